From an optimization exercise on the open Yosys and OpenROAD flow, aimed at small area, a short achievable clock period and few clock cycles; shortcuts taken in it are not production practice. At most, simulation tests tie the RTL to the original design; equivalence was not proved. Order is by start time. A run may have started before the one above it ended, and the first run may already hold edits. Some runs may be left out. An edit can pass the tests and still lose a function that they never use. Only the layout flow was run in run 1; the RTL was not checked for function there. The clock cells of runs 9 to 15 come from the design's own scripts or RTL, not from TritonCTS. The clock port is modelled as an ideal driver, which makes a skipped or thinned clock tree look cheaper than it is; a real chip needs a root buffer or a tree. Power is estimated from default activity; no workload was simulated.

`flow/constraint.sdc`:
```
create_clock -name core_clock -period 35.0 [get_ports {clk}]
set_input_delay 7.0000 -clock core_clock [delete_from_list [all_inputs] [get_ports {clk}]]
set_output_delay 7.0000 -clock core_clock [all_outputs]
set_load 0.01 [all_outputs]
```
`flow/run.sh`:
```
#!/bin/bash
# synth_recipe.tcl (not shown) runs the flow's synth.tcl, then flattens the netlist and writes it again
# the make line also repeats each setting of config.mk as NAME=value (left out here)
make -C /OpenROAD-flow-scripts/flow DESIGN_CONFIG=/design/flow/config.mk WORK_HOME=/design/flow/orfs CLKGATE_MAP_FILE= SYNTH_SCRIPT=/design/flow/synth_recipe.tcl finish
```
`flow/config.mk`:
```
export PLATFORM = sky130hd
export DESIGN_NAME = alu19
export DESIGN_NICKNAME = alu19
export VERILOG_FILES = /design/flow/design.v
export SDC_FILE = /design/flow/constraint.sdc
export NUM_CORES = 4
export LEC_CHECK = 0
export CAP_MARGIN = 20
export CORE_MARGIN = 2
export CORE_UTILIZATION = 40
export SLEW_MARGIN = 20
```
`flow/design.v`:
```
module alu19 (
    input             clk,
    input             rst,
    input             in_valid,
    output            in_ready,
    input      [3:0]  op,
    input      [18:0] a,
    input      [18:0] b,
    output reg        out_valid,
    output reg [18:0] result,
    output reg        zero,
    output reg        carry,
    output reg        overflow
);
    localparam integer KM = 3;              
    reg          busy;      
    reg          vq;        
    reg          first;     
    reg  [3:0]   opq;
    reg  [18:0]  A;         
    reg  [18:0]  B;         
    reg  [4:0]   cnt;       
    assign in_ready = ~busy;
    wire accept = in_valid & ~busy;
    wire is_mul = (opq == 4'd2);
    wire is_div = (opq == 4'd3);
    wire is_md  = is_mul | is_div;
    wire [18:0] res_in = first ? 19'd0 : result;
    reg [4:0] lz;
    integer i;
    always @(*) begin
        lz = 5'd18;
        for (i = 0; i < 19; i = i + 1)
            if (B[i]) lz = 5'd18 - i[4:0];
    end
    wire [18:0] dn    = B << lz;
    wire [18:0] d_in  = first ? dn : B;
    wire        b_zero = (B == 19'd0);
    wire [4:0]  cnt_in = first ? lz : cnt;
    reg [18:0] cs_s, cs_c, row;
    integer j;
    always @(*) begin
        cs_s = res_in;
        cs_c = 19'd0;
        for (j = 0; j < KM; j = j + 1) begin
            row  = (A << j) & {19{B[j]}};
            {cs_c, cs_s} = {((cs_s & cs_c) | (cs_s & row) | (cs_c & row)) << 1,
                            cs_s ^ cs_c ^ row};
        end
    end
    reg  [18:0] x, y;
    reg         cin;
    always @(*) begin
        x = A; cin = 1'b0;
        case (opq)
            4'd0:    y = B;
            4'd1:    begin y = ~B; cin = 1'b1; end
            4'd2:    begin x = cs_s; y = cs_c; end
            4'd3:    begin y = ~d_in; cin = 1'b1; end
            4'd4:    begin y = 19'd0; cin = 1'b1; end
            default: y = 19'h7FFFF;
        endcase
    end
    wire [19:0] sum = {1'b0, x} + {1'b0, y} + {19'd0, cin};
    wire        ge  = sum[19];               
    reg [18:0] r_next;
    always @(*) begin
        case (opq)
            4'd0, 4'd1, 4'd2, 4'd4, 4'd5: r_next = sum[18:0];
            4'd3:    r_next = (first & b_zero) ? 19'h7FFFF : {res_in[17:0], ge};
            4'd6:    r_next = A & B;
            4'd7:    r_next = A | B;
            4'd8:    r_next = A ^ B;
            4'd9:    r_next = ~A;
            default: r_next = 19'd0;
        endcase
    end
    wire c_add = (opq == 4'd0) & sum[19];
    wire v_add = (opq == 4'd0) & (A[18] == B[18]) & (sum[18] != A[18]);
    wire mul_done      = (B[18:KM] == 0);
    wire mul_last_next = (B[18:2*KM] == 0);
    wire div_done      = (first & b_zero) | (cnt_in == 5'd0);
    wire div_last_next = (cnt_in == 5'd1);
    wire fin = vq & (~is_md | (is_mul & mul_done) | (is_div & div_done));
    always @(posedge clk) begin
        result   <= r_next;
        zero     <= (r_next == 19'd0);
        carry    <= c_add;
        overflow <= v_add;
        if (accept) begin
            opq   <= op;
            A     <= a;
            B     <= b;
            first <= 1'b1;
        end else if (vq) begin
            first <= 1'b0;
            cnt   <= cnt_in - 5'd1;
            if (is_mul) begin
                A <= A << KM;
                B <= B >> KM;
            end else begin
                if (ge) A <= sum[18:0];
                B <= d_in >> 1;
            end
        end
        if (rst) begin
            busy      <= 1'b0;
            vq        <= 1'b0;
            out_valid <= 1'b0;
        end else begin
            out_valid <= fin;
            if (accept) begin
                vq   <= 1'b1;
                busy <= (op[3:1] == 3'b001);
            end else if (fin) begin
                vq   <= 1'b0;
                busy <= 1'b0;
            end else if (vq) begin
                busy <= is_mul ? ~mul_last_next : ~div_last_next;
            end
        end
    end
endmodule
```
==> results.yml, run 1 <==
outcome:
  status: "finished clean"
route:
  antenna_left: 0
  routed_wl_microns: 34000
  wl_per_cell_microns: 22.0
  wl_met1_microns: 15000
  viasPerCell: 6.11
  maxUsedRoutingLayer: "met4"
  wl_met2_microns: 14900
  first_pass_iters: 6
  met3_length_microns: 2670
  vias: 9463
  drc: 0
  drtIter0Drc: 1076
worst_setup_path:
  worstReg2RegEnd: "A[17]"
  start_kind: "input port"
  critPathCaptureType: "register"
  ff2ff_path_depth: 21
  r2r_slack_ns: 28.12
  worstPathRequired_ns: 35.02
  critical_path.max_fanout: 55
  crit_type: "input port to register"
  worst_ep_arrival_time_ns: 8.96
  rr_startpoint: "B[1]"
clocking:
  post_cts_resized: 0
  clock-root-buffer: "clkbuf_16"
  clk_pin_slew_worst_paths_ns: 0.07
  cts_tree: "built"
  cts_buffer_depth: 2
  cts_htree_levels: 3
  postCtsSetupRepairBufs: 0
  insertion_delay_ns: 0.37
  clock_sinks: 73
  cts_buffers: 9
  cts.hold.buffers_added: 0
global_route:
  grt_pass1_wl_microns: 52900
  antenna_found_initial: 0
  grt_pass1_vias: 8963
  grt_max_degree: 96
  grt_usage_pct: 28.0
  overflow: 0
logic_synthesis:
  synth_edf_count: 47
  yosys.area.top_type: "edfxtp_1"
  yosysSeqAreaShare_pct: 20.5
  async_flop_share_pct: 0
  synth.area.top_cells: "edfxtp_1 15%, ha_1 10%, fa_1 7.4%"
  yosys_most_used_dff: "edfxtp_1"
  synth_area_per_cell_sq_um: 7.68
  ys_warn_count: 1
  synth_area_sq_mm: 0.00944
  ys_ff_latch: 73
  syn_nets: 1386
  synth_top_area_share_pct: 15.0
  synthCells: 1229
  synth_cell_types: 86
final_layout:
  drive_gt1_share_pct: 5.61
  layout.nets: 1383
  design_area_sq_mm: 0.0105
  syn_to_final_growth_pct: 11.3
  ff_latch_area_sq_mm: 0.00193
  fillers: 2374
  antennaDiodeCount: 0
  multiInputGateArea_sq_mm: 0.00663
  final_cells: 1550
sta:
  period_minus_slack_ns: 8.94
  holdWs_ns: 0.484
  max_freq_mhz: 112
  setup_viol_count_final: 0
  post-route-period-util_pct: 25.5
  hold_viol: 0
  maxSlewHeadroom_pct: 20.2
  fin_skew_ns: 0.00958
  slew_violations: 0
  rsz0062_at_grt: "no"
  worst_pin_slew_ns: 1.19
  setup_slack_ns: 26.06
  setup_tns_ns: 0
floorplan:
  dieHeight_microns: 158
  io_pins: 69
  start_util_pct: 40.4
  core_sq_mm: 0.0233
  die-area_sq_mm: 0.0248
  num_rows: 56
  die_x_microns: 158
place:
  dp_slack_ns: 25.65
  gp_routability_congestion: 1.03
  post-dp-hpwl_microns: 25000
  numPortBuffers: 68
  dp.cells: 1534
  dpl_cell_area_sq_mm: 0.0102
hold_path:
  hp-start: "vq"
  hold_depth: 1
  hold_end: "first"
  hold_class: "register to register"
flow_run:
  maxCapViolCount: 0
pwr:
  power.leakage_nw: 4.33
  p_per_area_mw_per_mm2: 60.0
  irDropWorstVdd_mv: 0.0237
-- through the flow --
| stage | util, % | total power [mW] |
|---|---|---|
| 4_1_cts | 45.0 | 0.623 |
| 5_1_grt | 45.0 | 0.678 |
| 6_report | 45.0 | 0.631 |
| 3_5_place_dp | 43.8 | 0.523 |
| 2_1_floorplan | - | 0.404 |
| 3_3_place_gp | 43.8 | 0.519 |
-- Yosys cell counts, drive strengths merged (8+ instances only) --
library cell / instances
mux2: 8
o21a: 10
nor2: 122
inv: 121
buf: 29
o22ai: 17
a21o: 16
fa: 35
a211oi: 11
nor4: 11
a31oi: 14
dfxtp: 26
o221ai: 8
nor2b: 28
a21oi: 90
and2: 10
nor3: 22
a221o: 12
o21ai: 112
nand3: 18
o31ai: 12
nand2: 111
o211ai: 27
clkbuf: 67
mux2i: 37
edfxtp: 47
xnor2: 13
ha: 77
a22oi: 21
-- power breakdown --
group / total [mW] / switching (mW) / internal, mW / leakage [nW]
logic: 0.381 / 0.228 / 0.153 / 3.50
clock network: 0.0990 / 0.0484 / 0.0506 / 0.147
registers: 0.151 / 0.0315 / 0.119 / 0.678
total: 0.631 / 0.308 / 0.322 / 4.33
-- per-layer routing --
layer  GRT usage (%)  up-vias
li1                -     4371
met1            39.3     4527
met2            42.1      478
met3            5.12       87
met4            12.2        0
met5               0        -
-- critical path, cell delays in order --
cell             delay, ns
clkdlybuf4s50_1       0.40
nand2_1               0.06
buf_4                 0.41
inv_2                 0.52
nor2_1                0.54
-- kinds of logic (layout without fill, tap and decap cells) --
kind of cell | count (synthesis) | after routing | synth area share [%]
AOI/OAI and AO/OA | 395 | 395 | 27.5
xor gates and xnor gates | 20 | 20 | 1.86
adders and majority gates | 112 | 112 | 17.6
buffers and inverters | 219 | 221 | 9.35
DFF | 73 | 73 | 20.5
muxes | 45 | 45 | 4.92
and+or+nand+nor | 365 | 365 | 18.2
-- sequential cells by signal, summed over array words and instances, names as in the netlist --
signal,cells
A,19
B,19
busy,1
carry,1
cnt,5
first,1
opq,4
out_valid,1
overflow,1
result,19
vq,1
zero,1
-- worst max-delay path by stage --
stage | from | endpoint | slack, ns | cells after the start
detailed placement | in_valid | cnt[0] | 25.65 | 5
CTS | in_valid | busy | 26.02 | 7
finish | in_valid | cnt[0] | 26.06 | 5
global placement | in_valid | cnt[2] | 25.71 | 5
floorplan | in_valid | A[0] | 26.61 | 4
global route | in_valid | busy | 25.84 | 7
-- placed cells by master (no fill, tap or decap), types with 10 or more instances in the layout --
master           synthesis  final
a22oi_1                 21     21
a21o_1                  16     16
o211ai_1                26     26
o31ai_1                 11     11
buf_4                    2     14
nor2_1                 122    121
o21a_1                  10     10
nor2b_1                 28     28
edfxtp_1                47     47
a211oi_1                10     10
clkdlybuf4s50_1          0     68
a221o_1                 12     12
nor3_1                  22     22
a31oi_1                 14     14
ha_1                    77     77
nand3_1                 18     18
o21ai_0                104    104
dfxtp_1                 26     25
a21oi_1                 88     88
inv_1                  120    120
fa_1                    35     35
o22ai_1                 16     16
nand2_1                110    110
mux2i_1                 36     36
xnor2_1                 13     13
-- area by class of cell --
class | instances | area share, %
flip-flops and latches | 73 | 18.4
inverters | 123 | 4.40
clock buffers | 9 | 2.14
multi-input cells | 937 | 63.1
well taps | 319 | 3.80
repair buffers | 82 | 7.48
clock inverters | 7 | 0.655
==> inputs of run 2 (changes only) <==
==> flow/design.v (replaced) <==
module add19 (
    input  [18:0] x,
    input  [18:0] y,
    input         cin,
    output [18:0] s,
    output        cout,
    output [18:0] p,
    output [18:0] g
);
    assign p = x ^ y;
    assign g = x & y;
    wire [19:0] G [0:5];
    wire [19:0] P [0:5];
    assign G[0] = {g, cin};
    assign P[0] = {p, 1'b0};
    genvar l, i;
    generate
        for (l = 0; l < 5; l = l + 1) begin : lvl
            for (i = 0; i < 20; i = i + 1) begin : pos
                if ((i >> l) % 2 == 1) begin : comb
                    assign G[l+1][i] = G[l][i] | (P[l][i] & G[l][((i >> l) << l) - 1]);
                    assign P[l+1][i] = P[l][i] & P[l][((i >> l) << l) - 1];
                end else begin : pass
                    assign G[l+1][i] = G[l][i];
                    assign P[l+1][i] = P[l][i];
                end
            end
        end
    endgenerate
    assign s    = p ^ G[5][18:0];
    assign cout = G[5][19];
endmodule
module norm19 (
    input  [18:0] v,
    output [18:0] n,
    output [4:0]  lz
);
    wire [18:0] v16 = lz[4] ? {v[2:0], 16'd0}   : v;
    wire [18:0] v8  = lz[3] ? {v16[10:0], 8'd0} : v16;
    wire [18:0] v4  = lz[2] ? {v8[14:0], 4'd0}  : v8;
    wire [18:0] v2  = lz[1] ? {v4[16:0], 2'd0}  : v4;
    assign lz[4] = (v[18:3]   == 16'd0);
    assign lz[3] = (v16[18:11] == 8'd0);
    assign lz[2] = (v8[18:15]  == 4'd0);
    assign lz[1] = (v4[18:17]  == 2'd0);
    assign lz[0] = ~v2[18];
    assign n = lz[0] ? {v2[17:0], 1'b0} : v2;
endmodule
module alu19 (
    input             clk,
    input             rst,
    input             in_valid,
    output            in_ready,
    input      [3:0]  op,
    input      [18:0] a,
    input      [18:0] b,
    output reg        out_valid,
    output reg [18:0] result,
    output reg        zero,
    output reg        carry,
    output reg        overflow
);
    localparam integer KM = 3;              
    reg          busy;      
    reg          vq;        
    reg          first;     
    reg  [3:0]   opq;
    reg  [18:0]  A;         
    reg  [18:0]  B;         
    reg  [4:0]   cnt;       
    assign in_ready = ~busy;
    wire is_mul = (opq == 4'd2);
    wire is_div = (opq == 4'd3);
    wire is_md  = is_mul | is_div;
    wire [18:0] res_in = first ? 19'd0 : result;
    wire [18:0] dn;
    wire [4:0]  lz;
    norm19 nrm (.v(B), .n(dn), .lz(lz));
    wire [18:0] d_in   = first ? dn : B;
    wire        b_zero = (B == 19'd0);
    wire [4:0]  cnt_in = first ? lz : cnt;
    reg [18:0] cs_s, cs_c, row;
    integer j;
    always @(*) begin
        cs_s = res_in;
        cs_c = A & {19{B[0]}};
        for (j = 1; j < KM; j = j + 1) begin
            row  = (A << j) & {19{B[j]}};
            {cs_c, cs_s} = {((cs_s & cs_c) | (cs_s & row) | (cs_c & row)) << 1,
                            cs_s ^ cs_c ^ row};
        end
    end
    reg  [18:0] x, y;
    reg         cin;
    always @(*) begin
        x = A; cin = 1'b0;
        case (opq)
            4'd0, 4'd6, 4'd7, 4'd8: y = B;
            4'd1:    begin y = ~B; cin = 1'b1; end
            4'd2:    begin x = cs_s; y = cs_c; end
            4'd3:    begin y = ~d_in; cin = 1'b1; end
            4'd4:    begin y = 19'd0; cin = 1'b1; end
            default: y = 19'h7FFFF;
        endcase
    end
    wire [18:0] sum, pr, gn;
    wire        cout;
    add19 add (.x(x), .y(y), .cin(cin), .s(sum), .cout(cout), .p(pr), .g(gn));
    wire        ge = cout;                   
    reg [18:0] r_next;
    always @(*) begin
        case (opq)
            4'd0, 4'd1, 4'd2, 4'd4, 4'd5: r_next = sum;
            4'd3:    r_next = (first & b_zero) ? 19'h7FFFF : {res_in[17:0], ge};
            4'd6:    r_next = gn;                
            4'd7:    r_next = gn | pr;           
            4'd8, 4'd9: r_next = pr;             
            default: r_next = 19'd0;
        endcase
    end
    wire c_add = (opq == 4'd0) & cout;
    wire v_add = (opq == 4'd0) & (A[18] == B[18]) & (sum[18] != A[18]);
    wire mul_done      = (B[18:KM] == 0);
    wire mul_last_next = (B[18:2*KM] == 0);
    wire div_done      = (first & b_zero) | (cnt_in == 5'd0);
    wire div_last_next = (cnt_in == 5'd1);
    wire md_done       = is_mul ? mul_done : div_done;
    wire fin = vq & (~busy | md_done);
    always @(posedge clk) begin
        result   <= r_next;
        zero     <= (r_next == 19'd0);
        carry    <= c_add;
        overflow <= v_add;
        if (~busy) begin
            opq   <= op;
            A     <= a;
            B     <= b;
            first <= 1'b1;
        end else begin
            first <= 1'b0;
            cnt   <= cnt_in - 5'd1;
            if (is_mul) begin
                A <= A << KM;
                B <= B >> KM;
            end else begin
                if (ge) A <= sum;
                B <= d_in >> 1;
            end
        end
        if (rst) begin
            busy      <= 1'b0;
            vq        <= 1'b0;
            out_valid <= 1'b0;
        end else begin
            out_valid <= fin;
            if (~busy) begin
                vq   <= in_valid;
                busy <= in_valid & (op[3:1] == 3'b001);
            end else begin
                vq   <= ~md_done;
                busy <= ~md_done & ~(is_mul ? mul_last_next : div_last_next);
            end
        end
    end
endmodule
--- a/flow/config.mk
+++ b/flow/config.mk
@@ -5,6 +5,7 @@
 export SDC_FILE = /design/flow/constraint.sdc
 export NUM_CORES = 4
 export LEC_CHECK = 0
+export ABC_AREA = 1
 export CAP_MARGIN = 20
 export CORE_MARGIN = 2
 export CORE_UTILIZATION = 40
==> results.yml, run 2 <==
logic_synthesis:
  synth_edf_count: 28
  syn_nets: 1424
  synth_fa_ha_area_share_pct: 15.7
  synthCells: 1298
  yosys.area.top_type: "nand2_1"
  synth_top_family_by_area: "simple AND/OR/NAND/NOR gates"
  ys_ff_latch: 73
  async_flop_share_pct: 0
  ys_warn_count: 2
  synth.most_common_cell: "nand2_1"
  synth_cell_types: 45
  yosysSeqAreaShare_pct: 21.1
  yosys_most_used_dff: "dfxtp_1"
  synth_area_sq_mm: 0.00827
  synthTopCellsByCount: "391 x nand2_1, 208 x inv_1, 121 x o21ai_0"
  synth.area.top_cells: "nand2_1 18%, dfxtp_1 11%, edfxtp_1 10%"
  synth_xor_area_share_pct: 1.27
  synth_compound_area_share_pct: 15.0
  synthSimpleGateAreaFrac_pct: 33.9
  synth_top_area_share_pct: 17.8
  synthMuxAreaShare_pct: 0
  synth_area_per_cell_sq_um: 6.37
route:
  wl_met1_microns: 12400
  routed_wl_microns: 26900
  maxUsedRoutingLayer: "met4"
  drtIter0Drc: 764
  wl_per_cell_microns: 16.7
  met3_length_microns: 1540
  vias: 8376
  wl_met2_microns: 12400
  viasPerCell: 5.20
  first_pass_iters: 5
  antenna_left: 0
  drc: 0
pwr:
  power_frac_comb_pct: 51.7
  p_int_uw: 256
  switching_share_pct: 44.4
  p_per_area_mw_per_mm2: 48.8
  seqPwrFrac_pct: 26.0
  p_switching_uw: 204
  irDropWorstVdd_mv: 0.0250
  pwr-share-clk_pct: 22.3
  power.leakage_nw: 5.05
sta:
  worst_pin_slew_ns: 1.08
  period_minus_slack_ns: 8.26
  slew_violations: 0
  setup_tns_ns: 0
  max_freq_mhz: 121
  setup_viol_count_final: 0
  rsz0062_at_grt: "no"
  hold_viol: 0
  post-route-period-util_pct: 23.6
  fin_skew_ns: 0.00607
  holdWs_ns: 0.421
  maxSlewHeadroom_pct: 27.8
place:
  gp_routability_congestion: 0.937
  post-dp-hpwl_microns: 19600
  numPortBuffers: 68
worst_setup_path:
  crit_type: "register to output pin"
  critPathCaptureType: "output pin"
  ff2ff_path_depth: 36
  critical_path.max_fanout: 2
  worst_ep_arrival_time_ns: 1.26
  start_kind: "register"
  worstPathRequired_ns: 28.00
clocking:
  cts_tree: "built"
  cts_buffer_depth: 2
  clock_sinks: 73
  post_cts_resized: 0
  cts_htree_levels: 3
  clk_pin_slew_worst_paths_ns: 0.06
  cts.hold.buffers_added: 0
  postCtsSetupRepairBufs: 0
  cts_buffers: 9
  insertion_delay_ns: 0.36
  clock-root-buffer: "clkbuf_16"
final_layout:
  layout.nets: 1463
  final_cell_mix: "390 x nand2_1, 207 x inv_1, 121 x o21ai_0, 110 x nor2_1, 68 x clkdlybuf4s50_1"
  syn_to_final_growth_pct: 14.3
  antennaDiodeCount: 0
  layout_commonest_cell: "nand2_1"
  drive_gt1_share_pct: 6.71
  final_core_util_pct: 46.7
  top_regs: "A: 19 flops, B: 19 flops, result: 19 flops"
floorplan:
  dieHeight_microns: 148
  core_sq_mm: 0.0202
  num_rows: 52
  start_util_pct: 40.9
  die-area_sq_mm: 0.0218
  io_pins: 69
  die_x_microns: 148
global_route:
  grt_pass1_vias: 7981
  grt_usage_pct: 25.5
  grt_max_degree: 52
  antenna_found_initial: 0
  overflow: 0
  grt_pass1_wl_microns: 43200
hold_path:
  hold_class: "register to register"
  hold_depth: 2
outcome:
  status: "finished clean"
flow_run:
  maxCapViolCount: 0
-- run 2: per-layer routing --
layer  vias up  track usage, %
li1       4196               -
met1      3883            35.8
met2       260            40.7
met3        37            2.99
met4         0            8.85
met5         -               0
-- run 2: path summary, 6_finish.rpt --
check	startpoint	end	slack, ns
min reg2reg	vq	out_valid	0.42
max reg2reg	B[8]	zero	28.36
min	vq	out_valid	0.42
max	busy	in_ready	26.74
-- run 2: area by class of cell --
class / count / area (sq um)
fillers: 2160 / 10800
multi-input cells: 953 / 5450
flip-flops and latches: 73 / 1740
inverters: 220 / 831
repair buffers: 80 / 771
well taps: 270 / 338
clock buffers: 9 / 225
clock inverters: 7 / 92.6
-- run 2: through the flow --
stage | total power [mW] | setup slack [ns] | instances | instance area (sq um)
floorplan | 0.280 | 26.76 | 1298 | 8270
global placement | 0.354 | 26.91 | 1596 | 9130
detailed placement | 0.355 | 26.93 | 1596 | 9130
CTS | 0.460 | 26.73 | 1612 | 9450
global route | 0.498 | 26.70 | 1612 | 9450
finish | 0.461 | 26.74 | 1612 | 9450
-- run 2: cell families (layout without fill, tap and decap cells) --
| kind of cell | after synthesis | after routing |
|---|---|---|
| and+or+nand+nor | 637 | 637 |
| buffers and inverters | 272 | 316 |
| AOI/OAI and AO/OA | 223 | 223 |
| adders and majority gates | 81 | 81 |
| DFF | 73 | 73 |
| xor gates and xnor gates | 12 | 12 |
-- run 2: power by group through the flow --
stage,Sequential (mW),Combinational [mW],Clock [mW]
4_1_cts,0.120,0.236,0.105
6_report,0.120,0.238,0.103
3_3_place_gp,0.121,0.233,0
2_1_floorplan,0.120,0.160,0
3_5_place_dp,0.121,0.234,0
5_1_grt,0.122,0.268,0.108
-- run 2: critical path, cell delays in order (launching register included) --
cell	delay, ns
dfxtp_1	0.32
inv_2	0.05
clkdlybuf4s50_1	0.53
Testbench counts for the RTL of run 2, summed over its fixed seeds: cycles 42,245.
==> inputs of run 3 (changes only) <==
==> flow/flow/run.sh (new file) <==
#!/bin/bash
set -euo pipefail
W=$(pwd)
P=${FLOW_PLATFORM:-sky130hd}
R=$W/orfs/results/$P/alu19/base
L=$W/orfs/logs/$P/alu19/base
LIB=$FLOW_HOME/platforms/$P/lib/sky130_fd_sc_hd__tt_025C_1v80.lib
YOSYS=$FLOW_HOME/../tools/install/yosys/bin/yosys
[[ -x $YOSYS ]] || YOSYS=yosys

# 1. standard synthesis
bash standard.sh synth > $W/log_1_standard_synth.txt 2>&1
cp $R/1_2_yosys.v $W/netlist_standard.v

# 2. re-map the combinational logic
python3 flow/lib2map.py $LIB > $W/cellmap.v
DONTUSE=$(grep -o -- '-dont_use [^ ]*' $L/1_2_yosys.log | sort -u | tr '\n' ' ')
ABCSCRIPT='+strash;&get,-n;&fraig,-x;&put;scorr;dc2;strash;&get,-n;&dch,-f;&nf;&put;topo;upsize,-D,4500;dnsize,-D,4500'
cat > $W/reabc.ys <<YS
read_liberty -lib $LIB
read_verilog $W/netlist_standard.v
hierarchy -top $FLOW_TOP
techmap -map $W/cellmap.v
techmap
opt -fast
abc -liberty $LIB $DONTUSE -script $ABCSCRIPT
setundef -zero
splitnets
opt_clean -purge
hilomap -singleton -hicell sky130_fd_sc_hd__conb_1 HI -locell sky130_fd_sc_hd__conb_1 LO
insbuf -buf sky130_fd_sc_hd__buf_4 A X
opt_clean -purge
check -assert
stat -liberty $LIB
write_verilog -noattr -nohex -nodec $W/netlist_reabc.v
YS
$YOSYS -l $W/log_2_reabc.txt -q $W/reabc.ys > /dev/null 2>&1
grep -E '^\s*sky130_fd_sc_hd__[a-z]*df' $W/netlist_standard.v | awk '{print $1, $2}' | sort > $W/regs_standard.txt
grep -E '^\s*sky130_fd_sc_hd__[a-z]*df' $W/netlist_reabc.v | awk '{print $1, $2}' | sort > $W/regs_reabc.txt
cmp $W/regs_standard.txt $W/regs_reabc.txt
cp $W/netlist_reabc.v $R/1_2_yosys.v
rm -f $R/1_synth.odb $R/1_synth.sdc

# 3. the standard layout from the new netlist
export BUFFER_PORTS_ARGS="-buffer_cell sky130_fd_sc_hd__buf_1"
bash standard.sh > $W/log_3_standard_layout.txt 2>&1
==> flow/flow/lib2map.py (new file) <==
# write a yosys techmap file giving each combinational sky130hd cell its function
import re, sys
lib = open(sys.argv[1]).read()
out = []
pos = 0
cells = re.finditer(r'\n\s*cell\s*\(\s*"?(\w+)"?\s*\)\s*\{', lib)
starts = [(m.group(1), m.end()) for m in cells]
for idx, (name, st) in enumerate(starts):
    en = starts[idx+1][1] if idx+1 < len(starts) else len(lib)
    body = lib[st:en]
    if re.search(r'\b(ff|latch|statetable)\s*\(', body): continue
    pins = re.finditer(r'\n\s*pin\s*\(\s*"?(\w+)"?\s*\)\s*\{', body)
    ins, outs = [], []
    pl = [(m.group(1), m.end()) for m in pins]
    for j, (pn, ps) in enumerate(pl):
        pe = pl[j+1][1] if j+1 < len(pl) else len(body)
        pb = body[ps:pe]
        d = re.search(r'direction\s*:\s*"?(\w+)"?', pb)
        if not d: continue
        if d.group(1) == 'input': ins.append(pn)
        elif d.group(1) == 'output':
            f = re.search(r'function\s*:\s*"([^"]*)"', pb)
            if not f: outs = None; break
            outs.append((pn, f.group(1)))
    if not outs: continue
    def conv(f):
        f = f.replace('!', '~')
        # liberty: space between operands means AND; sky130 uses & so just strip
        return f
    ports = ins + [o for o, _ in outs]
    s = f"module {name} ({', '.join(ports)});\n"
    for i in ins: s += f"  input {i};\n"
    for o, f in outs: s += f"  output {o};\n  assign {o} = {conv(f)};\n"
    s += "endmodule\n"
    out.append(s)
print("".join(out))
==> flow/standard.sh (new file) <==
#!/bin/bash
# synth_recipe.tcl (not shown) runs the flow's synth.tcl, then flattens the netlist and writes it again
# the make line also repeats each setting of config.mk as NAME=value (left out here)
make -C /OpenROAD-flow-scripts/flow DESIGN_CONFIG=/design/flow/config.mk WORK_HOME=/design/flow/orfs CLKGATE_MAP_FILE= SYNTH_SCRIPT=/design/flow/synth_recipe.tcl "${@:-finish}"
removed: flow/run.sh
==> results.yml, run 3 <==
place:
  numPortBuffers: 68
  gp_routability_congestion: 0.978
  dpl_cell_area_sq_mm: 0.00762
  dp.cells: 1237
  post-dp-hpwl_microns: 19100
final_layout:
  drive_gt1_share_pct: 5.64
  layout.nets: 1068
  final_cell_mix: "127 x nand2_1, 87 x a21oi_1, 82 x nor2_1, 77 x o21ai_0, 68 x buf_1"
  final_cells: 1253
  design_area_sq_mm: 0.00794
  antennaDiodeCount: 0
  syn_to_final_growth_pct: 14.7
  top_regs: "A: 19 flops, B: 19 flops, result: 19 flops"
  layout_commonest_cell: "nand2_1"
sta:
  setup_tns_ns: 0
  maxSlewHeadroom_pct: 37.6
  slew_violations: 0
  fin_skew_ns: 0.00981
  max_freq_mhz: 127
  setup_viol_count_final: 0
  holdWs_ns: 0.459
  hold_viol: 0
  worst_pin_slew_ns: 0.933
  post-route-period-util_pct: 22.5
  period_minus_slack_ns: 7.88
  rsz0062_at_grt: "no"
route:
  viasPerCell: 6.46
  drtIter0Drc: 897
  vias: 8091
  drc: 0
  antenna_left: 0
  first_pass_iters: 5
  routed_wl_microns: 26900
  wl_per_cell_microns: 21.5
logic_synthesis:
  ys_warn_count: 2
  synthCells: 925
  synth_area_per_cell_sq_um: 7.49
  synth_area_sq_mm: 0.00692
  syn_nets: 970
clocking:
  postCtsSetupRepairBufs: 0
  clock_sinks: 73
  cts_buffers: 9
  clk_pin_slew_worst_paths_ns: 0.06
  cts_htree_levels: 3
  insertion_delay_ns: 0.35
  cts_buffer_depth: 2
  clock-root-buffer: "clkbuf_16"
  cts.hold.buffers_added: 0
  cts_tree: "built"
  post_cts_resized: 0
floorplan:
  start_util_pct: 40.5
  core_sq_mm: 0.0171
  dieHeight_microns: 136
  die-area_sq_mm: 0.0184
  num_rows: 48
  die_x_microns: 136
  io_pins: 69
flow_run:
  maxCapViolCount: 0
pwr:
  power.leakage_nw: 2.70
  irDropWorstVdd_mv: 0.0261
  p_per_area_mw_per_mm2: 42.6
  power.total_uw: 338
worst_setup_path:
  worst_ep_arrival_time_ns: 0.88
  worstPathRequired_ns: 28.00
  worstReg2RegEnd: "zero"
  r2r_slack_ns: 27.58
  ff2ff_path_depth: 21
  crit_type: "register to output pin"
  critPathCaptureType: "output pin"
  critical_path.max_fanout: 2
  rr_startpoint: "B[8]"
  start_kind: "register"
global_route:
  grt_pass1_wl_microns: 41100
  antenna_found_initial: 0
  grt_max_degree: 44
  grt_pass1_vias: 7276
  grt_usage_pct: 29.3
  overflow: 0
hold_path:
  hold_end: "out_valid"
  hp-start: "vq"
  hold_depth: 1
  hold_class: "register to register"
outcome:
  status: "finished clean"
## run 3: critical path, cell delays in order, from the launching register on
cell	delay, ns
dfxtp_1	0.33
clkinv_1	0.07
buf_1	0.13
## run 3: worst max path at each step
stage	startpoint	slack, ns	to
5_1_grt	busy	27.06	in_ready
2_1_floorplan	busy	26.64	in_ready
6_report	busy	27.12	in_ready
3_5_place_dp	op[2]	27.28	busy
4_1_cts	busy	27.10	in_ready
3_3_place_gp	op[2]	27.29	busy
## run 3: stage by stage
| stage | setup WS (ns) | utilization (%) |
|---|---|---|
| 3_5_place_dp | 27.28 | 44.5 |
| 5_1_grt | 27.06 | 46.4 |
| 6_report | 27.12 | 46.4 |
| 2_1_floorplan | 26.64 | - |
| 3_3_place_gp | 27.29 | 44.5 |
| 4_1_cts | 27.10 | 46.4 |
## run 3: layout make-up
class | instances | area (sq um)
Clock inverter | 6 | 92.6
Tap cell | 225 | 282
Sequential cell | 73 | 1740
Multi-Input combinational cell | 826 | 5100
Clock buffer | 10 | 229
Fill cell | 1791 | 9170
Timing Repair Buffer | 87 | 398
Inverter | 26 | 97.6
## run 3: per-layer routing
layer	up-vias	global-route usage (%)	share of wire [%]
met2	450	46.4	44
met4	0	11.6	3.4
met3	71	4.53	8.4
li1	3797	-	-
met1	3773	40.1	44
met5	-	0	0
## run 3: power breakdown
| group | switching [mW] | leakage (nW) | total, mW | internal, mW |
|---|---|---|---|---|
| Combinational | 0.0794 | 1.88 | 0.126 | 0.0464 |
| Sequential | 0.0119 | 0.665 | 0.111 | 0.0991 |
| Clock | 0.0387 | 0.149 | 0.101 | 0.0627 |
| Total | 0.130 | 2.70 | 0.338 | 0.208 |
==> inputs of run 4 (changes only) <==
--- a/flow/design.v
+++ b/flow/design.v
@@ -60,15 +60,15 @@
     output reg        carry,
     output reg        overflow
 );
-    localparam integer KM = 3;              
-    reg          busy;      
+    reg          ready;     
     reg          vq;        
     reg          first;     
     reg  [3:0]   opq;
     reg  [18:0]  A;         
     reg  [18:0]  B;         
+    reg          bm;        
     reg  [4:0]   cnt;       
-    assign in_ready = ~busy;
+    assign in_ready = ready;
     wire is_mul = (opq == 4'd2);
     wire is_div = (opq == 4'd3);
     wire is_md  = is_mul | is_div;
@@ -79,17 +79,20 @@
     wire [18:0] d_in   = first ? dn : B;
     wire        b_zero = (B == 19'd0);
     wire [4:0]  cnt_in = first ? lz : cnt;
-    reg [18:0] cs_s, cs_c, row;
-    integer j;
-    always @(*) begin
-        cs_s = res_in;
-        cs_c = A & {19{B[0]}};
-        for (j = 1; j < KM; j = j + 1) begin
-            row  = (A << j) & {19{B[j]}};
-            {cs_c, cs_s} = {((cs_s & cs_c) | (cs_s & row) | (cs_c & row)) << 1,
-                            cs_s ^ cs_c ^ row};
-        end
-    end
+    wire       b_m1 = ~first & bm;
+    wire       one0 = B[0] ^ b_m1;
+    wire       two0 = (B[1] & ~B[0] & ~b_m1) | (~B[1] & B[0] & b_m1);
+    wire       neg0 = B[1];
+    wire       one1 = B[2] ^ B[1];
+    wire       two1 = (B[3] & ~B[2] & ~B[1]) | (~B[3] & B[2] & B[1]);
+    wire       neg1 = B[3];
+    wire [18:0] a_m1 = {A[17:0], 1'b0};
+    wire [18:0] row0 = (({19{one0}} & A) | ({19{two0}} & a_m1)) ^ {19{neg0}};
+    wire [18:0] rw1  = (({19{one1}} & A) | ({19{two1}} & a_m1)) ^ {19{neg1}};
+    wire [18:0] row1 = {rw1[16:0], neg1, neg1};
+    wire [18:0] cs_s = res_in ^ row0 ^ row1;
+    wire [18:0] cs_c = {(res_in[17:0] & row0[17:0]) | (res_in[17:0] & row1[17:0]) |
+                        (row0[17:0] & row1[17:0]), neg1};
     reg  [18:0] x, y;
     reg         cin;
     always @(*) begin
@@ -97,7 +100,7 @@
         case (opq)
             4'd0, 4'd6, 4'd7, 4'd8: y = B;
             4'd1:    begin y = ~B; cin = 1'b1; end
-            4'd2:    begin x = cs_s; y = cs_c; end
+            4'd2:    begin x = cs_s; y = cs_c; cin = neg0; end
             4'd3:    begin y = ~d_in; cin = 1'b1; end
             4'd4:    begin y = 19'd0; cin = 1'b1; end
             default: y = 19'h7FFFF;
@@ -120,18 +123,18 @@
     end
     wire c_add = (opq == 4'd0) & cout;
     wire v_add = (opq == 4'd0) & (A[18] == B[18]) & (sum[18] != A[18]);
-    wire mul_done      = (B[18:KM] == 0);
-    wire mul_last_next = (B[18:2*KM] == 0);
+    wire mul_done      = (B[18:3] == 0);
+    wire mul_last_next = (B[18:7] == 0);
     wire div_done      = (first & b_zero) | (cnt_in == 5'd0);
     wire div_last_next = (cnt_in == 5'd1);
     wire md_done       = is_mul ? mul_done : div_done;
-    wire fin = vq & (~busy | md_done);
+    wire fin = vq & (ready | md_done);
     always @(posedge clk) begin
         result   <= r_next;
         zero     <= (r_next == 19'd0);
         carry    <= c_add;
         overflow <= v_add;
-        if (~busy) begin
+        if (ready) begin
             opq   <= op;
             A     <= a;
             B     <= b;
@@ -139,26 +142,27 @@
         end else begin
             first <= 1'b0;
             cnt   <= cnt_in - 5'd1;
+            bm    <= B[3];
             if (is_mul) begin
-                A <= A << KM;
-                B <= B >> KM;
+                A <= A << 4;
+                B <= B >> 4;
             end else begin
                 if (ge) A <= sum;
                 B <= d_in >> 1;
             end
         end
         if (rst) begin
-            busy      <= 1'b0;
+            ready     <= 1'b1;
             vq        <= 1'b0;
             out_valid <= 1'b0;
         end else begin
             out_valid <= fin;
-            if (~busy) begin
-                vq   <= in_valid;
-                busy <= in_valid & (op[3:1] == 3'b001);
+            if (ready) begin
+                vq    <= in_valid;
+                ready <= ~(in_valid & (op[3:1] == 3'b001));
             end else begin
-                vq   <= ~md_done;
-                busy <= ~md_done & ~(is_mul ? mul_last_next : div_last_next);
+                vq    <= ~md_done;
+                ready <= md_done | (is_mul ? mul_last_next : div_last_next);
             end
         end
     end
==> results.yml, run 4 <==
final_layout:
  antennaDiodeCount: 0
  layout.nets: 1056
  layout_commonest_cell: "nand2_1"
  final_core_util_pct: 46.8
  final_cell_mix: "107 x nand2_1, 97 x nor2_1, 82 x o21ai_0, 79 x xnor2_1, 76 x a21oi_1"
  drive_gt1_share_pct: 6.40
  syn_to_final_growth_pct: 14.6
  top_regs: "A: 19 flops, B: 19 flops, result: 19 flops"
pwr:
  switching_share_pct: 39.8
  power_frac_comb_pct: 40.8
  p_per_area_mw_per_mm2: 46.1
  seqPwrFrac_pct: 30.5
  pwr-share-clk_pct: 28.7
  p_int_uw: 224
  power.leakage_nw: 2.83
  p_switching_uw: 148
  irDropWorstVdd_mv: 0.0266
  power.total_uw: 372
sta:
  worst_pin_slew_ns: 1.16
  post-route-period-util_pct: 23.4
  setup_viol_count_final: 0
  rsz0062_at_grt: "no"
  max_freq_mhz: 122
  fin_skew_ns: 0.00953
  slew_violations: 0
  setup_tns_ns: 0
  hold_viol: 0
  maxSlewHeadroom_pct: 22.6
  period_minus_slack_ns: 8.18
clocking:
  clock_sinks: 74
  clk_pin_slew_worst_paths_ns: 0.07
  cts_tree: "built"
  cts_htree_levels: 3
  cts_buffer_depth: 2
  post_cts_resized: 0
  cts_buffers: 9
  clock-root-buffer: "clkbuf_16"
  insertion_delay_ns: 0.36
  postCtsSetupRepairBufs: 0
  cts.hold.buffers_added: 0
global_route:
  grt_max_degree: 50
  grt_pass1_vias: 7505
  overflow: 0
  grt_pass1_wl_microns: 42200
  antenna_found_initial: 0
  grt_usage_pct: 29.7
logic_synthesis:
  synthCells: 914
  ys_warn_count: 2
  syn_nets: 959
  synth_area_sq_mm: 0.00705
  synth_area_per_cell_sq_um: 7.71
worst_setup_path:
  worstPathRequired_ns: 28.00
  critical-path-max-stage-delay_ns: 0.32
  ff2ff_path_depth: 17
  critPathCaptureType: "output pin"
  critical_path.max_fanout: 28
  start_kind: "register"
  cpMaxStageDelayCell: "dfxtp_2"
  crit_chain: "buf_4 -> buf_1"
  crit_type: "register to output pin"
  worst_ep_arrival_time_ns: 1.18
route:
  wl_met1_microns: 12100
  maxUsedRoutingLayer: "met4"
  viasPerCell: 6.34
  routed_wl_microns: 27200
  wl_met2_microns: 11600
  vias: 7870
  wl_per_cell_microns: 21.9
  drtIter0Drc: 955
  antenna_left: 0
  met3_length_microns: 2400
  first_pass_iters: 5
  drc: 0
place:
  numPortBuffers: 68
  gp_routability_congestion: 0.937
  post-dp-hpwl_microns: 19100
floorplan:
  die-area_sq_mm: 0.0187
  num_rows: 48
  io_pins: 69
  dieHeight_microns: 137
  start_util_pct: 40.9
  core_sq_mm: 0.0172
  die_x_microns: 137
hold_path:
  hold_depth: 2
  hold_class: "register to register"
outcome:
  status: "finished clean"
flow_run:
  maxCapViolCount: 0
## run 4: layout make-up
type,count,area (sq um)
fill,1778,9160
multi-input combinational,823,5240
sequential,74,1770
timing repair buffer,86,390
tap,225,282
clock buffer,10,239
clock inverter,6,90.1
inverter,17,63.8
## run 4: path summary, 6_finish.rpt
| path | slack [ns] | to | from |
|---|---|---|---|
| worst max-delay path | 26.82 | in_ready | ready |
| worst min-delay path | 0.43 | out_valid | vq |
| worst max register to register | 27.72 | A[14] | B[3] |
| worst min register to register | 0.43 | out_valid | vq |
## run 4: power groups by stage
stage / logic [mW] / registers [mW] / clock network [mW]
floorplan: 0.106 / 0.115 / 0
global placement: 0.147 / 0.115 / 0
detailed placement: 0.148 / 0.115 / 0
CTS: 0.149 / 0.113 / 0.108
global route: 0.166 / 0.114 / 0.112
finish: 0.152 / 0.113 / 0.107
## run 4: per-layer routing
metal  GRT usage (%)  vias to the layer above
met2            44.4                      425
li1                -                     3698
met3            5.63                       77
met4            13.2                        0
met5               0                        -
met1            41.4                     3670
## run 4: worst max-delay path: cells and delay by family, from the launching register on
| family | cells | cell delay, ns |
|---|---|---|
| buffers and inverters | 2 | 0.48 |
| flip-flops | 1 | 0.32 |
## run 4: stage by stage
step / hold WS, ns / setup WS [ns] / instance area, sq um / cells
finish: 0.427 / 26.82 / 8070 / 1241
floorplan: 0.395 / 26.48 / 7050 / 914
detailed placement: 0.417 / 27.20 / 7740 / 1225
global placement: 0.411 / 27.21 / 7740 / 1225
CTS: 0.424 / 26.82 / 8070 / 1241
global route: 0.441 / 26.78 / 8070 / 1241
Testbench counts for the RTL of run 4, summed over its fixed seeds: cycles 39,688.
==> inputs of run 5 (changes only) <==
--- a/flow/design.v
+++ b/flow/design.v
@@ -60,7 +60,9 @@
     output reg        carry,
     output reg        overflow
 );
-    reg          ready;     
+    reg          ready_o;   
+    reg          busy;      
+    wire         ready = ~busy;
     reg          vq;        
     reg          first;     
     reg  [3:0]   opq;
@@ -68,7 +70,7 @@
     reg  [18:0]  B;         
     reg          bm;        
     reg  [4:0]   cnt;       
-    assign in_ready = ready;
+    assign in_ready = ready_o;
     wire is_mul = (opq == 4'd2);
     wire is_div = (opq == 4'd3);
     wire is_md  = is_mul | is_div;
@@ -152,17 +154,20 @@
             end
         end
         if (rst) begin
-            ready     <= 1'b1;
+            ready_o   <= 1'b1;
+            busy      <= 1'b0;
             vq        <= 1'b0;
             out_valid <= 1'b0;
         end else begin
             out_valid <= fin;
             if (ready) begin
                 vq    <= in_valid;
-                ready <= ~(in_valid & (op[3:1] == 3'b001));
+                ready_o <= ~(in_valid & (op[3:1] == 3'b001));
+                busy    <= in_valid & (op[3:1] == 3'b001);
             end else begin
                 vq    <= ~md_done;
-                ready <= md_done | (is_mul ? mul_last_next : div_last_next);
+                ready_o <= md_done | (is_mul ? mul_last_next : div_last_next);
+                busy    <= ~(md_done | (is_mul ? mul_last_next : div_last_next));
             end
         end
     end
==> results.yml, run 5 <==
outcome:
  status: "finished clean"
worst_setup_path:
  crit_chain: "buf_1"
  worstPathRequired_ns: 28.00
  path_buf_inv: 1
  rr_startpoint: "B[3]"
  cpMaxStageDelayCell: "dfxtp_1"
  worst_ep_arrival_time_ns: 0.86
  crit_type: "register to output pin"
  critical-path-max-stage-delay_ns: 0.33
  critPathLaunch: "zero"
  critical_path.max_fanout: 1
  critPathCaptureType: "output pin"
  start_kind: "register"
  crit_family: "flip-flops"
clocking:
  clock_sinks: 75
  clk_pin_slew_worst_paths_ns: 0.06
  cts_buffers: 9
  post_cts_resized: 0
  postCtsSetupRepairBufs: 0
  cts_htree_levels: 3
  cts_buffer_depth: 2
  cts_tree: "built"
  cts.hold.buffers_added: 0
  insertion_delay_ns: 0.35
  clock-root-buffer: "clkbuf_16"
pwr:
  p_switching_uw: 142
  p_int_uw: 218
  seqPwrFrac_pct: 31.6
  power_frac_comb_pct: 41.2
  p_per_area_mw_per_mm2: 45.0
  irDropWorstVdd_mv: 0.0264
  power.leakage_nw: 2.85
  switching_share_pct: 39.6
  pwr-share-clk_pct: 27.2
final_layout:
  final_core_util_pct: 46.5
  final_cell_mix: "117 x nand2_1, 93 x nor2_1, 79 x a21oi_1, 78 x o21ai_0, 74 x xnor2_1"
  syn_to_final_growth_pct: 14.9
  layout.nets: 1056
  layout_commonest_cell: "nand2_1"
  antennaDiodeCount: 0
  top_regs: "A: 19 flops, B: 19 flops, result: 19 flops"
  fillers: 1780
  drive_gt1_share_pct: 6.00
sta:
  period_minus_slack_ns: 7.86
  maxSlewHeadroom_pct: 37.7
  setup_viol_count_final: 0
  fin_skew_ns: 0.00893
  max_freq_mhz: 127
  slew_violations: 0
  rsz0062_at_grt: "no"
  setup_tns_ns: 0
  worst_pin_slew_ns: 0.931
  hold_viol: 0
  post-route-period-util_pct: 22.5
logic_synthesis:
  synthCells: 909
  ys_warn_count: 2
  synth_area_sq_mm: 0.00696
  synth_area_per_cell_sq_um: 7.65
  syn_nets: 954
global_route:
  antenna_found_initial: 1
  grt_pass1_wl_microns: 42500
  grt_usage_pct: 30.5
  overflow: 0
  grt_pass1_vias: 7317
  grt_max_degree: 57
floorplan:
  dieHeight_microns: 136
  die_x_microns: 136
  start_util_pct: 40.5
  core_sq_mm: 0.0172
  die-area_sq_mm: 0.0185
  num_rows: 48
  io_pins: 69
route:
  first_pass_iters: 8
  wl_met2_microns: 12800
  met3_length_microns: 2710
  drc: 0
  vias: 7893
  wl_per_cell_microns: 22.7
  antenna_left: 0
  routed_wl_microns: 28100
  viasPerCell: 6.36
  maxUsedRoutingLayer: "met4"
  drtIter0Drc: 1068
  wl_met1_microns: 11900
hold_path:
  hold_class: "register to register"
  hp-start: "vq"
place:
  numPortBuffers: 68
  post-dp-hpwl_microns: 19400
  gp_routability_congestion: 0.996
flow_run:
  maxCapViolCount: 0
[run 5: stage by stage]
step / std cells / setup slack (ns) / power, mW / hold WS [ns] / cell area, sq um
final: 1241 / 27.14 / 0.360 / 0.432 / 7990
after CTS: 1241 / 27.12 / 0.357 / 0.432 / 7990
after global placement: 1225 / 27.17 / 0.259 / 0.426 / 7680
after detailed placement: 1225 / 27.14 / 0.259 / 0.417 / 7680
after floorplan: 909 / 27.31 / 0.219 / 0.395 / 6960
after global routing: 1241 / 26.97 / 0.379 / 0.465 / 7990
[run 5: power by group through the flow]
stage               clock network, mW  logic (mW)  registers (mW)
floorplan                           0       0.103           0.116
global placement                    0       0.144           0.115
detailed placement                  0       0.144           0.115
CTS                            0.0983       0.146           0.113
global route                    0.102       0.162           0.115
finish                         0.0979       0.148           0.114
[run 5: layout make-up]
class	instances	area, sq um	share of cell area [%]
multi-input combinational	809	5090	63.7
inverter	25	93.8	1.17
clock buffer	13	292	3.65
sequential	75	1790	22.4
timing repair buffer	91	428	5.35
tap	225	282	3.52
clock inverter	3	16.3	0.204
[run 5: final timing paths]
path / to / slack (ns) / cells past startpoint
worst max-delay path: zero / 27.14 / 1
worst min-delay path: out_valid / 0.43 / 2
worst max register to register: zero / 27.47 / 23
worst min register to register: out_valid / 0.43 / 2
[run 5: layer usage]
| metal | vias up | global-route usage (%) |
|---|---|---|
| met5 | - | 0 |
| met4 | 0 | 10.8 |
| met3 | 52 | 5.48 |
| met2 | 461 | 48.4 |
| met1 | 3730 | 41.7 |
| li1 | 3650 | - |
Testbench counts for the RTL of run 5, summed over its fixed seeds: cycles 39,688.
==> inputs of run 6 (changes only) <==
--- a/flow/config.mk
+++ b/flow/config.mk
@@ -9,4 +9,5 @@
 export CAP_MARGIN = 20
 export CORE_MARGIN = 2
 export CORE_UTILIZATION = 40
+export CTS_BUF_LIST = sky130_fd_sc_hd__clkbuf_8
 export SLEW_MARGIN = 20
==> results.yml, run 6 <==
floorplan:
  dieHeight_microns: 136
  start_util_pct: 40.5
  die-area_sq_mm: 0.0185
  num_rows: 48
  io_pins: 69
  die_x_microns: 136
  core_sq_mm: 0.0172
sta:
  slew_violations: 0
  setup_slack_ns: 27.09
  worst_pin_slew_ns: 0.954
  setup_viol_count_final: 0
  post-route-period-util_pct: 22.6
  maxSlewHeadroom_pct: 36.1
  period_minus_slack_ns: 7.91
  setup_tns_ns: 0
  rsz0062_at_grt: "no"
  hold_viol: 0
  max_freq_mhz: 126
  fin_skew_ns: 0.0166
global_route:
  met1_usage_pct: 41.5
  overflow: 0
  grt_pass1_wl_microns: 42400
  grt_usage_pct: 30.5
  grt_max_degree: 57
  grt.met2_usage_pct: 48.5
  antenna_found_initial: 1
  gr-usage-met3_pct: 5.26
  grt-busiest-layer: "met2"
  grt_pass1_vias: 7313
route:
  first_pass_iters: 5
  drtIter0Drc: 1087
  wl_per_cell_microns: 22.5
  antenna_left: 0
  vias: 7796
  routed_wl_microns: 27900
  viasPerCell: 6.28
  drc: 0
final_layout:
  layout_commonest_cell: "nand2_1"
  final_cell_mix: "117 x nand2_1, 93 x nor2_1, 79 x a21oi_1, 78 x o21ai_0, 74 x xnor2_1"
  fillers: 1793
  antennaDiodeCount: 0
  multiInputGateArea_sq_mm: 0.00509
  syn_to_final_growth_pct: 13.5
  ff_latch_area_sq_mm: 0.00179
  drive_gt1_share_pct: 6.00
  top_regs: "A: 19 flops, B: 19 flops, result: 19 flops"
  layout.nets: 1056
clocking:
  cts_htree_levels: 3
  cts.hold.buffers_added: 0
  clk_pin_slew_worst_paths_ns: 0.08
  cts_buffer_depth: 2
  cts_tree: "built"
  insertion_delay_ns: 0.39
  clock-root-buffer: "clkbuf_8"
  postCtsSetupRepairBufs: 0
  post_cts_resized: 0
  cts_buffers: 9
  clock_sinks: 75
worst_setup_path:
  path_buf_inv: 1
  worstPathRequired_ns: 28.00
  crit_type: "register to output pin"
  critical_path.max_fanout: 1
  worst_ep_arrival_time_ns: 0.91
  crit_family: "flip-flops"
  critical-path-max-stage-delay_ns: 0.34
  crit_chain: "buf_1"
  critPathCaptureType: "output pin"
  start_kind: "register"
  cpMaxStageDelayCell: "dfxtp_1"
logic_synthesis:
  synth_area_per_cell_sq_um: 7.65
  synthCells: 909
  ys_warn_count: 2
  syn_nets: 954
  synth_area_sq_mm: 0.00696
pwr:
  power.leakage_nw: 2.80
  p_per_area_mw_per_mm2: 42.7
  irDropWorstVdd_mv: 0.0220
outcome:
  status: "finished clean"
hold_path:
  hold_class: "register to register"
flow_run:
  maxCapViolCount: 0
place:
  dp_slack_ns: 27.14
  gp_routability_congestion: 0.996
  numPortBuffers: 68
  post-dp-hpwl_microns: 19400
==> run 6: where the power goes <==
part | switching [mW] | total [mW] | internal [mW]
clock | 0.0372 | 0.0758 | 0.0386
combinational | 0.0906 | 0.148 | 0.0576
sequential | 0.0116 | 0.113 | 0.102
==> run 6: area by class of cell <==
| cell class | instances | area share, % |
|---|---|---|
| Clock buffer | 12 | 2.09 |
| Clock inverter | 4 | 0.586 |
| Inverter | 25 | 1.19 |
| Multi-Input combinational cell | 809 | 64.5 |
| Sequential cell | 75 | 22.7 |
| Tap cell | 225 | 3.57 |
| Timing Repair Buffer | 91 | 5.42 |
==> run 6: worst register-to-register path, stage by stage (launching register included) <==
cell	delay [ns]
dfxtp_1	0.31
buf_4	0.46
nor4_1	0.14
buf_4	0.19
a31oi_1	0.34
nand4_2	0.43
o21ai_2	0.57
nor4_2	0.16
nor3_4	0.77
mux2_2	0.41
o221ai_1	0.28
o21ai_0	0.20
and2_0	0.23
o311a_1	0.40
o21a_1	0.24
o2111ai_1	0.32
a21o_1	0.18
a21o_1	0.16
a2111o_1	0.20
o31ai_1	0.09
buf_4	0.14
o21ai_0	0.51
o211ai_1	0.44
nor4_1	0.34
==> run 6: worst paths after layout <==
path              start  slack (ns)  cells after the start        end
setup / recovery   zero       27.09                      1       zero
hold / removal       vq        0.43                      2  out_valid
hold reg to reg      vq        0.43                      2  out_valid
setup reg to reg   B[3]       27.38                     23       zero
==> run 6: per-layer routing <==
metal | vias up | wire [microns]
met4 | 0 | 895
met3 | 58 | 2690
met1 | 3641 | 11800
li1 | 3658 | -
met2 | 439 | 12500
met5 | - | 0
==> run 6: per-stage QoR <==
step	util [%]	area, sq um	std cells	hold slack (ns)	power, mW
finish	46.0	7900	1241	0.431	0.337
global route	46.0	7900	1241	0.471	0.356
CTS	46.0	7890	1241	0.437	0.335
detailed placement	44.7	7680	1225	0.417	0.259
global placement	44.7	7680	1225	0.426	0.259
floorplan	-	6960	909	0.395	0.219
==> inputs of run 7 (changes only) <==
--- a/flow/config.mk
+++ b/flow/config.mk
@@ -6,8 +6,10 @@
 export NUM_CORES = 4
 export LEC_CHECK = 0
 export ABC_AREA = 1
-export CAP_MARGIN = 20
+export CAP_MARGIN = 0
 export CORE_MARGIN = 2
 export CORE_UTILIZATION = 40
-export CTS_BUF_LIST = sky130_fd_sc_hd__clkbuf_8
-export SLEW_MARGIN = 20
+export CTS_BUF_LIST = sky130_fd_sc_hd__clkbuf_16
+export CTS_CLUSTER_DIAMETER = 200
+export CTS_CLUSTER_SIZE = 40
+export SLEW_MARGIN = 0
==> results.yml, run 7 <==
route:
  wl_met2_microns: 12700
  met3_length_microns: 2630
  wl_met1_microns: 11900
  maxUsedRoutingLayer: "met4"
  routed_wl_microns: 28100
  drc: 0
  first_pass_iters: 5
  viasPerCell: 6.36
  antenna_left: 0
  wl_per_cell_microns: 22.6
  vias: 7890
  drtIter0Drc: 996
clocking:
  clk_pin_slew_worst_paths_ns: 0.06
  clock-root-buffer: "clkbuf_16"
  cts_buffer_depth: 2
  post_cts_resized: 0
  cts_tree: "built"
  cts_htree_levels: 3
  insertion_delay_ns: 0.35
  clock_sinks: 75
  cts_buffers: 9
  postCtsSetupRepairBufs: 0
  cts.hold.buffers_added: 0
flow_run:
  maxCapViolCount: 0
global_route:
  grt_pass1_vias: 7330
  overflow: 0
  grt_usage_pct: 30.5
  antenna_found_initial: 1
  grt_pass1_wl_microns: 42500
  grt_max_degree: 57
worst_setup_path:
  worst_ep_arrival_time_ns: 0.87
  worstReg2RegEnd: "zero"
  ff2ff_path_depth: 23
  crit_family: "flip-flops"
  crit_type: "register to output pin"
  critical_path.max_fanout: 1
  critPathCaptureType: "output pin"
  crit_chain: "buf_1"
  cpMaxStageDelayCell: "dfxtp_1"
  rr_startpoint: "B[3]"
  path_buf_inv: 1
  start_kind: "register"
  r2r_slack_ns: 27.42
  worstPathRequired_ns: 28.00
  critical-path-max-stage-delay_ns: 0.33
final_layout:
  final_core_util_pct: 46.3
  final_cell_mix: "117 x nand2_1, 94 x nor2_1, 79 x a21oi_1, 78 x o21ai_0, 74 x xnor2_1"
  top_regs: "A: 19 flops, B: 19 flops, result: 19 flops"
  antennaDiodeCount: 0
  drive_gt1_share_pct: 5.71
  fillers: 1793
  design_area_sq_mm: 0.00796
  layout_commonest_cell: "nand2_1"
  syn_to_final_growth_pct: 14.4
  final_cells: 1241
  layout.nets: 1056
hold_path:
  hold_class: "register to register"
  hold_end: "out_valid"
  hold_depth: 2
  hp-start: "vq"
place:
  post-dp-hpwl_microns: 19400
  gp_routability_congestion: 0.996
  dpl_cell_area_sq_mm: 0.00768
  dp.cells: 1225
  numPortBuffers: 68
  dp_slack_ns: 27.14
floorplan:
  io_pins: 69
  core_sq_mm: 0.0172
  die_x_microns: 136
  die-area_sq_mm: 0.0185
  start_util_pct: 40.5
  num_rows: 48
  dieHeight_microns: 136
sta:
  rsz0062_at_grt: "no"
  setup_viol_count_final: 0
  setup_tns_ns: 0
  hold_viol: 0
  post-route-period-util_pct: 22.5
  max_freq_mhz: 127
  holdWs_ns: 0.434
  maxSlewHeadroom_pct: 24.0
  setup_slack_ns: 27.13
  slew_violations: 0
  fin_skew_ns: 0.00614
  period_minus_slack_ns: 7.87
  worst_pin_slew_ns: 1.14
pwr:
  power.total_uw: 353
  p_per_area_mw_per_mm2: 44.3
  irDropWorstVdd_mv: 0.0268
  power.leakage_nw: 2.84
logic_synthesis:
  syn_nets: 954
  synth_area_sq_mm: 0.00696
  synth_area_per_cell_sq_um: 7.65
  ys_warn_count: 2
  synthCells: 909
outcome:
  status: "finished clean"
## run 7: routing by layer
layer | track usage, % | vias to the layer above
met5 | 0 | -
met4 | 11.8 | 0
met3 | 4.66 | 55
met2 | 48.6 | 447
met1 | 41.6 | 3730
li1 | - | 3658
## run 7: final cells by class
cell class | count | area [sq um] | area share [%]
Tap cell | 225 | 282 | 3.54
Sequential cell | 75 | 1790 | 22.5
Clock buffer | 10 | 250 | 3.14
Multi-Input combinational cell | 809 | 5090 | 63.9
Timing Repair Buffer | 91 | 428 | 5.38
Clock inverter | 6 | 27.5 | 0.346
Inverter | 25 | 93.8 | 1.18
## run 7: worst max-delay path by stage
stage | startpoint | endpoint | cells past startpoint
global route | B[3] | zero | 22
floorplan | in_valid | ready_o | 5
global placement | in_valid | ready_o | 6
detailed placement | in_valid | ready_o | 6
finish | zero | zero | 1
CTS | zero | zero | 1
## run 7: power breakdown
part,leakage [nW],switching [mW],internal [mW]
registers,0.682,0.0116,0.102
clock network,0.143,0.0395,0.0515
logic,2.01,0.0909,0.0576
total,2.84,0.142,0.211
==> inputs of run 8 (changes only) <==
--- a/flow/flow/run.sh
+++ b/flow/flow/run.sh
@@ -15,7 +15,7 @@
 # 2. re-map the combinational logic
 python3 flow/lib2map.py $LIB > $W/cellmap.v
 DONTUSE=$(grep -o -- '-dont_use [^ ]*' $L/1_2_yosys.log | sort -u | tr '\n' ' ')
-ABCSCRIPT='+strash;&get,-n;&fraig,-x;&put;scorr;dc2;strash;&get,-n;&dch,-f;&nf;&put;topo;upsize,-D,4500;dnsize,-D,4500'
+ABCSCRIPT='+strash;&get,-n;&fraig,-x;&put;scorr;dc2;strash;&get,-n;&dch,-f;&put;dc2;strash;&get,-n;&dch,-f;&nf;&put;topo;upsize,-D,5500;dnsize,-D,5500'
 cat > $W/reabc.ys <<YS
 read_liberty -lib $LIB
 read_verilog $W/netlist_standard.v
==> flow/config.mk (replaced) <==
export PLATFORM = sky130hd
export DESIGN_NAME = alu19
export DESIGN_NICKNAME = alu19
export VERILOG_FILES = /design/flow/design.v
export SDC_FILE = /design/flow/constraint.sdc
export NUM_CORES = 4
export LEC_CHECK = 0
export ABC_AREA = 1
export CAP_MARGIN = 20
export CORE_MARGIN = 2
export CORE_UTILIZATION = 40
export CTS_BUF_LIST = sky130_fd_sc_hd__clkbuf_8
export SLEW_MARGIN = 20
==> results.yml, run 8 <==
worst_setup_path:
  crit_type: "register to output pin"
  cpMaxStageDelayCell: "dfxtp_1"
  critical_path.max_fanout: 2
  critPathCaptureType: "output pin"
  crit_chain: "buf_1"
  worstPathRequired_ns: 28.00
  worst_ep_arrival_time_ns: 0.92
  critical-path-max-stage-delay_ns: 0.38
  start_kind: "register"
  crit_family: "flip-flops"
  path_buf_inv: 1
clocking:
  cts_htree_levels: 3
  cts_buffer_depth: 2
  clk_pin_slew_worst_paths_ns: 0.07
  postCtsSetupRepairBufs: 0
  cts_tree: "built"
  post_cts_resized: 0
  cts_buffers: 9
  clock_sinks: 75
  cts.hold.buffers_added: 0
  clock-root-buffer: "clkbuf_8"
  insertion_delay_ns: 0.38
route:
  drc: 0
  drtIter0Drc: 869
  wl_per_cell_microns: 22.9
  first_pass_iters: 5
  routed_wl_microns: 27900
  viasPerCell: 6.43
  antenna_left: 0
  vias: 7827
floorplan:
  dieHeight_microns: 135
  die-area_sq_mm: 0.0183
  num_rows: 47
  io_pins: 69
  start_util_pct: 41.3
  die_x_microns: 135
  core_sq_mm: 0.0167
global_route:
  grt_max_degree: 60
  antenna_found_initial: 0
  overflow: 0
  grt_usage_pct: 31.0
  grt_pass1_vias: 7385
  grt_pass1_wl_microns: 42600
final_layout:
  final_cells: 1217
  drive_gt1_share_pct: 6.22
  layout_commonest_cell: "nand2_1"
  layout.nets: 1036
  final_cell_mix: "107 x nand2_1, 88 x a21oi_1, 87 x nor2_1, 87 x xnor2_1, 86 x o21ai_0"
  top_regs: "A: 19 flops, B: 19 flops, result: 19 flops"
  syn_to_final_growth_pct: 12.5
  fillers: 1763
sta:
  max_freq_mhz: 126
  setup_viol_count_final: 0
  hold_viol: 0
  worst_pin_slew_ns: 1.07
  period_minus_slack_ns: 7.92
  holdWs_ns: 0.417
  post-route-period-util_pct: 22.6
  setup_tns_ns: 0
  fin_skew_ns: 0.00995
  slew_violations: 0
  maxSlewHeadroom_pct: 28.5
  rsz0062_at_grt: "no"
place:
  dp.cells: 1200
  gp_routability_congestion: 0.987
  post-dp-hpwl_microns: 19100
  numPortBuffers: 68
logic_synthesis:
  ys_warn_count: 2
  syn_nets: 937
  synth_area_per_cell_sq_um: 7.73
  synth_area_sq_mm: 0.00689
  synthCells: 892
pwr:
  irDropWorstVdd_mv: 0.0193
  p_per_area_mw_per_mm2: 41.6
  power.leakage_nw: 2.54
hold_path:
  hold_class: "register to register"
outcome:
  status: "finished clean"
flow_run:
  maxCapViolCount: 0
run 8: worst paths after layout:
path | depth (start not counted) | slack (ns) | to | from
max | 1 | 27.08 | result[4] | result[4]
min | 2 | 0.42 | out_valid | vq
max reg2reg | 21 | 27.12 | A[13] | B[3]
min reg2reg | 2 | 0.42 | out_valid | vq
run 8: layer usage:
metal | share of wire, % | global-route usage, % | wire (microns) | vias to the layer above
met5 | 0 | 0 | 0 | -
met4 | 3.9 | 14.3 | 1080 | 0
met3 | 10 | 5.20 | 2830 | 74
met2 | 45 | 48.8 | 12500 | 482
met1 | 41 | 41.5 | 11500 | 3671
li1 | - | - | - | 3600
run 8: final cells by class:
class	count	area, sq um	share of cell area (%)
Tap cell	220	275	3.55
Multi-Input combinational cell	783	4990	64.3
Inverter	34	128	1.65
Sequential cell	75	1790	23.1
Timing Repair Buffer	88	405	5.23
Clock buffer	10	138	1.77
Clock inverter	6	25.0	0.323
Antenna cell	1	2.50	0.0323
run 8: stage by stage:
step | area [sq um] | util (%) | total power, mW | setup slack (ns)
floorplan | 6890 | - | 0.218 | 27.41
global placement | 7590 | 45.4 | 0.259 | 27.22
detailed placement | 7590 | 45.4 | 0.258 | 27.21
CTS | 7750 | 46.4 | 0.320 | 27.07
global route | 7750 | 46.4 | 0.341 | 26.70
finish | 7750 | 46.4 | 0.323 | 27.08
run 8: power breakdown:
part / internal, mW / switching, mW / total, mW
combinational: 0.0571 / 0.0893 / 0.146
sequential: 0.102 / 0.0131 / 0.115
clock: 0.0265 / 0.0351 / 0.0616
==> inputs of run 9 (changes only) <==
--- a/flow/design.v
+++ b/flow/design.v
@@ -67,6 +67,7 @@
     reg          first;     
     reg  [3:0]   opq;
     reg  [18:0]  A;         
+    reg          as;        
     reg  [18:0]  B;         
     reg          bm;        
     reg  [4:0]   cnt;       
@@ -81,6 +82,8 @@
     wire [18:0] d_in   = first ? dn : B;
     wire        b_zero = (B == 19'd0);
     wire [4:0]  cnt_in = first ? lz : cnt;
+    wire        as_in  = ~first & as;
+    wire        dsub   = ~as_in;            
     wire       b_m1 = ~first & bm;
     wire       one0 = B[0] ^ b_m1;
     wire       two0 = (B[1] & ~B[0] & ~b_m1) | (~B[1] & B[0] & b_m1);
@@ -103,7 +106,7 @@
             4'd0, 4'd6, 4'd7, 4'd8: y = B;
             4'd1:    begin y = ~B; cin = 1'b1; end
             4'd2:    begin x = cs_s; y = cs_c; cin = neg0; end
-            4'd3:    begin y = ~d_in; cin = 1'b1; end
+            4'd3:    begin y = d_in ^ {19{dsub}}; cin = dsub; end
             4'd4:    begin y = 19'd0; cin = 1'b1; end
             default: y = 19'h7FFFF;
         endcase
@@ -111,7 +114,7 @@
     wire [18:0] sum, pr, gn;
     wire        cout;
     add19 add (.x(x), .y(y), .cin(cin), .s(sum), .cout(cout), .p(pr), .g(gn));
-    wire        ge = cout;                   
+    wire        ge = ~(as_in ^ dsub ^ cout);
     reg [18:0] r_next;
     always @(*) begin
         case (opq)
@@ -149,7 +152,8 @@
                 A <= A << 4;
                 B <= B >> 4;
             end else begin
-                if (ge) A <= sum;
+                A  <= sum;
+                as <= ~ge;
                 B <= d_in >> 1;
             end
         end
--- a/flow/flow/run.sh
+++ b/flow/flow/run.sh
@@ -41,6 +41,15 @@
 cp $W/netlist_reabc.v $R/1_2_yosys.v
 rm -f $R/1_synth.odb $R/1_synth.sdc
 
-# 3. the standard layout from the new netlist
+# 3. standard placement
 export BUFFER_PORTS_ARGS="-buffer_cell sky130_fd_sc_hd__buf_1"
-bash standard.sh > $W/log_3_standard_layout.txt 2>&1
+bash standard.sh place > $W/log_3_standard_place.txt 2>&1
+
+# 4. clock buffers (flow/clock.tcl) in place of ORFS's CTS step
+RESULTS=$R PLATFORM_DIR=$FLOW_HOME/platforms/$P openroad -no_init -exit flow/clock.tcl > $W/log_4_clock.txt 2>&1
+cp $R/4_1_cts.odb $R/4_cts.odb
+{ cat $R/3_place.sdc; echo "set_propagated_clock [all_clocks]"; } > $R/4_cts.sdc
+touch $R/4_cts.odb $R/4_cts.sdc
+
+# 5. the rest of the standard layout (routing and finishing)
+bash standard.sh > $W/log_5_standard_layout.txt 2>&1
==> flow/flow/clock.tcl (new file) <==
# Clock distribution for this small design, in place of ORFS's CTS step: the
# clock port drives NB clkbuf_16 buffers, each of which drives the flip-flops
# of one vertical strip of the core (the sinks sorted by x, in equal shares),
# placed at the centre of its sinks. Every flip-flop thus sees the clock
# through exactly one buffer, with balanced loads. Reads 3_place.odb, writes
# 4_1_cts.odb and 4_cts.odb (the files ORFS's CTS step leaves).
set R $::env(RESULTS)
set P $::env(PLATFORM_DIR)
read_liberty $P/lib/sky130_fd_sc_hd__tt_025C_1v80.lib
read_db $R/3_place.odb
read_sdc $R/3_place.sdc
source $P/setRC.tcl
set NB 4
set block [ord::get_db_block]
set master [[ord::get_db] findMaster sky130_fd_sc_hd__clkbuf_16]
set clk [[$block findBTerm clk] getNet]
set xs {}
foreach it [$clk getITerms] {
  set loc [[$it getInst] getLocation]
  lappend xs [list [lindex $loc 0] [lindex $loc 1] $it]
}
set xs [lsort -integer -index 0 $xs]
puts "clock sinks: [llength $xs]"
set per [expr {int(ceil([llength $xs] / double($NB)))}]
for {set b 0} {$b < $NB} {incr b} {
  set grp [lrange $xs [expr {$b * $per}] [expr {($b + 1) * $per - 1}]]
  if {[llength $grp] == 0} { continue }
  set sx 0
  set sy 0
  foreach g $grp {
    incr sx [lindex $g 0]
    incr sy [lindex $g 1]
  }
  set inst [odb::dbInst_create $block $master clkbuf_m_$b]
  $inst setLocation [expr {$sx / [llength $grp]}] [expr {$sy / [llength $grp]}]
  $inst setPlacementStatus PLACED
  set net [odb::dbNet_create $block clknet_m_$b]
  $net setSigType CLOCK
  [$inst findITerm A] connect $clk
  [$inst findITerm X] connect $net
  foreach g $grp {
    set it [lindex $g 2]
    $it disconnect
    $it connect $net
  }
  puts "buffer clkbuf_m_$b drives [llength $grp] sinks"
}
detailed_placement
check_placement -verbose
set_propagated_clock [all_clocks]
estimate_parasitics -placement
report_clock_latency
report_clock_skew
report_checks -path_delay min -format end -group_path_count 3
report_checks -path_delay max -format end -group_path_count 3
write_db $R/4_1_cts.odb
--- a/flow/config.mk
+++ b/flow/config.mk
@@ -6,8 +6,7 @@
 export NUM_CORES = 4
 export LEC_CHECK = 0
 export ABC_AREA = 1
-export CAP_MARGIN = 20
+export CAP_MARGIN = 0
 export CORE_MARGIN = 2
 export CORE_UTILIZATION = 40
-export CTS_BUF_LIST = sky130_fd_sc_hd__clkbuf_8
-export SLEW_MARGIN = 20
+export SLEW_MARGIN = 0
==> results.yml, run 9 <==
outcome:
  status: "finished clean"
global_route:
  grt_usage_pct: 28.4
  grt_pass1_wl_microns: 39700
  overflow: 0
  grt_pass1_vias: 6873
  antenna_found_initial: 0
  grt_max_degree: 60
floorplan:
  core_sq_mm: 0.0165
  dieHeight_microns: 133
  io_pins: 69
  num_rows: 47
  die_x_microns: 133
  start_util_pct: 40.7
  die-area_sq_mm: 0.0178
final_layout:
  fillers: 1741
  layout.nets: 1002
  final_core_util_pct: 45.2
  top_regs: "A: 19 flops, B: 19 flops, result: 19 flops"
  antennaDiodeCount: 0
  syn_to_final_growth_pct: 11.1
  drive_gt1_share_pct: 4.61
  final_cell_mix: "88 x o21ai_0, 82 x a21oi_1, 80 x nor2_1, 76 x nand2_1, 76 x xnor2_1"
  layout_commonest_cell: "o21ai_0"
  ff_latch_area_sq_mm: 0.00163
  multiInputGateArea_sq_mm: 0.00495
flow_run:
  maxCapViolCount: 0
pwr:
  p_switching_uw: 120
  seqPwrFrac_pct: 37.3
  p_int_uw: 174
  pwr-share-clk_pct: 15.8
  power_frac_comb_pct: 46.8
  irDropWorstVdd_mv: 0.0401
  p_per_area_mw_per_mm2: 39.5
  power.leakage_nw: 2.50
  switching_share_pct: 40.9
place:
  post-dp-hpwl_microns: 18100
  gp_routability_congestion: 0.926
  numPortBuffers: 68
sta:
  max_freq_mhz: 129
  holdWs_ns: 0.423
  setup_tns_ns: 0
  worst_pin_slew_ns: 1.25
  slew_violations: 0
  maxSlewHeadroom_pct: 16.3
  hold_viol: 0
  period_minus_slack_ns: 7.77
  fin_skew_ns: 0.0188
  post-route-period-util_pct: 22.2
  rsz0062_at_grt: "no"
  setup_viol_count_final: 0
route:
  viasPerCell: 6.34
  drc: 0
  routed_wl_microns: 25900
  wl_per_cell_microns: 22.0
  drtIter0Drc: 943
  antenna_left: 0
  first_pass_iters: 6
  vias: 7450
clocking:
  clk_pin_slew_worst_paths_ns: 0.09
  insertion_delay_ns: 0.16
logic_synthesis:
  synthCells: 869
  synth_area_per_cell_sq_um: 7.71
  ys_warn_count: 2
  syn_nets: 914
  synth_area_sq_mm: 0.00670
worst_setup_path:
  worstSetupEndpoint: "zero"
  critPathLaunch: "B[3]"
  start_kind: "register"
  r2r_slack_ns: 27.23
  worst_ep_arrival_time_ns: 7.82
  ff2ff_path_depth: 24
  rr_startpoint: "B[3]"
  critPathCaptureType: "register"
  crit_type: "register to register"
  critical_path.max_fanout: 33
  worstPathRequired_ns: 35.05
  worstReg2RegEnd: "zero"
hold_path:
  hold_class: "register to register"
## run 9: cell types whose count changed in the layout (fill, tap and decap cells not counted), sizes merged, moves of 8 or more
cell    delta
a221oi    +16
dfxtp     +19
edfxtp    -18
nand2     -31
nor2       -8
nor2b      +9
xnor2     -11
xor2      +12
## run 9: cell type report
class	count	area share, %
multi-input cells	761	66.6
flip-flops and latches	76	21.9
repair buffers	82	4.84
well taps	220	3.70
inverters	32	1.61
plain buffers	4	1.34
## run 9: power by group through the flow
stage / registers (mW) / clock network, mW / logic [mW]
after floorplan: 0.112 / 0 / 0.0975
after global routing: 0.111 / 0.0501 / 0.150
final: 0.110 / 0.0466 / 0.138
after global placement: 0.111 / 0 / 0.134
after detailed placement: 0.111 / 0 / 0.134
## run 9: how the worst min path moves through the flow
stage               slack (ns)  cells past startpoint   endpoint  from
floorplan                 0.40                      2  out_valid    vq
global placement          0.41                      2  out_valid    vq
detailed placement        0.42                      2  out_valid    vq
global route              0.44                      2  out_valid    vq
finish                    0.42                      2  out_valid    vq
## run 9: per-stage QoR
stage | cell area (sq um) | setup slack, ns | instances | total power, mW
2_1_floorplan | 6700 | 27.53 | 869 | 0.210
3_3_place_gp | 7340 | 27.40 | 1171 | 0.245
3_5_place_dp | 7340 | 27.39 | 1171 | 0.246
5_1_grt | 7440 | 26.93 | 1175 | 0.311
6_report | 7440 | 27.23 | 1175 | 0.294
## run 9: worst max-delay path: stages (launching register included)
cell and delay [ns]:
dfxtp_1 0.31, buf_4 0.29, nor4_2 0.36, and4_4 0.35, a21oi_2 0.12, a41oi_1 0.39, nand4_4 0.43, o21ai_4 0.44
nor2_4 0.19, mux2_4 0.34, a222oi_1 0.45, nor2_1 0.20, o31a_1 0.37, a311oi_2 0.33, o31ai_4 0.12, a211oi_2 0.27
o21bai_1 0.15, a311oi_2 0.33, o31ai_1 0.18, a311oi_2 0.40, nor2_1 0.13, a41oi_1 0.44, o21ai_1 0.26, or4_1 0.58
nor4_1 0.21
## run 9: metal layers
metal | share of wire, % | GRT usage, %
met1 | 44 | 39.1
met2 | 45 | 46.9
met3 | 7.5 | 2.78
met4 | 3.4 | 9.22
met5 | 0 | 0
Testbench counts for the RTL of run 9, summed over its fixed seeds: cycles 39,688.
==> inputs of run 10 (changes only) <==
--- a/flow/design.v
+++ b/flow/design.v
@@ -79,11 +79,11 @@
     wire [18:0] dn;
     wire [4:0]  lz;
     norm19 nrm (.v(B), .n(dn), .lz(lz));
-    wire [18:0] d_in   = first ? dn : B;
     wire        b_zero = (B == 19'd0);
-    wire [4:0]  cnt_in = first ? lz : cnt;
+    wire        d_norm = first & ~B[18] & ~b_zero;
+    wire [4:0]  cnt_in = first ? 5'd0 : cnt;
     wire        as_in  = ~first & as;
-    wire        dsub   = ~as_in;            
+    wire        dsub   = ~as_in & ~d_norm;  
     wire       b_m1 = ~first & bm;
     wire       one0 = B[0] ^ b_m1;
     wire       two0 = (B[1] & ~B[0] & ~b_m1) | (~B[1] & B[0] & b_m1);
@@ -106,7 +106,7 @@
             4'd0, 4'd6, 4'd7, 4'd8: y = B;
             4'd1:    begin y = ~B; cin = 1'b1; end
             4'd2:    begin x = cs_s; y = cs_c; cin = neg0; end
-            4'd3:    begin y = d_in ^ {19{dsub}}; cin = dsub; end
+            4'd3:    begin y = (B & {19{~d_norm}}) ^ {19{dsub}}; cin = dsub; end
             4'd4:    begin y = 19'd0; cin = 1'b1; end
             default: y = 19'h7FFFF;
         endcase
@@ -119,7 +119,8 @@
     always @(*) begin
         case (opq)
             4'd0, 4'd1, 4'd2, 4'd4, 4'd5: r_next = sum;
-            4'd3:    r_next = (first & b_zero) ? 19'h7FFFF : {res_in[17:0], ge};
+            4'd3:    r_next = (first & b_zero) ? 19'h7FFFF :
+                              d_norm ? 19'd0 : {res_in[17:0], ge};
             4'd6:    r_next = gn;                
             4'd7:    r_next = gn | pr;           
             4'd8, 4'd9: r_next = pr;             
@@ -130,8 +131,8 @@
     wire v_add = (opq == 4'd0) & (A[18] == B[18]) & (sum[18] != A[18]);
     wire mul_done      = (B[18:3] == 0);
     wire mul_last_next = (B[18:7] == 0);
-    wire div_done      = (first & b_zero) | (cnt_in == 5'd0);
-    wire div_last_next = (cnt_in == 5'd1);
+    wire div_done      = (first & b_zero) | (~d_norm & (cnt_in == 5'd0));
+    wire div_last_next = ~d_norm & (cnt_in == 5'd1);
     wire md_done       = is_mul ? mul_done : div_done;
     wire fin = vq & (ready | md_done);
     always @(posedge clk) begin
@@ -146,15 +147,15 @@
             first <= 1'b1;
         end else begin
             first <= 1'b0;
-            cnt   <= cnt_in - 5'd1;
+            cnt   <= d_norm ? lz : cnt_in - 5'd1;
             bm    <= B[3];
             if (is_mul) begin
                 A <= A << 4;
                 B <= B >> 4;
             end else begin
-                A  <= sum;
-                as <= ~ge;
-                B <= d_in >> 1;
+                A  <= sum;                  
+                as <= ~ge & ~d_norm;
+                B  <= d_norm ? dn : B >> 1;
             end
         end
         if (rst) begin
==> results.yml, run 10 <==
sta:
  post-route-period-util_pct: 21.9
  max_freq_mhz: 130
  rsz0062_at_grt: "no"
  slew_violations: 0
  fin_skew_ns: 0.0160
  setup_viol_count_final: 0
  period_minus_slack_ns: 7.67
  maxSlewHeadroom_pct: 20.2
  hold_viol: 0
  worst_pin_slew_ns: 1.19
  setup_tns_ns: 0
route:
  wl_met2_microns: 11000
  routed_wl_microns: 23700
  drtIter0Drc: 545
  viasPerCell: 6.22
  met3_length_microns: 1870
  vias: 7143
  maxUsedRoutingLayer: "met4"
  wl_per_cell_microns: 20.6
  antenna_left: 0
  first_pass_iters: 5
  wl_met1_microns: 10300
  drc: 0
global_route:
  overflow: 0
  grt_usage_pct: 26.0
  grt_pass1_vias: 6562
  antenna_found_initial: 1
  grt_pass1_wl_microns: 36500
  grt_max_degree: 50
logic_synthesis:
  syn_nets: 890
  synthCells: 845
  ys_warn_count: 2
  synth_area_sq_mm: 0.00648
  synth_area_per_cell_sq_um: 7.66
worst_setup_path:
  crit_chain: "buf_1"
  path_buf_inv: 1
  cp.depth: 1
  worstPathRequired_ns: 28.00
  worst_ep_arrival_time_ns: 0.67
  crit_family: "flip-flops"
  critical-path-max-stage-delay_ns: 0.35
  ff2ff_path_depth: 21
  critPathCaptureType: "output pin"
  cpMaxStageDelayCell: "dfxtp_1"
  critical_path.max_fanout: 2
  crit_type: "register to output pin"
  start_kind: "register"
place:
  gp_routability_congestion: 0.903
  post-dp-hpwl_microns: 16600
  numPortBuffers: 68
floorplan:
  die-area_sq_mm: 0.0172
  io_pins: 69
  die_x_microns: 131
  start_util_pct: 40.9
  core_sq_mm: 0.0158
  dieHeight_microns: 131
  num_rows: 46
clocking:
  insertion_delay_ns: 0.16
  clk_pin_slew_worst_paths_ns: 0.09
final_layout:
  antennaDiodeCount: 0
  drive_gt1_share_pct: 2.90
  final_core_util_pct: 45.8
  layout.nets: 979
  layout_commonest_cell: "nand2_1"
  syn_to_final_growth_pct: 11.9
  final_cell_mix: "92 x nand2_1, 80 x a21oi_1, 75 x nor2_1, 74 x o21ai_0"
  top_regs: "A: 19 flops, B: 19 flops, result: 19 flops"
pwr:
  power.total_uw: 290
  irDropWorstVdd_mv: 0.0382
  power.leakage_nw: 2.42
  p_per_area_mw_per_mm2: 40.0
flow_run:
  maxCapViolCount: 0
hold_path:
  hold_class: "register to register"
  hold_depth: 1
outcome:
  status: "finished clean"
## run 10: final timing paths
check | from | end | slack (ns)
max | result[9] | result[9] | 27.33
min | vq | out_valid | 0.45
min reg2reg | vq | out_valid | 0.45
max reg2reg | B[1] | zero | 27.59
## run 10: power by group
group / switching (mW) / leakage, nW / internal, mW
sequential: 0.0128 / 0.650 / 0.0990
combinational: 0.0786 / 1.72 / 0.0532
clock: 0.0252 / 0.0493 / 0.0209
## run 10: layout make-up
type                    instances  area, sq um
multi-input cells             743         4780
repair buffers                 83          368
well taps                     216          270
inverters                      26         97.6
plain buffers                   4          100
fillers                      1629         8580
flip-flops and latches         76         1630
## run 10: worst register-to-register path: cells and delay by family (launching register included)
kind	cells	cell delay (ns)
AO/OA/AOI/OAI	10	3.02
flip-flops	1	0.95
buffers and inverters	1	0.44
XOR/XNOR	5	1.66
multiplexers	1	0.21
AND/OR/NAND/NOR	4	1.07
## run 10: per-layer routing
layer / up-vias / GRT usage (%)
li1: 3419 / -
met1: 3335 / 35.6
met4: 0 / 5.31
met3: 52 / 3.13
met2: 337 / 44.3
met5: - / 0
## run 10: stage by stage
| step | instance area [sq um] | cells | hold WS, ns | setup slack, ns |
|---|---|---|---|---|
| after floorplan | 6480 | 845 | 0.438 | 27.43 |
| after global placement | 7140 | 1144 | 0.449 | 27.27 |
| after detailed placement | 7140 | 1144 | 0.458 | 27.26 |
| after global routing | 7240 | 1148 | 0.471 | 27.11 |
| final | 7240 | 1148 | 0.453 | 27.33 |
Testbench counts for the RTL of run 10, summed over its fixed seeds: cycles 40,988.
==> inputs of run 11 (changes only) <==
--- a/flow/config.mk
+++ b/flow/config.mk
@@ -9,4 +9,5 @@
 export CAP_MARGIN = 0
 export CORE_MARGIN = 2
 export CORE_UTILIZATION = 40
+export GPL_TIMING_DRIVEN = 0
 export SLEW_MARGIN = 0
==> results.yml, run 11 <==
sta:
  rsz0062_at_grt: "no"
  setup_viol_count_final: 0
  period_minus_slack_ns: 7.97
  slew_violations: 0
  setup_tns_ns: 0
  hold_viol: 0
  worst_pin_slew_ns: 1.35
  max_freq_mhz: 125
  fin_skew_ns: 0.0157
  maxSlewHeadroom_pct: 9.58
  post-route-period-util_pct: 22.8
floorplan:
  dieHeight_microns: 131
  start_util_pct: 40.9
  num_rows: 46
  die-area_sq_mm: 0.0172
  die_x_microns: 131
  io_pins: 69
  core_sq_mm: 0.0158
route:
  viasPerCell: 6.29
  vias: 7177
  routed_wl_microns: 23800
  drtIter0Drc: 689
  drc: 0
  antenna_left: 0
  first_pass_iters: 5
  wl_per_cell_microns: 20.8
clocking:
  clk_pin_slew_worst_paths_ns: 0.09
  insertion_delay_ns: 0.16
pwr:
  power.leakage_nw: 2.43
  irDropWorstVdd_mv: 0.0282
  p_per_area_mw_per_mm2: 40.0
worst_setup_path:
  worst_ep_arrival_time_ns: 8.05
  path_buf_inv: 1
  start_kind: "register"
  critPathCaptureType: "register"
  crit_family: "compound AO/OA/AOI/OAI gates"
  critical-path-max-stage-delay_ns: 1.06
  crit_chain: "clkinv_1 -> a31o_1 -> a221oi_1 -> o21ai_1 -> maj3_1 -> a211o_1 -> a311oi_1 -> nor3_1 -> o311a_1 -> o311ai_0 -> a311oi_1 -> o311ai_0 -> a21oi_1 -> o31ai_1 -> a21oi_1 -> xnor2_1 -> o21ai_0 -> or4_1 -> nor3_1"
  cpMaxStageDelayCell: "dfxtp_1"
  worstPathRequired_ns: 35.08
  critical_path.max_fanout: 20
  crit_type: "register to register"
logic_synthesis:
  syn_nets: 890
  synth_area_sq_mm: 0.00648
  synth_area_per_cell_sq_um: 7.66
  synthCells: 845
  ys_warn_count: 2
flow_run:
  maxCapViolCount: 0
final_layout:
  fillers: 1723
  antennaDiodeCount: 0
  syn_to_final_growth_pct: 12.3
  final_cells: 1141
  final_cell_mix: "92 x nand2_1, 80 x a21oi_1, 75 x nor2_1, 74 x o21ai_0"
  layout.nets: 972
  top_regs: "A: 19 flops, B: 19 flops, result: 19 flops"
  drive_gt1_share_pct: 2.59
  layout_commonest_cell: "nand2_1"
global_route:
  overflow: 0
  grt_pass1_wl_microns: 37100
  gr-usage-met3_pct: 2.82
  grt_max_degree: 41
  grt.met2_usage_pct: 43.8
  met1_usage_pct: 37.0
  grt_pass1_vias: 6648
  antenna_found_initial: 0
  grt_usage_pct: 26.3
  grt-busiest-layer: "met2"
outcome:
  status: "finished clean"
place:
  post-dp-hpwl_microns: 16800
  gp_routability_congestion: 0.936
  dp.cells: 1137
  numPortBuffers: 68
hold_path:
  hold_class: "register to register"
-- run 11: cell count changes in the layout (fill, tap and decap cells not counted), sizes merged --
cell	change
buf	-7
clkinv	-1
inv	+1
-- run 11: layout make-up --
cell class | count | area [sq um] | share of cell area, %
multi-input cells | 743 | 4790 | 65.9
flip-flops and latches | 76 | 1630 | 22.5
repair buffers | 76 | 379 | 5.21
well taps | 216 | 270 | 3.71
inverters | 26 | 97.6 | 1.34
plain buffers | 4 | 100 | 1.38
-- run 11: worst register-to-register path, delay by kind of cell, from the launching register on --
kind / cells / cell delay (ns)
xor+xnor: 1 / 0.19
fa+ha+maj: 1 / 0.48
flops: 1 / 1.06
compound gates: 13 / 4.27
simple gates: 3 / 0.90
buf+inv: 1 / 0.98
-- run 11: per-layer routing --
layer,vias up,wire length (microns)
li1,3402,-
met1,3403,10400
met2,327,11000
met3,45,1820
met4,0,547
met5,-,0
-- run 11: through the flow --
step | area (sq um) | setup WS, ns | utilization, % | power (mW) | hold WS, ns
global placement | 7000 | 26.27 | 44.2 | 0.241 | 0.449
floorplan | 6480 | 27.43 | - | 0.208 | 0.438
finish | 7280 | 27.03 | 46.0 | 0.291 | 0.466
detailed placement | 7180 | 27.20 | 45.3 | 0.244 | 0.449
global route | 7280 | 26.50 | 46.0 | 0.309 | 0.473
-- run 11: power breakdown --
group / internal, mW / total (mW) / switching [mW]
clock: 0.0209 / 0.0458 / 0.0249
sequential: 0.0991 / 0.114 / 0.0149
combinational: 0.0537 / 0.132 / 0.0779
total: 0.174 / 0.291 / 0.118
-- run 11: final timing paths --
path,start,to,slack [ns],depth (start not counted)
hold / removal,vq,out_valid,0.47,1
setup reg to reg,first,zero,27.03,19
hold reg to reg,vq,out_valid,0.47,1
setup / recovery,first,zero,27.03,19
==> inputs of run 12 (changes only) <==
--- a/flow/config.mk
+++ b/flow/config.mk
@@ -8,6 +8,5 @@
 export ABC_AREA = 1
 export CAP_MARGIN = 0
 export CORE_MARGIN = 2
-export CORE_UTILIZATION = 40
-export GPL_TIMING_DRIVEN = 0
+export CORE_UTILIZATION = 75
 export SLEW_MARGIN = 0
==> results.yml, run 12 <==
outcome:
  status: "finished clean"
final_layout:
  antennaDiodeCount: 0
  final_core_util_pct: 85.5
  syn_to_final_growth_pct: 9.62
  layout_commonest_cell: "nand2_1"
  drive_gt1_share_pct: 2.79
  layout.nets: 980
  fillers: 524
  top_regs: "A: 19 flops, B: 19 flops, result: 19 flops"
  final_cell_mix: "92 x nand2_1, 80 x a21oi_1, 75 x nor2_1, 74 x o21ai_0"
place:
  gp_routability_congestion: 1.07
  numPortBuffers: 68
  post-dp-hpwl_microns: 16100
route:
  vias: 8128
  viasPerCell: 7.83
  first_pass_iters: 10
  antenna_left: 0
  wl_per_cell_microns: 22.8
  drc: 0
  routed_wl_microns: 23700
  drtIter0Drc: 1510
global_route:
  overflow: 0
  grt_usage_pct: 47.7
  grt_max_degree: 49
  grt_pass1_vias: 7686
  grt_pass1_wl_microns: 37400
  antenna_found_initial: 0
pwr:
  power.leakage_nw: 2.43
  p_per_area_mw_per_mm2: 41.7
  irDropWorstVdd_mv: 0.0613
  power.total_uw: 296
clocking:
  insertion_delay_ns: 0.16
  clk_pin_slew_worst_paths_ns: 0.09
sta:
  holdWs_ns: 0.464
  maxSlewHeadroom_pct: 15.6
  rsz0062_at_grt: "no"
  setup_tns_ns: 0
  slew_violations: 0
  hold_viol: 0
  worst_pin_slew_ns: 1.26
  period_minus_slack_ns: 7.70
  max_freq_mhz: 130
  post-route-period-util_pct: 22.0
  fin_skew_ns: 0.0203
  setup_viol_count_final: 0
floorplan:
  num_rows: 33
  die-area_sq_mm: 0.00939
  core_sq_mm: 0.00830
  start_util_pct: 78.0
  io_pins: 69
  dieHeight_microns: 96.9
  die_x_microns: 96.9
flow_run:
  maxCapViolCount: 0
logic_synthesis:
  synth_area_per_cell_sq_um: 7.66
  synthCells: 845
  synth_area_sq_mm: 0.00648
  syn_nets: 890
  ys_warn_count: 2
worst_setup_path:
  path_buf_inv: 1
  rr_startpoint: "first"
  critPathLaunch: "result[12]"
  critical_path.max_fanout: 2
  crit_chain: "buf_1"
  cpMaxStageDelayCell: "dfxtp_1"
  critical-path-max-stage-delay_ns: 0.38
  crit_type: "register to output pin"
  worstPathRequired_ns: 28.00
  worst_ep_arrival_time_ns: 0.70
  start_kind: "register"
  crit_family: "flip-flops"
  critPathCaptureType: "output pin"
hold_path:
  hold_class: "register to register"
  hp-start: "vq"
## run 12: cell types whose count changed in the layout (fill, tap and decap cells not counted), sizes merged
cell    delta
clkinv     +1
buf        +8
inv        -1
## run 12: per-layer routing
metal | GRT usage [%] | routed length (microns)
met1 | 58.8 | 7730
met5 | 0 | 0
met3 | 9.75 | 3810
met2 | 76.4 | 10200
met4 | 29.0 | 1940
## run 12: through the flow
step / setup slack [ns] / area [sq um] / instances
floorplan: 27.43 / 6480 / 845
detailed placement: 27.23 / 7000 / 1034
global placement: 27.29 / 7000 / 1034
finish: 27.30 / 7100 / 1038
global route: 27.29 / 7100 / 1038
## run 12: worst paths after layout
kind         cells after the start  slack [ns]          to
max                              1       27.30  result[12]
min                              1        0.46   out_valid
max reg2reg                     20       27.80        zero
min reg2reg                      1        0.46   out_valid
## run 12: layout make-up
class                   count  area, sq um  share of cell area (%)
multi-input cells         743         4760                    67.1
well taps                 105          131                    1.85
flip-flops and latches     76         1630                    23.0
repair buffers             84          375                    5.29
plain buffers               4          100                    1.41
inverters                  26         97.6                    1.37
## run 12: report_power, final
group	internal [mW]	leakage [nW]	switching [mW]
sequential	0.0991	0.650	0.0127
clock	0.0208	0.0493	0.0236
combinational	0.0536	1.73	0.0864
==> inputs of run 13 (changes only) <==
--- a/flow/config.mk
+++ b/flow/config.mk
@@ -8,5 +8,5 @@
 export ABC_AREA = 1
 export CAP_MARGIN = 0
 export CORE_MARGIN = 2
-export CORE_UTILIZATION = 75
+export CORE_UTILIZATION = 60
 export SLEW_MARGIN = 0
==> results.yml, run 13 <==
global_route:
  overflow: 0
  antenna_found_initial: 0
  grt_pass1_vias: 6906
  grt_usage_pct: 39.2
  grt_pass1_wl_microns: 36000
  grt_max_degree: 40
pwr:
  irDropWorstVdd_mv: 0.0529
  power_frac_comb_pct: 46.4
  switching_share_pct: 40.9
  p_switching_uw: 120
  p_per_area_mw_per_mm2: 41.1
  p_int_uw: 173
  pwr-share-clk_pct: 15.6
  seqPwrFrac_pct: 38.0
  power.leakage_nw: 2.42
worst_setup_path:
  rr_startpoint: "first"
  path_buf_inv: 1
  critical_path.max_fanout: 2
  crit_family: "flip-flops"
  worst_ep_arrival_time_ns: 0.71
  worstReg2RegEnd: "zero"
  start_kind: "register"
  critPathCaptureType: "output pin"
  cp.depth: 1
  crit_type: "register to output pin"
  critPathLaunch: "result[12]"
  worstPathRequired_ns: 28.00
  critical-path-max-stage-delay_ns: 0.38
  cpMaxStageDelayCell: "dfxtp_1"
  crit_chain: "buf_1"
  r2r_slack_ns: 27.71
  ff2ff_path_depth: 20
final_layout:
  antennaDiodeCount: 0
  fillers: 912
  final_cell_mix: "92 x nand2_1, 80 x a21oi_1, 75 x nor2_1, 74 x o21ai_0"
  layout.nets: 979
  layout_commonest_cell: "nand2_1"
  drive_gt1_share_pct: 2.79
  syn_to_final_growth_pct: 10.2
  ff_latch_area_sq_mm: 0.00163
  final_cells: 1068
  multiInputGateArea_sq_mm: 0.00477
  top_regs: "A: 19 flops, B: 19 flops, result: 19 flops"
logic_synthesis:
  synth_area_sq_mm: 0.00648
  ys_warn_count: 2
  synthCells: 845
  synth_area_per_cell_sq_um: 7.66
  syn_nets: 890
hold_path:
  hold_depth: 1
  hold_end: "out_valid"
  hold_class: "register to register"
  hp-start: "vq"
route:
  antenna_left: 0
  vias: 7529
  viasPerCell: 7.05
  drc: 0
  routed_wl_microns: 23300
  drtIter0Drc: 874
  first_pass_iters: 7
  wl_per_cell_microns: 21.8
floorplan:
  num_rows: 37
  dieHeight_microns: 108
  io_pins: 69
  die_x_microns: 108
  start_util_pct: 62.2
  die-area_sq_mm: 0.0116
  core_sq_mm: 0.0104
sta:
  maxSlewHeadroom_pct: 23.7
  max_freq_mhz: 130
  period_minus_slack_ns: 7.71
  worst_pin_slew_ns: 1.14
  rsz0062_at_grt: "no"
  setup_tns_ns: 0
  slew_violations: 0
  setup_viol_count_final: 0
  post-route-period-util_pct: 22.0
  fin_skew_ns: 0.0254
  hold_viol: 0
place:
  dp.cells: 1064
  numPortBuffers: 68
  gp_routability_congestion: 0.976
  post-dp-hpwl_microns: 16300
outcome:
  status: "finished clean"
flow_run:
  maxCapViolCount: 0
clocking:
  clk_pin_slew_worst_paths_ns: 0.10
  insertion_delay_ns: 0.16
run 13: metal layers:
metal	vias up	part of all wire, %	track usage, %
li1	3420	-	-
met1	3477	39	51.3
met2	542	46	66.2
met3	90	11	4.84
met4	0	3.7	14.4
met5	-	0	0
run 13: area by class of cell:
class | instances | share of cell area [%]
multi-input cells | 743 | 66.8
repair buffers | 83 | 5.15
plain buffers | 4 | 1.40
well taps | 136 | 2.38
inverters | 26 | 1.37
flip-flops and latches | 76 | 22.9
run 13: worst max path at each step:
| stage | endpoint |
|---|---|
| after floorplan | ready_o |
| final | result[12] |
| after detailed placement | ready_o |
| after global placement | ready_o |
| after global routing | result[12] |
run 13: per-stage QoR:
step                      util (%)  hold WS [ns]  area (sq um)  setup slack [ns]  total power, mW
final                         68.5         0.463          7140             27.29            0.293
after global routing          68.5         0.480          7140             27.28            0.307
after detailed placement      67.6         0.458          7040             27.28            0.244
after global placement        67.6         0.447          7040             27.28            0.240
after floorplan                  -         0.438          6480             27.43            0.208
run 13: power groups by stage:
| stage | Clock [mW] | Sequential [mW] | Combinational (mW) |
|---|---|---|---|
| floorplan | 0 | 0.113 | 0.0948 |
| global placement | 0 | 0.112 | 0.128 |
| detailed placement | 0 | 0.113 | 0.131 |
| global route | 0.0483 | 0.112 | 0.146 |
| finish | 0.0456 | 0.111 | 0.136 |
==> inputs of run 14 (changes only) <==
--- a/flow/design.v
+++ b/flow/design.v
@@ -70,7 +70,6 @@
     reg          as;        
     reg  [18:0]  B;         
     reg          bm;        
-    reg  [4:0]   cnt;       
     assign in_ready = ready_o;
     wire is_mul = (opq == 4'd2);
     wire is_div = (opq == 4'd3);
@@ -81,7 +80,15 @@
     norm19 nrm (.v(B), .n(dn), .lz(lz));
     wire        b_zero = (B == 19'd0);
     wire        d_norm = first & ~B[18] & ~b_zero;
-    wire [4:0]  cnt_in = first ? 5'd0 : cnt;
+    wire [18:0] b_or;                        
+    assign b_or[18] = B[18];
+    genvar gi;
+    generate
+        for (gi = 17; gi >= 0; gi = gi - 1) begin : smear
+            assign b_or[gi] = b_or[gi+1] | B[gi];
+        end
+    endgenerate
+    wire [18:0] b_msb = B & ~{1'b0, b_or[18:1]};
     wire        as_in  = ~first & as;
     wire        dsub   = ~as_in & ~d_norm;  
     wire       b_m1 = ~first & bm;
@@ -120,7 +127,7 @@
         case (opq)
             4'd0, 4'd1, 4'd2, 4'd4, 4'd5: r_next = sum;
             4'd3:    r_next = (first & b_zero) ? 19'h7FFFF :
-                              d_norm ? 19'd0 : {res_in[17:0], ge};
+                              d_norm ? b_msb : {res_in[17:0], ge};
             4'd6:    r_next = gn;                
             4'd7:    r_next = gn | pr;           
             4'd8, 4'd9: r_next = pr;             
@@ -131,8 +138,8 @@
     wire v_add = (opq == 4'd0) & (A[18] == B[18]) & (sum[18] != A[18]);
     wire mul_done      = (B[18:3] == 0);
     wire mul_last_next = (B[18:7] == 0);
-    wire div_done      = (first & b_zero) | (~d_norm & (cnt_in == 5'd0));
-    wire div_last_next = ~d_norm & (cnt_in == 5'd1);
+    wire div_done      = first ? (b_zero | B[18]) : result[18];
+    wire div_last_next = ~first & result[17];
     wire md_done       = is_mul ? mul_done : div_done;
     wire fin = vq & (ready | md_done);
     always @(posedge clk) begin
@@ -147,7 +154,6 @@
             first <= 1'b1;
         end else begin
             first <= 1'b0;
-            cnt   <= d_norm ? lz : cnt_in - 5'd1;
             bm    <= B[3];
             if (is_mul) begin
                 A <= A << 4;
--- a/flow/config.mk
+++ b/flow/config.mk
@@ -8,5 +8,5 @@
 export ABC_AREA = 1
 export CAP_MARGIN = 0
 export CORE_MARGIN = 2
-export CORE_UTILIZATION = 60
+export CORE_UTILIZATION = 40
 export SLEW_MARGIN = 0
==> results.yml, run 14 <==
outcome:
  status: "finished clean"
route:
  viasPerCell: 6.51
  antenna_left: 0
  drtIter0Drc: 888
  routed_wl_microns: 26500
  wl_per_cell_microns: 22.7
  first_pass_iters: 7
  vias: 7603
  drc: 0
global_route:
  overflow: 0
  grt_max_degree: 52
  grt_usage_pct: 30.4
  antenna_found_initial: 0
  grt_pass1_vias: 7075
  grt_pass1_wl_microns: 40200
pwr:
  p_per_area_mw_per_mm2: 38.8
  power.leakage_nw: 2.48
  irDropWorstVdd_mv: 0.0313
clocking:
  clk_pin_slew_worst_paths_ns: 0.09
  insertion_delay_ns: 0.16
worst_setup_path:
  crit_chain: "buf_1"
  start_kind: "register"
  crit_type: "register to output pin"
  r2r_slack_ns: 27.55
  critical_path.max_fanout: 2
  path_buf_inv: 1
  worst_ep_arrival_time_ns: 0.71
  crit_family: "flip-flops"
  worstPathRequired_ns: 28.00
  critical-path-max-stage-delay_ns: 0.39
  cpMaxStageDelayCell: "dfxtp_1"
  critPathCaptureType: "output pin"
final_layout:
  layout.nets: 999
  final_core_util_pct: 45.6
  antennaDiodeCount: 0
  layout_commonest_cell: "o21ai_0"
  syn_to_final_growth_pct: 12.1
  final_cell_mix: "106 x o21ai_0, 83 x a21oi_1, 82 x nor2_1, 72 x nand2_1, 68 x buf_1"
  top_regs: "A: 19 flops, B: 19 flops, result: 19 flops"
  final_cells: 1168
  design_area_sq_mm: 0.00722
  drive_gt1_share_pct: 2.94
place:
  dpl_cell_area_sq_mm: 0.00712
  numPortBuffers: 68
  post-dp-hpwl_microns: 18400
  dp.cells: 1164
  gp_routability_congestion: 0.989
floorplan:
  die_x_microns: 131
  num_rows: 46
  core_sq_mm: 0.0158
  die-area_sq_mm: 0.0171
  io_pins: 69
  dieHeight_microns: 131
  start_util_pct: 40.7
flow_run:
  maxCapViolCount: 0
logic_synthesis:
  synth_area_sq_mm: 0.00644
  synthCells: 861
  syn_nets: 906
  synth_area_per_cell_sq_um: 7.48
  ys_warn_count: 2
sta:
  rsz0062_at_grt: "no"
  post-route-period-util_pct: 22.0
  slew_violations: 0
  hold_viol: 0
  worst_pin_slew_ns: 1.04
  setup_tns_ns: 0
  setup_viol_count_final: 0
  period_minus_slack_ns: 7.71
  max_freq_mhz: 130
  holdWs_ns: 0.418
  fin_skew_ns: 0.0165
  maxSlewHeadroom_pct: 30.6
hold_path:
  hold_class: "register to register"
## run 14: stage by stage
step | power, mW | setup slack (ns)
2_1_floorplan | 0.195 | 27.41
3_3_place_gp | 0.232 | 27.26
3_5_place_dp | 0.232 | 27.24
5_1_grt | 0.295 | 27.26
6_report | 0.280 | 27.29
## run 14: worst paths after layout
| check | from | to | depth (start not counted) |
|---|---|---|---|
| worst max register to register | B[1] | zero | 17 |
| worst max-delay path | result[6] | result[6] | 1 |
| worst min register to register | vq | out_valid | 2 |
| worst min-delay path | vq | out_valid | 2 |
## run 14: final cells by class
type                            instances  area, sq um
Inverter                               18         67.6
Fill cell                            1666         8610
Multi-Input combinational cell        772         4900
Timing Repair Buffer                   87          398
Sequential cell                        71         1480
Buffer                                  4          100
Tap cell                              216          270
## run 14: layer usage
layer | track usage (%) | wire [microns]
met4 | 11.5 | 1020
met2 | 49.5 | 11700
met3 | 4.64 | 2700
met1 | 40.6 | 11000
met5 | 0 | 0
## run 14: power by group
part / switching, mW / internal, mW
Sequential: 0.0137 / 0.0915
Clock: 0.0246 / 0.0208
Combinational: 0.0773 / 0.0519
Total: 0.116 / 0.164
Testbench counts for the RTL of run 14, summed over its fixed seeds: cycles 40,988.
==> inputs of run 15 (changes only) <==
--- a/flow/design.v
+++ b/flow/design.v
@@ -79,7 +79,8 @@
     wire [4:0]  lz;
     norm19 nrm (.v(B), .n(dn), .lz(lz));
     wire        b_zero = (B == 19'd0);
-    wire        d_norm = first & ~B[18] & ~b_zero;
+    wire        cout;                        
+    wire        d_norm = first & ~B[18] & ~b_zero & cout;
     wire [18:0] b_or;                        
     assign b_or[18] = B[18];
     genvar gi;
@@ -90,7 +91,7 @@
     endgenerate
     wire [18:0] b_msb = B & ~{1'b0, b_or[18:1]};
     wire        as_in  = ~first & as;
-    wire        dsub   = ~as_in & ~d_norm;  
+    wire        dsub   = ~as_in;            
     wire       b_m1 = ~first & bm;
     wire       one0 = B[0] ^ b_m1;
     wire       two0 = (B[1] & ~B[0] & ~b_m1) | (~B[1] & B[0] & b_m1);
@@ -113,13 +114,12 @@
             4'd0, 4'd6, 4'd7, 4'd8: y = B;
             4'd1:    begin y = ~B; cin = 1'b1; end
             4'd2:    begin x = cs_s; y = cs_c; cin = neg0; end
-            4'd3:    begin y = (B & {19{~d_norm}}) ^ {19{dsub}}; cin = dsub; end
+            4'd3:    begin y = B ^ {19{dsub}}; cin = dsub; end
             4'd4:    begin y = 19'd0; cin = 1'b1; end
             default: y = 19'h7FFFF;
         endcase
     end
     wire [18:0] sum, pr, gn;
-    wire        cout;
     add19 add (.x(x), .y(y), .cin(cin), .s(sum), .cout(cout), .p(pr), .g(gn));
     wire        ge = ~(as_in ^ dsub ^ cout);
     reg [18:0] r_next;
@@ -138,7 +138,7 @@
     wire v_add = (opq == 4'd0) & (A[18] == B[18]) & (sum[18] != A[18]);
     wire mul_done      = (B[18:3] == 0);
     wire mul_last_next = (B[18:7] == 0);
-    wire div_done      = first ? (b_zero | B[18]) : result[18];
+    wire div_done      = first ? (b_zero | B[18] | ~cout) : result[18];
     wire div_last_next = ~first & result[17];
     wire md_done       = is_mul ? mul_done : div_done;
     wire fin = vq & (ready | md_done);
@@ -159,7 +159,7 @@
                 A <= A << 4;
                 B <= B >> 4;
             end else begin
-                A  <= sum;                  
+                if (~d_norm) A <= sum;
                 as <= ~ge & ~d_norm;
                 B  <= d_norm ? dn : B >> 1;
             end
==> results.yml, run 15 <==
final_layout:
  final_cell_mix: "95 x nand2_1, 85 x o21ai_0, 81 x a21oi_1, 68 x buf_1"
  top_regs: "A: 19 flops, B: 19 flops, result: 19 flops"
  final_core_util_pct: 45.9
  drive_gt1_share_pct: 3.00
  final_cells: 1149
  syn_to_final_growth_pct: 11.4
  layout_commonest_cell: "nand2_1"
  antennaDiodeCount: 0
  design_area_sq_mm: 0.00731
  layout.nets: 980
place:
  post-dp-hpwl_microns: 17100
  dp.cells: 1145
  numPortBuffers: 68
  dpl_cell_area_sq_mm: 0.00721
  gp_routability_congestion: 0.926
  dp_slack_ns: 27.27
floorplan:
  dieHeight_microns: 132
  io_pins: 69
  num_rows: 46
  die-area_sq_mm: 0.0174
  core_sq_mm: 0.0159
  die_x_microns: 132
  start_util_pct: 41.2
logic_synthesis:
  ys_warn_count: 2
  synth_area_per_cell_sq_um: 7.76
  synthCells: 845
  synth_area_sq_mm: 0.00656
  syn_nets: 890
route:
  vias: 7249
  drc: 0
  routed_wl_microns: 24300
  first_pass_iters: 5
  antenna_left: 0
  wl_per_cell_microns: 21.2
  viasPerCell: 6.31
  drtIter0Drc: 856
sta:
  hold_viol: 0
  max_freq_mhz: 130
  setup_tns_ns: 0
  worst_pin_slew_ns: 1.24
  maxSlewHeadroom_pct: 16.7
  rsz0062_at_grt: "no"
  post-route-period-util_pct: 22.0
  period_minus_slack_ns: 7.71
  setup_viol_count_final: 0
  slew_violations: 0
  fin_skew_ns: 0.0234
  setup_slack_ns: 27.29
worst_setup_path:
  rr_startpoint: "first"
  r2r_slack_ns: 27.88
  critical_path.max_fanout: 3
  start_kind: "register"
  worstPathRequired_ns: 28.00
  critical-path-max-stage-delay_ns: 0.38
  crit_type: "register to output pin"
  ff2ff_path_depth: 18
  crit_chain: "buf_1"
  worstSetupEndpoint: "result[18]"
  crit_family: "flip-flops"
  critPathLaunch: "result[18]"
  worstReg2RegEnd: "A[11]"
  cpMaxStageDelayCell: "dfxtp_1"
  path_buf_inv: 1
  worst_ep_arrival_time_ns: 0.71
  cp.depth: 1
  critPathCaptureType: "output pin"
hold_path:
  hold_class: "register to register"
pwr:
  power.leakage_nw: 2.50
  p_per_area_mw_per_mm2: 39.4
  irDropWorstVdd_mv: 0.0424
global_route:
  grt_usage_pct: 26.8
  grt_max_degree: 48
  grt_pass1_vias: 6709
  overflow: 0
  grt_pass1_wl_microns: 37700
  antenna_found_initial: 0
outcome:
  status: "finished clean"
clocking:
  insertion_delay_ns: 0.16
  clk_pin_slew_worst_paths_ns: 0.10
flow_run:
  maxCapViolCount: 0
==> run 15: cell count changes in the layout (fill, tap and decap cells not counted), moves of 8 or more <==
cell	change
nand3_1	-9
nand2b_1	+18
nor2b_1	-13
o21ai_0	-21
o221ai_1	+8
nand2_1	+23
nor2_1	-19
dfxtp_1	-18
edfxtp_1	+19
a22oi_1	+8
==> run 15: how the worst min path moves through the flow <==
stage	from	endpoint	cells after the start
floorplan	vq	out_valid	2
global placement	vq	out_valid	2
detailed placement	vq	out_valid	2
global route	vq	out_valid	2
finish	vq	out_valid	2
==> run 15: cell type report <==
type	instances	area (sq um)
buffer	4	100
fill	1679	8630
inverter	24	90.1
multi-input combinational	750	4800
sequential	71	1670
tap	216	270
timing repair buffer	84	375
==> run 15: power breakdown <==
part           switching (mW)  total (mW)  leakage, nW  internal [mW]
Clock                  0.0240      0.0448       0.0493         0.0208
Combinational          0.0828       0.137         1.81         0.0538
Sequential             0.0118       0.107        0.646         0.0950
Total                   0.119       0.288         2.50          0.170
==> run 15: metrics by stage <==
step | hold WS, ns | power, mW
3_3_place_gp | 0.416 | 0.241
2_1_floorplan | 0.395 | 0.204
6_report | 0.423 | 0.288
3_5_place_dp | 0.418 | 0.242
5_1_grt | 0.463 | 0.305
==> run 15: worst register-to-register path, cell delays in order (launching register included) <==
cell       delay, ns
dfxtp_1         0.31
buf_4           0.30
nor2b_1         0.14
o21ai_0         0.57
and2_0          0.81
a22oi_1         0.23
xnor2_1         0.29
xor2_1          0.21
xnor2_1         0.13
mux2i_1         0.11
or2_0           0.27
nand3_1         0.11
a311oi_1        0.16
o311ai_1        0.44
nand4_1         0.22
a31o_1          0.30
a2111oi_2       0.69
o21a_2          0.55
nand2_1         0.76
==> run 15: layer usage <==
layer,part of all wire [%],vias up,wire length (microns),GRT usage (%)
met5,0,-,0,0
met4,3.4,0,838,9.24
met3,8.0,68,1940,2.50
met2,44,366,10700,42.8
met1,45,3384,10900,37.7
li1,-,3431,-,-
Testbench counts for the RTL of run 15, summed over its fixed seeds: cycles 39,756.

what the ideal ports hide:
The flow's constraints put no driver on any port. The routed layouts listed below were extracted and timed again, unchanged, in two steps.
Step 1: set_driving_cell puts a clkbuf_16 on clk and a buf_2 on each other input, an assumption about the parent block.
Step 2 also shifts input and output timing later by t, the mid clock arrival at the registers, as if the neighbouring blocks saw the same clock.
Three values: ideal, step 1, step 2; two values: the first two.
| run | shift t [ns] | setup WS [ns] | latest minus earliest clock arrival (ns) |
|---|---|---|---|
| run 1 | 0.410 | 26.061 / 26.081 / 25.671 | 0.009 / 0.010 |
| run 2 | 0.396 | 26.743 / 26.702 / 26.905 | 0.006 / 0.006 |
| run 3 | 0.395 | 27.123 / 27.076 / 27.315 | 0.010 / 0.010 |
| run 4 | 0.400 | 26.818 / 26.775 / 27.175 | 0.009 / 0.010 |
| run 5 | 0.394 | 27.136 / 27.090 / 27.127 | 0.009 / 0.009 |
| run 6 | 0.427 | 27.093 / 27.052 / 27.132 | 0.016 / 0.017 |
| run 7 | 0.393 | 27.133 / 27.088 / 27.130 | 0.006 / 0.006 |
| run 8 | 0.416 | 27.082 / 27.043 / 27.123 | 0.010 / 0.010 |
| run 9 | 0.230 | 27.233 / 27.233 / 27.233 | 0.019 / 0.019 |
| run 10 | 0.233 | 27.331 / 27.247 / 27.265 | 0.016 / 0.016 |
| run 11 | 0.229 | 27.031 / 27.031 / 27.031 | 0.016 / 0.016 |
| run 12 | 0.222 | 27.297 / 27.220 / 27.206 | 0.020 / 0.020 |
| run 13 | 0.226 | 27.287 / 27.213 / 27.251 | 0.026 / 0.025 |
| run 14 | 0.233 | 27.289 / 27.206 / 27.243 | 0.016 / 0.017 |
| run 15 | 0.237 | 27.287 / 27.199 / 27.253 | 0.023 / 0.023 |
After both steps every run listed still meets setup and hold. The setup slack of run 1, which loses most, moves by +0.020 ns with the drivers and by -0.390 ns with both steps.
